Source: an optimization exercise on an open RTL-to-GDS flow (aim: small area). Production flows keep margins and buffers that such runs may drop. Function was checked by simulation only, so behaviour that the tests miss may differ from the original. The runs stand in the order in which they began. Some may have run side by side, so a run need not build on the results above it, and the first need not be the original design. The series may have gaps, and a smaller design here may also do less where the tests do not look. No activity file was given, so power comes from the tool's default toggle rates.

==> flow/config.mk <==
export PLATFORM = sky130hd
export DESIGN_NAME = top_freq_test
export DESIGN_NICKNAME = top_freq_test
export VERILOG_FILES = /design/flow/design.v
export SDC_FILE = /design/flow/constraint.sdc
export NUM_CORES = 4
export LEC_CHECK = 0
export CAP_MARGIN = 40
export CORE_MARGIN = 2
export CORE_UTILIZATION = 35
export SLEW_MARGIN = 40
==> flow/constraint.sdc <==
create_clock -name core_clock -period 80.0 [get_ports {clk}]
set_input_delay 16.0000 -clock core_clock [delete_from_list [all_inputs] [get_ports {clk}]]
set_output_delay 16.0000 -clock core_clock [all_outputs]
set_load 0.01 [all_outputs]
==> flow/design.v <==
module freq_detector(
    input             clk               ,
    input             rst_n             ,
    input             pulse_in          ,  
    output reg [31:0] freq                 
);
localparam CLK_FREQ = 20000000;   
localparam CLK_300MHz = 300000; 
reg [31:0] freq_reg;  
reg  pulse_in_d1, pulse_in_d2;
wire rising_edge;
always @(posedge clk or negedge rst_n) begin
     if (!rst_n) begin
         pulse_in_d1 <= 1'b0;
         pulse_in_d2 <= 1'b0;
     end 
     else begin
         pulse_in_d1 <= pulse_in;
         pulse_in_d2 <= pulse_in_d1;
     end
 end
assign rising_edge = (pulse_in_d1 && !pulse_in_d2);  
reg [31:0]PULSE_ticks;      
always @(posedge clk or negedge rst_n) begin
    if (!rst_n) begin
        PULSE_ticks <= 0;
        freq_reg    <= 0;
    end
    else begin
    PULSE_ticks <= PULSE_ticks + 1;  
        if(rising_edge)begin   
            PULSE_ticks <= 1;  
            freq_reg <= CLK_FREQ / PULSE_ticks;  
        end
    end
end
always @(posedge clk or negedge rst_n) begin
    if(!rst_n)begin
        freq <= 0;
    end
    else if(freq_reg <= CLK_300MHz)begin
        freq <= freq_reg;
    end
end
endmodule
module top_freq_test (
    input wire         clk        ,  
    input wire         rst_n      ,  
    input wire         pulse_sig_1,  
    input wire         pulse_sig_2,  
    input wire         pulse_sig_3,  
    input wire         pulse_sig_4,  
    output wire [19:0] freq_out_1 ,  
    output wire [19:0] freq_out_2 ,  
    output wire [19:0] freq_out_3 ,  
    output wire [19:0] freq_out_4    
);
localparam CLK_FREQ = 20_000_000;   
wire rst;
assign rst = ~rst_n;
reg   [19:0] freq;
    freq_detector u_freq_detector_0(
        .clk      (clk          ),
        .rst_n    (rst_n        ),
        .pulse_in (pulse_sig_1  ),
        .freq     (freq_out_1   )
    );
    freq_detector u_freq_detector_1(
        .clk      (clk          ),
        .rst_n    (rst_n        ),
        .pulse_in (pulse_sig_2  ),
        .freq     (freq_out_2   )
    );
    freq_detector u_freq_detector_2(
        .clk      (clk          ),
        .rst_n    (rst_n        ),
        .pulse_in (pulse_sig_3 ),
        .freq     (freq_out_3   )
    );
    freq_detector u_freq_detector_3(
        .clk      (clk          ),
        .rst_n    (rst_n        ),
        .pulse_in (pulse_sig_4  ),
        .freq     (freq_out_4   )
    );
endmodule
==> flow/run.sh <==
#!/bin/bash
# synth_recipe.tcl (not shown) runs the flow's synth.tcl, then flattens the netlist and writes it again
# the make line also repeats each setting of config.mk as NAME=value (left out here)
make -C /OpenROAD-flow-scripts/flow DESIGN_CONFIG=/design/flow/config.mk WORK_HOME=/design/flow/orfs CLKGATE_MAP_FILE= SYNTH_SCRIPT=/design/flow/synth_recipe.tcl finish
==> results.toml, run 1 <==
[synthesis]
yosysSeqAreaShare_pct = 6.25
synth_top_area_share_pct = 18.2
yosys.area_share.adder_pct = 18.2
synth_cell_type_count = 104
synth_top_family_by_area = "compound AO/OA/AOI/OAI gates"
synth_compound_area_share_pct = 33.5
ys_ff_latch = 344
synth_largest_area_cell = "ha_1"
synth_xor_area_share_pct = 9.88
synth-simple-area-share_pct = 24.6
synth_mux_area_share_pct = 3.90
yosysWarnings = 5
syn_area_um2 = 138000
synth_cells = 19993
synth.avg_cell_area_um2 = 6.89
ys_top_cells_by_area = "ha_1 18%, xnor2_1 6.6%, dfrtp_1 6.3%"
ys_async_sr_fraction_pct = 100
synth_ff_type = "dfrtp_1"
synth-edff-count = 0

[setup_path]
worstReg2RegEnd = "u_freq_detector_3.freq_reg[0]$_DFFE_PN0P_"
crit_fanout = 23
startpoint = "u_freq_detector_3.PULSE_ticks[20]$_DFF_PN0_"
critical-path-max-stage-delay_ps = 740
rr_worst_depth = 312
crit_required_ps = 80690
reg2reg_from = "u_freq_detector_3.PULSE_ticks[20]$_DFF_PN0_"
cp-end-kind = "register"
slowest_stage = "or3_2"
cpMostUsedCell = "ha_1"
r2r_slack_ps = 4390
cp-start-kind = "register"
worstSetupPathType = "reg -> reg"
crit_arrival_ps = 76300
cp-endpoint = "u_freq_detector_3.freq_reg[0]$_DFFE_PN0P_"

[placement]
placed_area_um2 = 161000
port_buffers = 85
hpwl_um = 464000
globalplace.congestion = 1.02
placed_cells = 27028

[hold_path]
hp-class = "reg -> reg"

[global_routing]
grt_max_degree = 65
grt_pass1_wl_um = 893000
grt_usage_pct = 28.1
gr-total-overflow = 0
antenna_found_initial = 16
grt_pass1_vias = 151714

[layout]
drive_gt1_share_pct = 15.6
seqCellArea_um2 = 8620
nFillCells = 41031
design_area_um2 = 164000
num-nets-final = 23892
stdcell_count = 27158
area_delta_synth_final_pct = 19.1
multiInputGateArea_um2 = 125000

[routing]
dr.pass1.iters = 8
drt_iter0_drc = 14403
routed_wl_um = 588000
wl_per_cell_um = 21.6
vias = 161749
drc_errors = 0
drt-vias-per-instance = 5.96
ant_nets = 0

[floorplan]
ios = 86
fp.coreArea_um2 = 392000
die_h_um = 631
dieArea_um2 = 399000
start_util_pct = 35.1
rows = 230
die_w_um = 631

[flow_run]
drv_cap = 0

[clock_tree]
clk_latency_ps = 790
numCtsBuffers = 55
cts_buffer_depth = 3
clock-root-buffer = "clkbuf_16"
cts_tree = "yes"
clock_sinks = 344
clkTransAtPathRegs_ps = 70
htreeDepth = 2

[timing]
max_slew_margin_pct = 37.0
finalHoldViolations = 0
fmax_mhz = 13.2
post-route-period-util_pct = 94.5
hold_slack_ps = 418
setup_violations = 0
worst_pin_slew_ps = 937
maxSlewViolCount = 0
skew_ps = 52.1
fin_crit_ps = 75610

[outcome]
status = "no timing/DRC/antenna violations"
-- cell usage after synthesis (all sizes together) (212+ instances only) --
library cell / n
a21oi: 1705
o21ai: 1405
o211ai: 239
nor3: 555
nand2b: 315
a31oi: 345
dfrtp: 344
ha: 2000
nand3: 554
nor2b: 272
nand2: 2091
o31ai: 212
a21o: 732
mux2: 354
o21a: 535
xor2: 523
xnor2: 1030
inv: 741
nor2: 2234
a211oi: 234
clkbuf: 528
-- worst max-delay path: cells and delay by family (launching register included) --
kind,cells,cell delay [ps]
buffers and inverters,35,6410
flip-flops,1,470
multiplexers,8,2800
AND/OR/NAND/NOR,76,16860
AO/OA/AOI/OAI,160,38600
adder cells (fa/ha/maj),31,9740
XOR/XNOR,2,350
-- layout by cell type (no fill, tap or decap), types with 353 or more instances in the layout --
master	netlist	routed
a21o_1	732	726
a21oi_1	1705	1682
buf_4	0	2360
ha_1	2000	2000
inv_1	741	724
mux2_2	353	353
nand2_1	2090	2079
nand3_1	554	551
nor2_1	2234	2219
nor3_1	551	539
o21a_1	535	531
o21ai_0	1368	1346
xnor2_1	1030	1030
xor2_1	523	523
-- cells by family (layout without fill, tap and decap cells) --
logic type               Yosys count  count (layout)
AND/OR/NAND/NOR                 7273            7274
AO/OA/AOI/OAI                   6960            6960
adder cells (fa/ha/maj)         2000            2000
XOR/XNOR                        1553            1553
buffers and inverters           1372            3310
multiplexers                     491             491
flip-flops                       344             344
other                              0               6
-- routing by layer --
metal / share of wire, % / track usage (%) / routed length [µm]
met1: 44 / 37.4 / 261000
met2: 44 / 46.0 / 260000
met3: 6.3 / 2.62 / 37000
met4: 5.0 / 12.0 / 29400
met5: 0.011 / 0 / 66
-- area by class of cell --
cell class / instances / area share, %
Sequential cell: 344 / 5.25
Tap cell: 5220 / 3.98
Clock buffer: 66 / 0.890
Timing Repair Buffer: 2463 / 11.5
Multi-Input combinational cell: 18278 / 76.3
Clock inverter: 37 / 0.274
Inverter: 744 / 1.71
Antenna cell: 6 / 0.00915
-- how the worst min path moves through the flow --
stage                                            startpoint                                 endpoint  slack (ps)  cells past startpoint
floorplan           u_freq_detector_0.pulse_in_d1$_DFF_PN0_  u_freq_detector_0.pulse_in_d2$_DFF_PN0_         370                      0
global placement    u_freq_detector_2.pulse_in_d1$_DFF_PN0_  u_freq_detector_2.pulse_in_d2$_DFF_PN0_         400                      0
detailed placement  u_freq_detector_1.pulse_in_d1$_DFF_PN0_  u_freq_detector_1.pulse_in_d2$_DFF_PN0_         410                      0
CTS                 u_freq_detector_3.pulse_in_d1$_DFF_PN0_  u_freq_detector_3.pulse_in_d2$_DFF_PN0_         430                      0
global route        u_freq_detector_2.pulse_in_d1$_DFF_PN0_  u_freq_detector_2.pulse_in_d2$_DFF_PN0_         430                      0
finish              u_freq_detector_2.pulse_in_d1$_DFF_PN0_  u_freq_detector_2.pulse_in_d2$_DFF_PN0_         420                      0
-- per-stage QoR --
step           setup TNS (ps)  worst slack, ps  util [%]
2_1_floorplan               0             7520         -
3_3_place_gp                0             1660      41.0
3_5_place_dp                0             1220      41.1
4_1_cts                     0              875      41.6
5_1_grt                  -137            -94.5      41.8
6_report                    0             4390      41.8
-- timing repair --
| item | 4_1_cts | 5_1_grt |
|---|---|---|
| buffers inserted | 0 | 20 |
| gates resized for setup | 0 | 154 |
| setup endpoints to repair | 0 | 8 |
| hold buffers | 0 | 0 |
Power of run 1 is left out: the tool's default activity adds up to more than one toggle a clock period on the data nets, which glitch-free logic cannot reach.
==> run 2, diff against run 1 <==
==> flow/design.v (replaced) <==
module freq_detector(
    input             clk,
    input             rst_n,
    input             pulse_in,
    output reg [18:0] freq
);
reg d1, d2, d3;
always @(posedge clk or negedge rst_n) begin
    if (!rst_n) begin
        d1 <= 1'b0;
        d2 <= 1'b0;
        d3 <= 1'b0;
    end else begin
        d1 <= pulse_in;
        d2 <= d1;
        d3 <= d2;
    end
end
wire st1 = d1 & ~d2;    
wire st2 = d2 & ~d3;    
wire st0 = ~st1 & ~st2;
reg  [19:0] cnt;
wire        sat = &cnt[19:15];
wire [20:0] ic;                  
wire [19:0] cnt_inc;
assign ic[0] = st0 & ~sat;
genvar i;
generate
    for (i = 0; i < 20; i = i + 1) begin : g_inc
        assign cnt_inc[i] = cnt[i] ^ ic[i];
        assign ic[i+1]    = cnt[i] & ic[i];
    end
endgenerate
always @(posedge clk or negedge rst_n) begin
    if (!rst_n)
        cnt <= 20'd0;
    else if (st2)
        cnt <= 20'd2;
    else
        cnt <= cnt_inc;
end
wire lt67 = ~|cnt[19:7] & (~cnt[6] | (~|cnt[5:2] & ~(cnt[1] & cnt[0])));
reg  [6:0]  Q;
reg  [12:0] R;
wire [6:0]  Qg = st1 ? 7'd0 : Q;
wire [13:0] bw;                  
wire [12:0] rd;
assign bw[0] = 1'b0;
generate
    for (i = 0; i < 13; i = i + 1) begin : g_rd
        if (i < 7) begin : g_lo
            assign rd[i]   = R[i] ^ Qg[i] ^ bw[i];
            assign bw[i+1] = (~R[i] & Qg[i]) | (~R[i] & bw[i]) | (Qg[i] & bw[i]);
        end else begin : g_hi
            assign rd[i]   = R[i] ^ bw[i];
            assign bw[i+1] = ~R[i] & bw[i];
        end
    end
endgenerate
wire        neg = bw[13];
wire [13:0] ac;
wire [12:0] radj;
assign ac[0] = 1'b1;
generate
    for (i = 0; i < 13; i = i + 1) begin : g_ra
        assign radj[i] = rd[i] ^ cnt[i] ^ ac[i];
        assign ac[i+1] = (rd[i] & cnt[i]) | (rd[i] & ac[i]) | (cnt[i] & ac[i]);
    end
endgenerate
wire [7:0] qc;
wire [6:0] Qdec;
assign qc[0] = neg;
generate
    for (i = 0; i < 7; i = i + 1) begin : g_qd
        assign Qdec[i] = Q[i] ^ qc[i];
        assign qc[i+1] = ~Q[i] & qc[i];
    end
endgenerate
wire [6:0]  Qn = lt67 ? 7'd72  : Qdec;
wire [12:0] Rn = lt67 ? 13'd58 : (neg ? radj : rd);
always @(posedge clk) begin
    Q <= Qn;
    R <= Rn;
end
reg  [19:0] SR;       
reg  [7:0]  qs;       
wire [19:0] rin = st0 ? {7'd0, Rn} : SR;
wire        cin = ~st0;               
wire [3:0]  cb  = {st0, st0, 1'b0, st0};    
wire [19:0] ncnt = ~cnt;
wire [19:0] r0, r1, r2, r3;
wire [3:0]  qb;
div_row u_r0 (.p({rin, cb[3]}), .nd(ncnt), .cin(cin), .q(qb[3]), .r(r0));
div_row u_r1 (.p({r0,  cb[2]}), .nd(ncnt), .cin(cin), .q(qb[2]), .r(r1));
div_row u_r2 (.p({r1,  cb[1]}), .nd(ncnt), .cin(cin), .q(qb[1]), .r(r2));
div_row u_r3 (.p({r2,  cb[0]}), .nd(ncnt), .cin(cin), .q(qb[0]), .r(r3));
always @(posedge clk) begin
    SR <= r3;
    qs <= {qs[3:0], qb};
end
always @(posedge clk or negedge rst_n) begin
    if (!rst_n)
        freq <= 19'd0;
    else if (st2 & ~lt67)
        freq <= {Q, qs, qb};
end
endmodule
module div_row(
    input  [20:0] p,
    input  [19:0] nd,
    input         cin,
    output        q,
    output [19:0] r
);
wire [20:0] c;
wire [19:0] s;
assign c[0] = cin;
genvar i;
generate
    for (i = 0; i < 20; i = i + 1) begin : g_b
        assign s[i]   = p[i] ^ nd[i] ^ c[i];
        assign c[i+1] = (p[i] & nd[i]) | (p[i] & c[i]) | (nd[i] & c[i]);
    end
endgenerate
assign q = p[20] | c[20];
assign r = q ? s : p[19:0];
endmodule
module top_freq_test (
    input wire         clk        ,
    input wire         rst_n      ,
    input wire         pulse_sig_1,
    input wire         pulse_sig_2,
    input wire         pulse_sig_3,
    input wire         pulse_sig_4,
    output wire [19:0] freq_out_1 ,
    output wire [19:0] freq_out_2 ,
    output wire [19:0] freq_out_3 ,
    output wire [19:0] freq_out_4
);
assign freq_out_1[19] = 1'b0;
assign freq_out_2[19] = 1'b0;
assign freq_out_3[19] = 1'b0;
assign freq_out_4[19] = 1'b0;
freq_detector u_freq_detector_0 (.clk(clk), .rst_n(rst_n), .pulse_in(pulse_sig_1), .freq(freq_out_1[18:0]));
freq_detector u_freq_detector_1 (.clk(clk), .rst_n(rst_n), .pulse_in(pulse_sig_2), .freq(freq_out_2[18:0]));
freq_detector u_freq_detector_2 (.clk(clk), .rst_n(rst_n), .pulse_in(pulse_sig_3), .freq(freq_out_3[18:0]));
freq_detector u_freq_detector_3 (.clk(clk), .rst_n(rst_n), .pulse_in(pulse_sig_4), .freq(freq_out_4[18:0]));
endmodule
==> run 2 against run 1 <==
Against the previous run: still clean; setup slack better by 35000 ps; clock skew is 32 ps lower; synthesized cell count down 87%; sequential share of layout area increased by 20 points; area after synthesis fell by 80%; die area down 79%; non-clock buffer count fell by 2336; critical path depth shrank 193; via count is 88% lower; register-to-register slack better by 35000 ps; critical path type unchanged; critical endpoint is now u_freq_detector_0.SR[3]$_DFF_P_; highest routed layer is now met4.
==> results.toml, run 2 <==
[synthesis]
synth_common_cells = "360 x fa_1, 253 x inv_1, 199 x nand2_1, 192 x dfxtp_1, 187 x nor2_1"
synth_cells = 2698
yosysWarnings = 1
synth_most_common_cell = "fa_1"
synth-edff-count = 0
ys_ff_latch = 360
synth_ff_type = "dfxtp_1"
yosysSeqAreaShare_pct = 28.9
synth_largest_area_cell = "fa_1"
ys_top_cells_by_area = "fa_1 26%, dfrtp_1 15%, dfxtp_1 14%"
synth_cell_type_count = 85
ys_async_sr_fraction_pct = 46.7
syn_area_um2 = 27800
synth.avg_cell_area_um2 = 10.3
synth_top_area_share_pct = 25.9

[timing]
skew_ps = 19.9
fmax_mhz = 24.5
setup_violations = 0
maxSlewViolCount = 0
finalHoldViolations = 0
worst_pin_slew_ps = 836
max_slew_margin_pct = 43.9
rsz0062_at_grt = "false"
post-route-period-util_pct = 51.1
fin_crit_ps = 40870
setup_tns_ps = 0

[setup_path]
cp-end-kind = "register"
cpMostUsedCell = "fa_1"
cp-start-kind = "register"
slowest_stage = "nor4_2"
crit_fanout = 20
crit_required_ps = 80490
crit_arrival_ps = 41360
critical-path-max-stage-delay_ps = 790
worstSetupPathType = "reg -> reg"

[clock_tree]
post_cts_buffers = 0
numCtsBuffers = 45
htreeDepth = 2
clock-root-buffer = "clkbuf_16"
cts_tree = "yes"
cts_hold_buf = 0
cts_buffer_depth = 3
clk_latency_ps = 600
clkTransAtPathRegs_ps = 60
cts-resized-gates = 0
clock_sinks = 360

[pwr]
irDropWorstVdd_uv = 18.6
leakagePower_nw = 12.8
p_per_area_nw_per_um2 = 30.1

[layout]
num_antenna_cells = 0
final_cell_mix = "359 x fa_1, 253 x inv_1, 197 x nand2_1"
final_util_pct = 39.7
area_delta_synth_final_pct = 12.5
drive_gt1_share_pct = 8.85
num-nets-final = 3262
final_common_cell = "fa_1"

[routing]
drt_iter0_drc = 1114
drt-vias-per-instance = 5.18
dr.pass1.iters = 5
vias = 19846
wl_per_cell_um = 18.3
routed_wl_um = 70100
drc_errors = 0
ant_nets = 0

[global_routing]
grt_pass1_vias = 21197
grt_usage_pct = 17.7
antenna_found_initial = 0
gr-total-overflow = 0
grt_pass1_wl_um = 117000
grt_max_degree = 70

[hold_path]
hp-class = "reg -> reg"

[floorplan]
die_h_um = 286
die_w_um = 286
fp.coreArea_um2 = 78900
dieArea_um2 = 81800
start_util_pct = 35.3
ios = 86
rows = 103

[placement]
globalplace.congestion = 0.856
port_buffers = 81
hpwl_um = 51700

[flow_run]
drv_cap = 0

[outcome]
status = "no timing/DRC/antenna violations"
==> run 2: changes by cell type in the layout (fill, tap and decap cells not counted), moves of 521 or more <==
cell / delta
nand3_1: -521
nand2_1: -1882
ha_1: -1848
buf_4: -2316
o21ai_0: -1213
nor2_1: -2032
a21o_1: -716
a21oi_1: -1598
o21a_1: -525
xnor2_1: -1008
==> run 2: worst max-delay path, delay by kind of cell (launching register included) <==
family                     cells  cell delay, ps
AOI/OAI and AO/OA              9            1450
adders and majority gates     86           34000
DFF                            1             430
muxes                          2             500
and+or+nand+nor                8            2190
buffers and inverters         14            2100
==> run 2: area by class of cell <==
class / instances / area [µm²]
sequential: 360 / 8050
fill: 7764 / 47600
inverter: 263 / 987
tap: 1050 / 1310
clock buffer: 59 / 1260
multi-input combinational: 1947 / 18300
timing repair buffer: 127 / 1170
clock inverter: 25 / 288
==> run 2: metrics by stage <==
stage / hold WS, ps / instances / worst slack, ps / total power, mW / instance area (µm²)
global route: 354 / 3831 / 37150 / 1.03 / 31300
detailed placement: 335 / 3747 / 39050 / 0.727 / 29800
finish: 345 / 3831 / 39130 / 0.941 / 31300
CTS: 348 / 3831 / 38920 / 0.950 / 31300
floorplan: 327 / 2701 / 41250 / 0.616 / 27900
global placement: 334 / 3746 / 39110 / 0.722 / 29700
==> run 2: path summary, 6_finish.rpt <==
kind | from | endpoint | slack [ps] | cells past startpoint
hold reg to reg | u_freq_detector_3.qs[3]$_DFF_P_ | u_freq_detector_3.qs[7]$_DFF_P_ | 340 | 0
max in group asynchronous | rst_n | u_freq_detector_2.freq[8]$_DFFE_PN0P_ | 62940 | 3
min in group asynchronous | rst_n | u_freq_detector_1.d1$_DFF_PN0_ | 15420 | 1
hold / removal | u_freq_detector_3.qs[3]$_DFF_P_ | u_freq_detector_3.qs[7]$_DFF_P_ | 340 | 0
setup reg to reg | u_freq_detector_0.d2$_DFF_PN0_ | u_freq_detector_0.SR[3]$_DFF_P_ | 39130 | 119
setup / recovery | u_freq_detector_0.d2$_DFF_PN0_ | u_freq_detector_0.SR[3]$_DFF_P_ | 39130 | 119
==> run 2: cell families after synthesis <==
kind of cell	Yosys count	share of synthesized area [%]
muxes	167	6.26
adders and majority gates	512	32.7
AOI/OAI and AO/OA	508	12.8
xor gates and xnor gates	28	0.881
buffers and inverters	394	5.70
and+or+nand+nor	728	12.7
other	1	0.0135
DFF	360	28.9
==> run 2: per-layer routing <==
layer	up-vias	global-route usage, %	wire length [µm]
met5	-	0	0
met4	0	5.38	1790
li1	9299	-	-
met2	479	29.4	33400
met1	9953	24.1	31500
met3	115	2.34	3340
==> run 2: power by group <==
group          switching (mW)  internal (mW)
clock                  0.0885          0.125
combinational           0.271          0.233
sequential             0.0157          0.207
total                   0.376          0.566
==> run 3, diff against run 2 <==
==> flow/design.v (replaced) <==
module freq_detector(
    input             clk,
    input             rst_n,
    input             pulse_in,
    output reg [18:0] freq
);
reg d1, d2, d3;
always @(posedge clk or negedge rst_n) begin
    if (!rst_n) begin
        d1 <= 1'b0;
        d2 <= 1'b0;
        d3 <= 1'b0;
    end else begin
        d1 <= pulse_in;
        d2 <= d1;
        d3 <= d2;
    end
end
wire pre = pulse_in & ~d1;    
wire st1 = d1 & ~d2;          
wire st2 = d2 & ~d3;          
wire st0 = pre & ~st2;        
wire hold = pre | st1;
reg  [19:0] K;
wire        sat = &K[19:15];
wire [20:0] ic;
wire [19:0] K_inc;
assign ic[0] = ~hold & ~sat;
genvar i;
generate
    for (i = 0; i < 20; i = i + 1) begin : g_inc
        assign K_inc[i] = K[i] ^ ic[i];
        assign ic[i+1]  = K[i] & ic[i];
    end
endgenerate
always @(posedge clk or negedge rst_n) begin
    if (!rst_n)
        K <= 20'd1;
    else if (st2)
        K <= 20'd3;
    else
        K <= K_inc;
end
wire lt67 = ~|K[19:7] & (~K[6] | (~|K[5:2] & ~(K[1] & K[0])));
reg  [6:0]  Q;
reg  [19:0] X;
wire [13:0] bw;                  
wire [12:0] rd;
assign bw[0] = 1'b0;
generate
    for (i = 0; i < 13; i = i + 1) begin : g_rd
        if (i < 7) begin : g_lo
            assign rd[i]   = X[i] ^ Q[i] ^ bw[i];
            assign bw[i+1] = (~X[i] & Q[i]) | (~X[i] & bw[i]) | (Q[i] & bw[i]);
        end else begin : g_hi
            assign rd[i]   = X[i] ^ bw[i];
            assign bw[i+1] = ~X[i] & bw[i];
        end
    end
endgenerate
wire        neg = bw[13];
wire [13:0] ac;
wire [12:0] radj;
assign ac[0] = 1'b1;
generate
    for (i = 0; i < 13; i = i + 1) begin : g_ra
        assign radj[i] = rd[i] ^ K[i] ^ ac[i];
        assign ac[i+1] = (rd[i] & K[i]) | (rd[i] & ac[i]) | (K[i] & ac[i]);
    end
endgenerate
wire [7:0] qc;
wire [6:0] Qdec;
assign qc[0] = neg & ~hold;
generate
    for (i = 0; i < 7; i = i + 1) begin : g_qd
        assign Qdec[i] = Q[i] ^ qc[i];
        assign qc[i+1] = ~Q[i] & qc[i];
    end
endgenerate
wire [12:0] Rn = lt67 ? 13'd58 : (neg ? radj : rd);    
reg  [7:0]  qs;       
wire [3:0]  cb = {st0, st0, 1'b0, st0};    
wire [19:0] nK = ~K;
wire [19:0] r0, r1, r2, r3;
wire [3:0]  qb;
div_row u_r0 (.p({X,  cb[3]}), .nd(nK), .q(qb[3]), .r(r0));
div_row u_r1 (.p({r0, cb[2]}), .nd(nK), .q(qb[2]), .r(r1));
div_row u_r2 (.p({r1, cb[1]}), .nd(nK), .q(qb[1]), .r(r2));
div_row u_r3 (.p({r2, cb[0]}), .nd(nK), .q(qb[0]), .r(r3));
always @(posedge clk) begin
    Q  <= lt67 ? 7'd72 : Qdec;
    X  <= (st0 | st1) ? r3 : {7'd0, Rn};
    qs <= {qs[3:0], qb};
end
always @(posedge clk or negedge rst_n) begin
    if (!rst_n)
        freq <= 19'd0;
    else if (st2 & ~lt67)
        freq <= {Q, qs, qb};
end
endmodule
module div_row(
    input  [20:0] p,
    input  [19:0] nd,
    output        q,
    output [19:0] r
);
wire [20:0] c;
wire [19:0] s;
assign c[0] = 1'b1;
genvar i;
generate
    for (i = 0; i < 20; i = i + 1) begin : g_b
        assign s[i]   = p[i] ^ nd[i] ^ c[i];
        assign c[i+1] = (p[i] & nd[i]) | (p[i] & c[i]) | (nd[i] & c[i]);
    end
endgenerate
assign q = p[20] | c[20];
assign r = q ? s : p[19:0];
endmodule
module top_freq_test (
    input wire         clk        ,
    input wire         rst_n      ,
    input wire         pulse_sig_1,
    input wire         pulse_sig_2,
    input wire         pulse_sig_3,
    input wire         pulse_sig_4,
    output wire [19:0] freq_out_1 ,
    output wire [19:0] freq_out_2 ,
    output wire [19:0] freq_out_3 ,
    output wire [19:0] freq_out_4
);
assign freq_out_1[19] = 1'b0;
assign freq_out_2[19] = 1'b0;
assign freq_out_3[19] = 1'b0;
assign freq_out_4[19] = 1'b0;
freq_detector u_freq_detector_0 (.clk(clk), .rst_n(rst_n), .pulse_in(pulse_sig_1), .freq(freq_out_1[18:0]));
freq_detector u_freq_detector_1 (.clk(clk), .rst_n(rst_n), .pulse_in(pulse_sig_2), .freq(freq_out_2[18:0]));
freq_detector u_freq_detector_2 (.clk(clk), .rst_n(rst_n), .pulse_in(pulse_sig_3), .freq(freq_out_3[18:0]));
freq_detector u_freq_detector_3 (.clk(clk), .rst_n(rst_n), .pulse_in(pulse_sig_4), .freq(freq_out_4[18:0]));
endmodule
--- a/flow/config.mk
+++ b/flow/config.mk
@@ -5,7 +5,8 @@
 export SDC_FILE = /design/flow/constraint.sdc
 export NUM_CORES = 4
 export LEC_CHECK = 0
-export CAP_MARGIN = 40
+export CAP_MARGIN = 0
 export CORE_MARGIN = 2
-export CORE_UTILIZATION = 35
-export SLEW_MARGIN = 40
+export CORE_UTILIZATION = 50
+export GPL_TIMING_DRIVEN = 0
+export SLEW_MARGIN = 0
==> run 3 against run 2 <==
Against the previous run: still clean on timing, DRC and antenna; sequential power fell by 11%; via count is 16% lower; utilization increased by 17 points; wire length is 16% lower; flip-flop and latch count decreased by 52; critical path depth decreased by 11; area after synthesis shrank 12%; final cell count is 20% lower; clock power fell by 9%; worst hold slack better by 0.60 ps; global-route usage rose by 6.9 points; setup slack got worse by 14000 ps; critical path type is now in -> reg.
==> results.toml, run 3 <==
[outcome]
status = "no timing/DRC/antenna violations"

[pwr]
leakagePower_nw = 12.3
irDropWorstVdd_uv = 23.0
total_power_uw = 931
p_per_area_nw_per_um2 = 33.6

[hold_path]
hold_path_end = "u_freq_detector_2.qs[6]$_DFF_P_"
hp-class = "reg -> reg"
whs_path_depth = 0
min_from = "u_freq_detector_2.qs[2]$_DFF_P_"

[timing]
rsz0062_at_grt = "false"
setup_tns_ps = 0
skew_ps = 24.7
max_slew_margin_pct = 40.7
hold_slack_ps = 345
post-route-period-util_pct = 68.1
finalHoldViolations = 0
maxSlewViolCount = 0
worst_pin_slew_ps = 889
fin_crit_ps = 54480
fmax_mhz = 18.4
setup_violations = 0

[setup_path]
slowest_stage = "clkbuf_1"
crit_fanout = 10
cp-end-kind = "register"
reg2reg_from = "u_freq_detector_1.d2$_DFF_PN0_"
crit_arrival_ps = 54950
cpMostUsedCell = "fa_1"
cp-start-kind = "primary input"
rr_worst_depth = 109
worstReg2RegEnd = "u_freq_detector_1.X[11]$_DFF_P_"
critical-path-max-stage-delay_ps = 560
r2r_slack_ps = 40690
worstSetupPathType = "in -> reg"
crit_required_ps = 80460

[placement]
port_buffers = 81
placed_cells = 2997
hpwl_um = 45900
globalplace.congestion = 0.856

[floorplan]
ios = 86
die_w_um = 226
dieArea_um2 = 51000
start_util_pct = 50.4
die_h_um = 226
rows = 81
fp.coreArea_um2 = 48700

[routing]
ant_nets = 0
drt-vias-per-instance = 5.45
drt_iter0_drc = 970
wl_per_cell_um = 19.2
drc_errors = 0
routed_wl_um = 59000
dr.pass1.iters = 5
vias = 16713

[synthesis]
synth_xor_area_share_pct = 0.712
synth-simple-area-share_pct = 10.2
yosysSeqAreaShare_pct = 28.5
ys_async_sr_fraction_pct = 54.5
synth_cells = 2247
synth_compound_area_share_pct = 10.9
synth_largest_area_cell = "fa_1"
synth_most_common_cell = "fa_1"
yosysWarnings = 1
ys_ff_latch = 308
synth_top_family_by_area = "adder cells"
synth.avg_cell_area_um2 = 10.9
syn_area_um2 = 24600
synth-edff-count = 0
ys_top_cells_by_area = "fa_1 30%, dfrtp_1 17%, dfxtp_1 11%"
synth_mux_area_share_pct = 6.35
synth_ff_type = "dfrtp_1"
synth_top_area_share_pct = 30.0
synth_cell_type_count = 74
synth_common_cells = "368 x fa_1, 262 x inv_1, 190 x nand2_1, 164 x dfrtp_1, 144 x ha_1"
yosys.area_share.adder_pct = 37.3

[layout]
final_util_pct = 56.8
num-nets-final = 2891
area_delta_synth_final_pct = 12.6
final_common_cell = "fa_1"
seqCellArea_um2 = 7010
drive_gt1_share_pct = 10.5
stdcell_count = 3067
nFillCells = 4276
final_cell_mix = "368 x fa_1, 262 x inv_1, 190 x nand2_1"
multiInputGateArea_um2 = 16100
num_antenna_cells = 0

[clock_tree]
clock_sinks = 308
cts_tree = "yes"
clock-root-buffer = "clkbuf_16"
clk_latency_ps = 570
numCtsBuffers = 38
cts_hold_buf = 0
post_cts_buffers = 0
cts-resized-gates = 0
cts_buffer_depth = 3
htreeDepth = 2
clkTransAtPathRegs_ps = 60

[global_routing]
grt_pass1_wl_um = 98200
grt_max_degree = 112
antenna_found_initial = 0
grt_pass1_vias = 18206
grt_usage_pct = 24.6
gr-total-overflow = 0

[flow_run]
drv_cap = 0
## run 3: changes by cell type in the layout (fill, tap and decap cells not counted), moves of 30 or more
cell,previous run,this run
a21oi_1,84,40
and2_1,110,39
buf_4,44,12
clkbuf_1,7,66
dfxtp_1,192,140
mux2_2,56,86
mux2i_1,111,58
nor2_1,187,104
nor2b_1,9,50
## run 3: worst max path at each step
stage                           start  slack, ps                         endpoint
after floorplan           pulse_sig_2      28610   u_freq_detector_1.X[0]$_DFF_P_
after detailed placement  pulse_sig_2      24870  u_freq_detector_1.X[11]$_DFF_P_
after global placement    pulse_sig_2      25080  u_freq_detector_1.X[11]$_DFF_P_
final                     pulse_sig_2      25520  u_freq_detector_1.X[11]$_DFF_P_
after global routing      pulse_sig_2      23800   u_freq_detector_1.X[9]$_DFF_P_
after CTS                 pulse_sig_2      25310  u_freq_detector_1.X[11]$_DFF_P_
## run 3: per-stage QoR
step                setup WS [ps]  cell area, µm²
finish                      25520           27700
global route                23800           27700
CTS                         25310           27700
detailed placement          24870           26300
global placement            25080           26200
floorplan                   28610           24600
## run 3: power breakdown
part / leakage (nW) / internal, mW / switching, mW
Sequential: 3.36 / 0.175 / 0.0235
Clock: 0.693 / 0.124 / 0.0712
Combinational: 8.22 / 0.242 / 0.296
Total: 12.3 / 0.540 / 0.391
## run 3: cells by family after synthesis
family / Yosys count
fa+ha+maj: 512
buf+inv: 369
mux: 145
other cells: 1
compound gates: 373
flops: 308
xor+xnor: 20
simple gates: 519
## run 3: critical path, delay by kind of cell
| kind | cells | cell delay (ps) |
|---|---|---|
| fa+ha+maj | 76 | 32400 |
| compound gates | 9 | 1880 |
| simple gates | 7 | 1020 |
| buf+inv | 16 | 3660 |
## run 3: layout make-up
class,count,area share [%]
repair buffers,83,3.06
clock inverters,18,1.07
inverters,272,3.70
clock buffers,52,4.04
multi-input cells,1573,58.1
well taps,664,3.00
flip-flops and latches,308,25.3
plain buffers,97,1.68
## run 3: routing by layer
layer / routed length (µm) / share of wire [%] / GRT usage (%)
met3: 2320 / 3.9 / 2.86
met2: 29100 / 49 / 41.4
met4: 1220 / 2.1 / 6.86
met1: 26300 / 45 / 33.7
met5: 0 / 0 / 0
==> run 4, diff against run 3 <==
--- a/flow/config.mk
+++ b/flow/config.mk
@@ -8,5 +8,8 @@
 export CAP_MARGIN = 0
 export CORE_MARGIN = 2
 export CORE_UTILIZATION = 50
+export CTS_BUF_LIST = sky130_fd_sc_hd__clkbuf_8
+export CTS_CLUSTER_DIAMETER = 60
+export CTS_CLUSTER_SIZE = 16
 export GPL_TIMING_DRIVEN = 0
 export SLEW_MARGIN = 0
==> run 4 against run 3 <==
Against the previous run: setup slack improved by 76 ps; count of clock-buffer cells in the layout down 13; non-clock buffer count unchanged; synthesized cell count is the same; wire length shrank 0.48%; clock power down 33%; critical path type unchanged; final cell count about the same; clock skew grew 6.3 ps; maximum frequency up 0.14%; highest routed layer unchanged; global-route usage decreased by 0.076 points; still clean on timing, DRC and antenna; via count is 0.10% lower; largest cell class unchanged.
==> results.toml, run 4 <==
[layout]
final_common_cell = "fa_1"
drive_gt1_share_pct = 10.7
area_delta_synth_final_pct = 10.4
design_area_um2 = 27100
num-nets-final = 2891
nFillCells = 4363
final_cell_mix = "368 x fa_1, 263 x inv_1, 190 x nand2_1"

[synthesis]
synth_ff_type = "dfrtp_1"
synth_cell_type_count = 74
synth_top_area_share_pct = 30.0
ys_async_sr_fraction_pct = 54.5
synth-edff-count = 0
synth_cells = 2247
yosysSeqAreaShare_pct = 28.5
syn_area_um2 = 24600
yosysWarnings = 1
ys_top_cells_by_area = "fa_1 30%, dfrtp_1 17%, dfxtp_1 11%"
ys_ff_latch = 308
synth_most_common_cell = "fa_1"
synth.avg_cell_area_um2 = 10.9
synth_largest_area_cell = "fa_1"
synth_common_cells = "368 x fa_1, 262 x inv_1, 190 x nand2_1, 164 x dfrtp_1, 144 x ha_1"

[hold_path]
hp-class = "reg -> reg"
min_from = "u_freq_detector_2.qs[1]$_DFF_P_"

[placement]
dp_worst_setup_slack_ps = 24870
globalplace.congestion = 0.856
port_buffers = 81
hpwl_um = 45900
placed_area_um2 = 26300

[timing]
setup_violations = 0
fmax_mhz = 18.4
worst_pin_slew_ps = 887
setup_tns_ps = 0
fin_crit_ps = 54410
skew_ps = 31.1
max_slew_margin_pct = 40.9
setup_slack_ps = 25590
rsz0062_at_grt = "false"
post-route-period-util_pct = 68.0
maxSlewViolCount = 0
finalHoldViolations = 0

[global_routing]
gr-total-overflow = 0
grt_usage_pct = 24.5
antenna_found_initial = 0
grt_pass1_vias = 18240
grt_pass1_wl_um = 98200
grt_max_degree = 112

[pwr]
total_power_uw = 865
internal-power_uw = 471
p_sw_share_pct = 45.5
irDropWorstVdd_uv = 21.5
p_per_area_nw_per_um2 = 31.9
pwr-share-clk_pct = 15.1
pwr-share-seq_pct = 22.9
comb_power_share_pct = 62.0
p_switching_uw = 394
leakagePower_nw = 12.0

[clock_tree]
clkTransAtPathRegs_ps = 100
numCtsBuffers = 38
post_cts_buffers = 0
cts_tree = "yes"
htreeDepth = 2
cts-resized-gates = 0
cts_buffer_depth = 3
clk_latency_ps = 640
clock-root-buffer = "clkbuf_8"
clock_sinks = 308
cts_hold_buf = 0

[routing]
ant_nets = 0
drt_iter0_drc = 959
drt-vias-per-instance = 5.44
routed_wl_um = 58700
drc_errors = 0
vias = 16696
dr.pass1.iters = 5
wl_per_cell_um = 19.1

[floorplan]
dieArea_um2 = 51000
die_w_um = 226
rows = 81
ios = 86
fp.coreArea_um2 = 48700
die_h_um = 226
start_util_pct = 50.4

[setup_path]
slowest_stage = "clkbuf_1"
worstSetupPathType = "in -> reg"
startpoint = "pulse_sig_2"
cp-end-kind = "register"
crit_required_ps = 80510
crit_family = "adder cells"
crit_fanout = 10
reg2reg_from = "u_freq_detector_1.d2$_DFF_PN0_"
crit_arrival_ps = 54920
cp-start-kind = "primary input"
cpMostUsedCell = "fa_1"
worst-path-buf-inv = 16
critical-path-max-stage-delay_ps = 560

[flow_run]
drv_cap = 0

[outcome]
status = "no timing/DRC/antenna violations"
-- run 4: changes by cell type in the layout (fill, tap and decap cells not counted) --
cell	before	now
clkinv_8	0	5
clkbuf_1	66	60
inv_8	0	8
clkbuf_16	41	0
clkinv_2	8	2
inv_6	0	6
bufinv_16	8	1
diode_2	0	1
clkbuf_8	5	39
clkinv_4	0	2
inv_1	262	263
clkinvlp_4	2	6
-- run 4: logic make-up after synthesis --
logic type | synth area share (%)
AOI/OAI and AO/OA | 10.9
buffers and inverters | 6.06
xor gates and xnor gates | 0.712
muxes | 6.35
other | 0.0153
DFF | 28.5
and+or+nand+nor | 10.2
adders and majority gates | 37.3
-- run 4: worst paths after layout --
path | cells after the start | endpoint | slack [ps]
max in group asynchronous | 2 | u_freq_detector_0.K[0]$_DFF_PN1_ | 63670
hold reg to reg | 0 | u_freq_detector_2.qs[5]$_DFF_P_ | 350
hold / removal | 0 | u_freq_detector_2.qs[5]$_DFF_P_ | 350
setup / recovery | 108 | u_freq_detector_1.X[11]$_DFF_P_ | 25590
min in group asynchronous | 1 | u_freq_detector_1.freq[18]$_DFFE_PN0P_ | 15430
setup reg to reg | 109 | u_freq_detector_1.X[11]$_DFF_P_ | 40690
-- run 4: cell type report --
cell class                 instances  area [µm²]  share of cell area [%]
multi-input combinational       1573       16100                    59.3
tap                              664         831                    3.06
timing repair buffer              83         848                    3.13
inverter                         272        1020                    3.77
clock inverter                    31         330                    1.22
buffer                            97         465                    1.71
sequential                       308        7010                    25.8
clock buffer                      39         537                    1.98
antenna                            1        2.50                 0.00922
-- run 4: per-stage QoR --
| stage | cells | util (%) | hold slack [ps] |
|---|---|---|---|
| after floorplan | 2250 | - | 327 |
| after global placement | 2995 | 53.8 | 330 |
| after detailed placement | 2997 | 53.9 | 335 |
| after CTS | 3067 | 55.7 | 352 |
| after global routing | 3067 | 55.7 | 357 |
| final | 3068 | 55.7 | 350 |
-- run 4: power groups by stage --
| stage | Sequential (mW) | Clock, mW | Combinational (mW) |
|---|---|---|---|
| finish | 0.198 | 0.130 | 0.536 |
| global route | 0.202 | 0.141 | 0.628 |
| CTS | 0.199 | 0.136 | 0.542 |
| detailed placement | 0.202 | 0 | 0.541 |
| global placement | 0.201 | 0 | 0.510 |
| floorplan | 0.195 | 0 | 0.420 |
-- run 4: worst reg2reg max path: cells and delay by family (launching register included) --
kind | cells | cell delay [ps]
and+or+nand+nor | 8 | 1280
buffers and inverters | 16 | 3240
DFF | 1 | 410
adders and majority gates | 76 | 32440
AOI/OAI and AO/OA | 9 | 1870
-- run 4: routing by layer --
| metal | share of wire, % | up-vias | routed length, µm | global-route usage [%] |
|---|---|---|---|---|
| li1 | - | 7744 | - | - |
| met1 | 45 | 8587 | 26600 | 33.6 |
| met2 | 49 | 286 | 28800 | 41.4 |
| met3 | 3.5 | 79 | 2040 | 2.63 |
| met4 | 2.2 | 0 | 1270 | 6.81 |
| met5 | 0 | - | 0 | 0 |
==> run 5, diff against run 4 <==
--- a/flow/config.mk
+++ b/flow/config.mk
@@ -5,6 +5,7 @@
 export SDC_FILE = /design/flow/constraint.sdc
 export NUM_CORES = 4
 export LEC_CHECK = 0
+export ABC_AREA = 1
 export CAP_MARGIN = 0
 export CORE_MARGIN = 2
 export CORE_UTILIZATION = 50
==> run 5 against run 4 <==
Against the previous run: worst hold slack improved by 5.8 ps; synthesized cell count rose by 36%; first-iteration DRC count grew 12%; count of clock-buffer cells in the layout down 2; area after synthesis is 4.4% higher; total power grew 12%; wire length is 7.3% higher; setup slack gained 2400 ps; clock power is 6% lower; maximum frequency increased by 4.6%; via count increased by 17%; critical endpoint is now u_freq_detector_0.X[5]$_DFF_P_.
==> results.toml, run 5 <==
[synthesis]
ys_ff_latch = 308
yosysWarnings = 1
synth-simple-area-share_pct = 21.3
synth_top_area_share_pct = 28.7
synth_largest_area_cell = "fa_1"
synth_common_cells = "861 x nand2_1, 568 x inv_1, 368 x fa_1, 194 x nor2_1, 190 x o21ai_0"
yosys.area_share.adder_pct = 35.7
yosysSeqAreaShare_pct = 27.3
synth_cell_type_count = 37
synth_top_family_by_area = "adder cells"
synth_xor_area_share_pct = 0.341
ys_top_cells_by_area = "fa_1 29%, dfrtp_1 16%, nand2_1 13%"
synth_cells = 3067
synth_most_common_cell = "nand2_1"
synth.avg_cell_area_um2 = 8.37
synth_mux_area_share_pct = 0.117
syn_area_um2 = 25700
synth_ff_type = "dfrtp_1"
ys_async_sr_fraction_pct = 54.5
synth_compound_area_share_pct = 4.72
synth-edff-count = 0

[global_routing]
antenna_found_initial = 0
grt_pass1_wl_um = 106000
grt_pass1_vias = 20384
gr-total-overflow = 0
grt_max_degree = 108
grt_usage_pct = 25.0

[clock_tree]
clock_sinks = 308
clock-root-buffer = "clkbuf_8"
cts_tree = "yes"
post_cts_buffers = 0
cts_hold_buf = 0
numCtsBuffers = 35
htreeDepth = 2
cts-resized-gates = 0
clkTransAtPathRegs_ps = 90
clk_latency_ps = 640
cts_buffer_depth = 3

[pwr]
p_per_area_nw_per_um2 = 34.3
leakagePower_nw = 14.3
irDropWorstVdd_uv = 19.8

[routing]
ant_nets = 0
drt-vias-per-instance = 5.02
dr.pass1.iters = 6
vias = 19541
drt_iter0_drc = 1075
routed_wl_um = 62900
wl_per_cell_um = 16.2
drc_errors = 0

[layout]
num-nets-final = 3707
drive_gt1_share_pct = 5.85
num_antenna_cells = 0
final_common_cell = "nand2_1"
final_util_pct = 55.2
area_delta_synth_final_pct = 9.62
final_cell_mix = "861 x nand2_1, 574 x inv_1, 368 x fa_1"

[flow_run]
drv_cap = 0

[setup_path]
cpMostUsedCell = "fa_1"
cp-start-kind = "primary input"
critical-path-max-stage-delay_ps = 500
reg2reg_from = "u_freq_detector_0.d3$_DFF_PN0_"
worstSetupPathType = "in -> reg"
rr_worst_depth = 106
crit_arrival_ps = 52560
slowest_stage = "fa_1"
crit_required_ps = 80520
crit_fanout = 10
cp-end-kind = "register"
startpoint = "pulse_sig_1"
worstReg2RegEnd = "u_freq_detector_0.X[5]$_DFF_P_"
r2r_slack_ps = 43320

[placement]
port_buffers = 81
dp_worst_setup_slack_ps = 27270
globalplace.congestion = 0.909
hpwl_um = 49700

[floorplan]
dieArea_um2 = 53200
rows = 83
fp.coreArea_um2 = 51000
die_h_um = 231
ios = 86
die_w_um = 231
start_util_pct = 50.4

[timing]
setup_violations = 0
finalHoldViolations = 0
skew_ps = 32.7
setup_tns_ps = 0
max_slew_margin_pct = 53.6
worst_pin_slew_ps = 696
maxSlewViolCount = 0
fmax_mhz = 19.2
post-route-period-util_pct = 65.0
fin_crit_ps = 52040
setup_slack_ps = 27960
rsz0062_at_grt = "false"

[outcome]
status = "no timing/DRC/antenna violations"

[hold_path]
hold_path_end = "u_freq_detector_2.qs[6]$_DFF_P_"
hp-class = "reg -> reg"
whs_path_depth = 0
min_from = "u_freq_detector_2.qs[2]$_DFF_P_"
[run 5: layout make-up]
| cell class | instances | area [µm²] |
|---|---|---|
| fill | 4803 | 22800 |
| multi-input combinational | 2080 | 16000 |
| sequential | 308 | 7010 |
| inverter | 579 | 2170 |
| tap | 680 | 851 |
| timing repair buffer | 82 | 843 |
| buffer | 103 | 510 |
| clock buffer | 37 | 509 |
| clock inverter | 26 | 256 |
[run 5: critical path, delay by kind of cell]
kind / cells / cell delay [ps]
AND/OR/NAND/NOR: 14 / 1660
AO/OA/AOI/OAI: 2 / 500
adder cells (fa/ha/maj): 76 / 32560
buffers and inverters: 13 / 1790
[run 5: routing by layer]
metal / up-vias / GRT usage [%] / share of wire (%)
met5: - / 0 / 0
met4: 0 / 8.02 / 3.1
met3: 127 / 4.14 / 5.2
met2: 450 / 41.6 / 47
met1: 9491 / 33.5 / 44
li1: 9473 / - / -
[run 5: how the worst max path moves through the flow]
stage | endpoint | slack, ps | depth (start not counted)
final | u_freq_detector_0.X[5]$_DFF_P_ | 27960 | 105
after global routing | u_freq_detector_0.X[4]$_DFF_P_ | 26640 | 105
after CTS | u_freq_detector_0.X[12]$_DFF_P_ | 27870 | 105
after detailed placement | u_freq_detector_0.X[12]$_DFF_P_ | 27270 | 105
after global placement | u_freq_detector_0.X[5]$_DFF_P_ | 27510 | 105
after floorplan | u_freq_detector_1.X[10]$_DFF_P_ | 30330 | 106
[run 5: kinds of logic (layout without fill, tap and decap cells)]
logic type               count (synthesis)  count (layout)
multiplexers                             3               3
AND/OR/NAND/NOR                       1318            1318
XOR/XNOR                                10              10
AO/OA/AOI/OAI                          233             233
flip-flops                             308             308
other                                    1               4
buffers and inverters                  682             827
adder cells (fa/ha/maj)                512             512
[run 5: stage by stage]
step	area, µm²	hold WS (ps)	power (mW)	cells
6_report	28100	356	0.966	3895
5_1_grt	28100	364	1.10	3895
4_1_cts	28100	354	0.977	3895
3_5_place_dp	27400	339	0.849	3832
3_3_place_gp	27400	334	0.814	3831
2_1_floorplan	25700	331	0.706	3070
[run 5: report_power, final]
group	switching (mW)	internal (mW)
Combinational	0.392	0.256
Clock	0.0692	0.0531
Sequential	0.0222	0.174
Total	0.483	0.483
==> run 6, diff against run 5 <==
==> flow/flow/run.sh (new file) <==
#!/bin/bash
# Standard ORFS layout (standard.sh), with two changes:
#  * port buffers use sky130_fd_sc_hd__buf_1 (every port still gets a buffer)
#  * clock tree synthesis does not insert dummy loads
# The whole make output goes to flow.log in this folder.
set -euo pipefail
export BUFFER_PORTS_ARGS="-buffer_cell sky130_fd_sc_hd__buf_1"
export CTS_ARGS="-sink_clustering_enable -repair_clock_nets -dont_use_dummy_load -buf_list sky130_fd_sc_hd__clkbuf_8 -sink_clustering_size 16 -sink_clustering_max_diameter 60"
bash standard.sh finish > flow.log 2>&1
==> flow/standard.sh (new file) <==
#!/bin/bash
# synth_recipe.tcl (not shown) runs the flow's synth.tcl, then flattens the netlist and writes it again
# the make line also repeats each setting of config.mk as NAME=value (left out here)
make -C /OpenROAD-flow-scripts/flow DESIGN_CONFIG=/design/flow/config.mk WORK_HOME=/design/flow/orfs CLKGATE_MAP_FILE= SYNTH_SCRIPT=/design/flow/synth_recipe.tcl "${@:-finish}"
--- a/flow/config.mk
+++ b/flow/config.mk
@@ -5,7 +5,6 @@
 export SDC_FILE = /design/flow/constraint.sdc
 export NUM_CORES = 4
 export LEC_CHECK = 0
-export ABC_AREA = 1
 export CAP_MARGIN = 0
 export CORE_MARGIN = 2
 export CORE_UTILIZATION = 50
removed: flow/run.sh
==> run 6 against run 5 <==
Against the previous run: via count decreased by 15%; die area down 4.2%; final area down 6.5%; combinational power decreased by 17%; global-route usage fell by 0.89 points; clock power fell by 21%; clock skew rose by 26 ps; sequential power is essentially flat; register-to-register slack got worse by 2700 ps; worst hold slack got worse by 36 ps; utilization decreased by 1.2 points; critical path depth increased by 3; largest cell class unchanged; largest power group unchanged.
==> results.toml, run 6 <==
[synthesis]
yosysSeqAreaShare_pct = 28.5
synth_cells = 2247
syn_area_um2 = 24600
yosysWarnings = 1
synth_top_area_share_pct = 30.0
ys_top_cells_by_area = "fa_1 30%, dfrtp_1 17%, dfxtp_1 11%"
synth.avg_cell_area_um2 = 10.9
synth_ff_type = "dfrtp_1"
synth_cell_type_count = 74
ys_ff_latch = 308
synth_common_cells = "368 x fa_1, 262 x inv_1, 190 x nand2_1, 164 x dfrtp_1, 144 x ha_1"
ys_async_sr_fraction_pct = 54.5
synth_most_common_cell = "fa_1"
synth-edff-count = 0
synth_largest_area_cell = "fa_1"

[global_routing]
gr-total-overflow = 0
grt_max_degree = 39
grt_pass1_wl_um = 96900
grt_usage_pct = 24.1
grt_pass1_vias = 18208
antenna_found_initial = 0

[timing]
max_slew_margin_pct = 37.3
setup_violations = 0
post-route-period-util_pct = 67.6
hold_slack_ps = 320
finalHoldViolations = 0
worst_pin_slew_ps = 935
setup_tns_ps = 0
fin_crit_ps = 54080
fmax_mhz = 18.5
maxSlewViolCount = 0
rsz0062_at_grt = "false"
skew_ps = 58.4

[placement]
globalplace.congestion = 0.883
port_buffers = 81
hpwl_um = 45900

[routing]
wl_met3_um = 2430
met1_length_um = 25900
drc_errors = 0
highest_layer = "met4"
wl_met2_um = 27900
ant_nets = 0
vias = 16636
wl_per_cell_um = 19.0
drt-vias-per-instance = 5.48
dr.pass1.iters = 5
drt_iter0_drc = 828
routed_wl_um = 57600

[clock_tree]
clk_latency_ps = 630
clkTransAtPathRegs_ps = 80
clock_sinks = 308
cts_tree = "yes"
post_cts_buffers = 0
cts_hold_buf = 0
cts_buffer_depth = 3
numCtsBuffers = 36
cts-resized-gates = 0
clock-root-buffer = "clkbuf_8"
htreeDepth = 2

[setup_path]
slowest_stage = "clkbuf_1"
crit_fanout = 10
crit_arrival_ps = 54570
cp-start-kind = "primary input"
crit_required_ps = 80500
cpMostUsedCell = "fa_1"
worst-path-buf-inv = 16
worstSetupPathType = "in -> reg"
critical-path-max-stage-delay_ps = 580
crit_family = "adder cells"
cp-end-kind = "register"

[layout]
final_common_cell = "fa_1"
nFillCells = 4345
drive_gt1_share_pct = 9.57
num_antenna_cells = 0
num-nets-final = 2891
area_delta_synth_final_pct = 7.01
final_cell_mix = "368 x fa_1, 262 x inv_1, 190 x nand2_1"

[floorplan]
fp.coreArea_um2 = 48700
die_h_um = 226
rows = 81
die_w_um = 226
start_util_pct = 50.4
ios = 86
dieArea_um2 = 51000

[pwr]
irDropWorstVdd_uv = 18.7
leakagePower_nw = 11.7
total_power_uw = 833
p_per_area_nw_per_um2 = 31.7

[hold_path]
hp-class = "reg -> reg"

[outcome]
status = "no timing/DRC/antenna violations"

[flow_run]
drv_cap = 0
## run 6: final timing paths
check	start	end	slack, ps	cells past startpoint
setup / recovery	pulse_sig_2	u_freq_detector_1.X[10]$_DFF_P_	25920	108
min in group asynchronous	rst_n	u_freq_detector_1.freq[18]$_DFFE_PN0P_	15490	1
max in group asynchronous	rst_n	u_freq_detector_0.K[19]$_DFF_PN0_	63440	3
hold reg to reg	u_freq_detector_2.qs[2]$_DFF_P_	u_freq_detector_2.qs[6]$_DFF_P_	320	0
hold / removal	u_freq_detector_2.qs[2]$_DFF_P_	u_freq_detector_2.qs[6]$_DFF_P_	320	0
setup reg to reg	u_freq_detector_1.d2$_DFF_PN0_	u_freq_detector_1.X[10]$_DFF_P_	40620	109
## run 6: area by class of cell
class | count | area [µm²] | share of cell area [%]
clock buffer | 36 | 495 | 1.88
timing repair buffer | 85 | 385 | 1.46
multi-input combinational | 1573 | 16100 | 61.2
buffer | 97 | 465 | 1.77
inverter | 272 | 1020 | 3.89
sequential | 308 | 7010 | 26.7
tap | 664 | 831 | 3.16
## run 6: cell families (layout without fill, tap and decap cells)
logic type	count (synthesis)	after routing	synth area share, %
flops	308	308	28.5
buf+inv	369	490	6.06
compound gates	373	373	10.9
xor+xnor	20	20	0.712
fa+ha+maj	512	512	37.3
other cells	1	4	0.0153
simple gates	519	519	10.2
mux	145	145	6.35
## run 6: worst reg2reg max path, delay by kind of cell (launching register included)
kind | cells | cell delay, ps
fa+ha+maj | 76 | 32370
buf+inv | 16 | 3310
compound gates | 9 | 1890
simple gates | 8 | 1260
flops | 1 | 420
## run 6: metrics by stage
step	cells	instance area, µm²	setup slack (ps)	util [%]
6_report	3035	26300	25920	54.0
5_1_grt	3035	26300	24250	54.0
4_1_cts	3035	26300	25830	54.0
3_5_place_dp	2999	25800	25320	53.0
3_3_place_gp	2995	25700	25490	52.8
2_1_floorplan	2250	24600	28610	-
## run 6: where the power goes
part | switching (mW) | internal, mW | leakage (nW) | total [mW]
sequential | 0.0231 | 0.175 | 3.36 | 0.198
clock | 0.0563 | 0.0401 | 0.259 | 0.0963
combinational | 0.297 | 0.241 | 8.05 | 0.539
## run 6: per-layer routing
metal | track usage, % | vias up
met2 | 40.1 | 312
met5 | 0 | -
li1 | - | 7707
met1 | 33.3 | 8532
met3 | 3.37 | 85
met4 | 6.45 | 0
==> run 7, diff against run 6 <==
--- a/flow/design.v
+++ b/flow/design.v
@@ -43,29 +43,29 @@
 end
 wire lt67 = ~|K[19:7] & (~K[6] | (~|K[5:2] & ~(K[1] & K[0])));
 reg  [6:0]  Q;
-reg  [19:0] X;
-wire [13:0] bw;                  
-wire [12:0] rd;
-assign bw[0] = 1'b0;
+reg  [19:0] nX;
+wire [13:0] sc;
+wire [12:0] s;
+assign sc[0] = 1'b0;
 generate
-    for (i = 0; i < 13; i = i + 1) begin : g_rd
+    for (i = 0; i < 13; i = i + 1) begin : g_s
         if (i < 7) begin : g_lo
-            assign rd[i]   = X[i] ^ Q[i] ^ bw[i];
-            assign bw[i+1] = (~X[i] & Q[i]) | (~X[i] & bw[i]) | (Q[i] & bw[i]);
+            assign s[i]    = nX[i] ^ Q[i] ^ sc[i];
+            assign sc[i+1] = (nX[i] & Q[i]) | (nX[i] & sc[i]) | (Q[i] & sc[i]);
         end else begin : g_hi
-            assign rd[i]   = X[i] ^ bw[i];
-            assign bw[i+1] = ~X[i] & bw[i];
+            assign s[i]    = nX[i] ^ sc[i];
+            assign sc[i+1] = nX[i] & sc[i];
         end
     end
 endgenerate
-wire        neg = bw[13];
+wire        neg = sc[13];
 wire [13:0] ac;
-wire [12:0] radj;
-assign ac[0] = 1'b1;
+wire [12:0] sadj;
+assign ac[0] = 1'b0;
 generate
     for (i = 0; i < 13; i = i + 1) begin : g_ra
-        assign radj[i] = rd[i] ^ K[i] ^ ac[i];
-        assign ac[i+1] = (rd[i] & K[i]) | (rd[i] & ac[i]) | (K[i] & ac[i]);
+        assign sadj[i] = s[i] ^ ~K[i] ^ ac[i];
+        assign ac[i+1] = (s[i] & ~K[i]) | (s[i] & ac[i]) | (~K[i] & ac[i]);
     end
 endgenerate
 wire [7:0] qc;
@@ -77,19 +77,18 @@
         assign qc[i+1] = ~Q[i] & qc[i];
     end
 endgenerate
-wire [12:0] Rn = lt67 ? 13'd58 : (neg ? radj : rd);    
+wire [12:0] nRn = lt67 ? ~13'd58 : (neg ? sadj : s);
 reg  [7:0]  qs;       
-wire [3:0]  cb = {st0, st0, 1'b0, st0};    
-wire [19:0] nK = ~K;
+wire [3:0]  ncb = ~{st0, st0, 1'b0, st0};    
 wire [19:0] r0, r1, r2, r3;
 wire [3:0]  qb;
-div_row u_r0 (.p({X,  cb[3]}), .nd(nK), .q(qb[3]), .r(r0));
-div_row u_r1 (.p({r0, cb[2]}), .nd(nK), .q(qb[2]), .r(r1));
-div_row u_r2 (.p({r1, cb[1]}), .nd(nK), .q(qb[1]), .r(r2));
-div_row u_r3 (.p({r2, cb[0]}), .nd(nK), .q(qb[0]), .r(r3));
+div_row u_r0 (.np({nX, ncb[3]}), .d(K), .q(qb[3]), .nr(r0));
+div_row u_r1 (.np({r0, ncb[2]}), .d(K), .q(qb[2]), .nr(r1));
+div_row u_r2 (.np({r1, ncb[1]}), .d(K), .q(qb[1]), .nr(r2));
+div_row u_r3 (.np({r2, ncb[0]}), .d(K), .q(qb[0]), .nr(r3));
 always @(posedge clk) begin
     Q  <= lt67 ? 7'd72 : Qdec;
-    X  <= (st0 | st1) ? r3 : {7'd0, Rn};
+    nX <= (st0 | st1) ? r3 : {7'h7f, nRn};
     qs <= {qs[3:0], qb};
 end
 always @(posedge clk or negedge rst_n) begin
@@ -100,23 +99,23 @@
 end
 endmodule
 module div_row(
-    input  [20:0] p,
-    input  [19:0] nd,
+    input  [20:0] np,
+    input  [19:0] d,
     output        q,
-    output [19:0] r
+    output [19:0] nr
 );
-wire [20:0] c;
-wire [19:0] s;
-assign c[0] = 1'b1;
+wire [20:0] b;        
+wire [19:0] ns;       
+assign b[0] = 1'b0;
 genvar i;
 generate
     for (i = 0; i < 20; i = i + 1) begin : g_b
-        assign s[i]   = p[i] ^ nd[i] ^ c[i];
-        assign c[i+1] = (p[i] & nd[i]) | (p[i] & c[i]) | (nd[i] & c[i]);
+        assign ns[i]  = np[i] ^ d[i] ^ b[i];
+        assign b[i+1] = (np[i] & d[i]) | (np[i] & b[i]) | (d[i] & b[i]);
     end
 endgenerate
-assign q = p[20] | c[20];
-assign r = q ? s : p[19:0];
+assign q  = ~(np[20] & b[20]);
+assign nr = q ? ns : np[19:0];
 endmodule
 module top_freq_test (
     input wire         clk        ,
==> flow/flow/run.sh (replaced) <==
#!/bin/bash
# The standard layout (standard.sh), with these changes:
#  * synthesis: the ABC mapping script is flow/abc_area_map.script (area
#    mapping without ABC's buffering/upsizing for delay), and Yosys's generic
#    'abc -fast' pass inside 'synth -run fine:' is skipped (-noabc); the
#    rest of ORFS's synthesis (flop mapping, flattening, names) is unchanged.
#  * port buffers are sky130_fd_sc_hd__buf_1 (every port still gets one).
#  * clock tree synthesis uses clkbuf_8 and inserts no dummy loads.
# make's whole output goes to flow.log here; ORFS's per-step logs are under orfs/logs.
set -euo pipefail
here=$(pwd)
rm -rf "$here/scripts"
cp -r "$FLOW_HOME/scripts" "$here/scripts"
cp "$here/flow/abc_area_map.script" "$here/scripts/abc_speed.script"
sed -i 's/synth -top $::env(DESIGN_NAME) -run fine: {\*}$synth_full_args/synth -top $::env(DESIGN_NAME) -run fine: -noabc {*}$synth_full_args/' "$here/scripts/synth.tcl"
grep -q -- '-run fine: -noabc' "$here/scripts/synth.tcl"
export SCRIPTS_DIR="$here/scripts"
export BUFFER_PORTS_ARGS="-buffer_cell sky130_fd_sc_hd__buf_1"
export CTS_ARGS="-sink_clustering_enable -repair_clock_nets -dont_use_dummy_load -buf_list sky130_fd_sc_hd__clkbuf_8 -sink_clustering_size 16 -sink_clustering_max_diameter 60"
bash standard.sh finish > flow.log 2>&1
==> flow/flow/abc_area_map.script (new file) <==
strash
dch
map -a
topo
&get -n
&st
&dch
&nf -R 1000 -p
&put
--- a/flow/config.mk
+++ b/flow/config.mk
@@ -8,8 +8,5 @@
 export CAP_MARGIN = 0
 export CORE_MARGIN = 2
 export CORE_UTILIZATION = 50
-export CTS_BUF_LIST = sky130_fd_sc_hd__clkbuf_8
-export CTS_CLUSTER_DIAMETER = 60
-export CTS_CLUSTER_SIZE = 16
 export GPL_TIMING_DRIVEN = 0
 export SLEW_MARGIN = 0
==> run 7 against run 6 <==
Against the previous run: sequential power hardly changed; utilization grew 1.0 points; maximum frequency down 3.8%; combinational power is 15% lower; non-clock buffer count decreased by 69; count of clock-buffer cells in the layout up 4; clock power is 6% higher.
==> results.toml, run 7 <==
[outcome]
status = "no timing/DRC/antenna violations"

[pwr]
p_switching_uw = 330
total_power_uw = 754
irDropWorstVdd_uv = 17.0
pwr-share-clk_pct = 13.5
p_sw_share_pct = 43.8
p_per_area_nw_per_um2 = 30.3
comb_power_share_pct = 60.7
leakagePower_nw = 10.9
internal-power_uw = 424
pwr-share-seq_pct = 25.8

[synthesis]
synth_cells = 1839
synth_common_cells = "372 x fa_1, 260 x mux2_1, 196 x nand2_1, 164 x dfrtp_1, 140 x dfxtp_1"
ys_async_sr_fraction_pct = 54.5
synth-edff-count = 0
ys_ff_latch = 308
yosysWarnings = 1
synth_most_common_cell = "fa_1"
yosysSeqAreaShare_pct = 30.6
ys_top_cells_by_area = "fa_1 32%, dfrtp_1 18%, mux2_1 13%"
synth_cell_type_count = 30
synth_top_area_share_pct = 32.5
synth.avg_cell_area_um2 = 12.5
synth_ff_type = "dfrtp_1"
synth_largest_area_cell = "fa_1"
syn_area_um2 = 22900

[clock_tree]
clkTransAtPathRegs_ps = 90
clock-root-buffer = "clkbuf_8"
clock_sinks = 308
htreeDepth = 2
cts_buffer_depth = 3
cts_tree = "yes"
cts-resized-gates = 0
clk_latency_ps = 630
cts_hold_buf = 0
post_cts_buffers = 0
numCtsBuffers = 40

[global_routing]
grt_usage_pct = 21.4
grt_max_degree = 37
grt_pass1_wl_um = 81500
gr-total-overflow = 0
antenna_found_initial = 0
grt_pass1_vias = 15798

[timing]
hold_slack_ps = 326
skew_ps = 55.0
setup_tns_ps = 0
max_slew_margin_pct = 19.0
worst_pin_slew_ps = 1210
fmax_mhz = 17.8
setup_violations = 0
rsz0062_at_grt = "false"
setup_slack_ps = 23800
finalHoldViolations = 0
fin_crit_ps = 56200
post-route-period-util_pct = 70.3
maxSlewViolCount = 0

[setup_path]
cp-end-kind = "register"
cpMostUsedCell = "fa_1"
crit_family = "adder cells"
worst-path-buf-inv = 7
critical-path-max-stage-delay_ps = 840
cp-start-kind = "primary input"
crit_fanout = 24
crit_arrival_ps = 56660
worstSetupPathType = "in -> reg"
slowest_stage = "nand2_1"
crit_required_ps = 80460

[placement]
placed_cells = 2551
globalplace.congestion = 0.801
placed_area_um2 = 24400
port_buffers = 81
dp_worst_setup_slack_ps = 22830
hpwl_um = 36000

[floorplan]
dieArea_um2 = 47600
rows = 78
ios = 86
fp.coreArea_um2 = 45300
die_h_um = 218
die_w_um = 218
start_util_pct = 50.6

[layout]
final_common_cell = "fa_1"
multiInputGateArea_um2 = 15500
seqCellArea_um2 = 7010
final_cell_mix = "372 x fa_1, 260 x mux2_1, 196 x nand2_1"
design_area_um2 = 24900
nFillCells = 3937
area_delta_synth_final_pct = 8.63
num-nets-final = 2507
num_antenna_cells = 0
stdcell_count = 2591
final_util_pct = 55.0
drive_gt1_share_pct = 4.07

[routing]
wl_per_cell_um = 17.8
drc_errors = 0
drt_iter0_drc = 522
vias = 13898
dr.pass1.iters = 5
drt-vias-per-instance = 5.36
ant_nets = 0
routed_wl_um = 46200

[flow_run]
drv_cap = 0

[hold_path]
hp-class = "reg -> reg"
## run 7: changes by cell type in the layout (fill, tap and decap cells not counted), moves of 22 or more
cell,before,now
inv_1,262,0
mux2_1,1,260
clkinv_1,0,96
mux2_2,86,0
and2_0,0,72
clkbuf_1,60,0
nor2_1,104,48
mux2i_1,58,12
nor2b_1,50,4
o221ai_1,40,0
and2_1,39,0
o21ai_0,141,108
nand3_1,32,3
o22a_1,22,0
## run 7: path summary, 6_finish.rpt
| kind | startpoint | to | slack, ps | cells past startpoint |
|---|---|---|---|---|
| setup / recovery | pulse_sig_2 | u_freq_detector_1.nX[0]$_DFF_P_ | 23800 | 97 |
| hold / removal | u_freq_detector_2.qs[2]$_DFF_P_ | u_freq_detector_2.qs[6]$_DFF_P_ | 330 | 0 |
| setup reg to reg | u_freq_detector_1.d2$_DFF_PN0_ | u_freq_detector_1.nX[0]$_DFF_P_ | 38360 | 96 |
| hold reg to reg | u_freq_detector_2.qs[2]$_DFF_P_ | u_freq_detector_2.qs[6]$_DFF_P_ | 330 | 0 |
| max in group asynchronous | rst_n | u_freq_detector_0.K[0]$_DFF_PN1_ | 63630 | 4 |
| min in group asynchronous | rst_n | u_freq_detector_2.K[4]$_DFF_PN0_ | 15300 | 1 |
## run 7: area by class of cell
cell class,count,area share (%)
clock buffer,40,2.21
tap,600,3.01
buffer,4,0.121
multi-input combinational,1434,62.4
timing repair buffer,109,2.63
sequential,308,28.1
inverter,96,1.45
## run 7: kinds of logic after synthesis
group           synth area share (%)
compound gates                  6.07
xor+xnor                       0.306
fa+ha+maj                       39.9
buf+inv                         1.70
flops                           30.6
mux                             13.3
other cells                   0.0164
simple gates                    8.14
## run 7: power by group through the flow
stage               Combinational, mW  Clock [mW]  Sequential, mW
floorplan                       0.374           0           0.192
CTS                             0.467       0.107           0.195
global placement                0.441           0           0.198
detailed placement              0.464           0           0.198
global route                    0.553       0.113           0.198
finish                          0.458       0.102           0.195
## run 7: metal layers
layer	wire, µm	up-vias	share of wire [%]	global-route usage (%)
met1	21100	7079	46	29.1
met4	1080	0	2.3	6.24
li1	-	6551	-	-
met5	0	-	0	0
met2	22500	195	49	35.9
met3	1490	73	3.2	2.81
## run 7: worst register-to-register path, delay by kind of cell (launching register included)
kind / cells / cell delay, ps
DFF: 1 / 400
adders and majority gates: 77 / 35710
buffers and inverters: 6 / 1600
and+or+nand+nor: 5 / 2040
AOI/OAI and AO/OA: 8 / 1780
==> run 8, diff against run 7 <==
--- a/flow/flow/run.sh
+++ b/flow/flow/run.sh
@@ -5,7 +5,7 @@
 #    'abc -fast' pass inside 'synth -run fine:' is skipped (-noabc); the
 #    rest of ORFS's synthesis (flop mapping, flattening, names) is unchanged.
 #  * port buffers are sky130_fd_sc_hd__buf_1 (every port still gets one).
-#  * clock tree synthesis uses clkbuf_8 and inserts no dummy loads.
+#  * clock tree synthesis uses clkbuf_4 and inserts no dummy loads.
 # make's whole output goes to flow.log here; ORFS's per-step logs are under orfs/logs.
 set -euo pipefail
 here=$(pwd)
@@ -16,5 +16,5 @@
 grep -q -- '-run fine: -noabc' "$here/scripts/synth.tcl"
 export SCRIPTS_DIR="$here/scripts"
 export BUFFER_PORTS_ARGS="-buffer_cell sky130_fd_sc_hd__buf_1"
-export CTS_ARGS="-sink_clustering_enable -repair_clock_nets -dont_use_dummy_load -buf_list sky130_fd_sc_hd__clkbuf_8 -sink_clustering_size 16 -sink_clustering_max_diameter 60"
+export CTS_ARGS="-sink_clustering_enable -repair_clock_nets -dont_use_dummy_load -buf_list sky130_fd_sc_hd__clkbuf_4 -sink_clustering_size 10 -sink_clustering_max_diameter 40"
 bash standard.sh finish > flow.log 2>&1
==> run 8 against run 7 <==
Against the previous run: utilization down 0.099 points; sequential share of layout area up 0.051 points; largest cell class unchanged; final cell count is 1.1% higher; first-iteration DRC count fell by 8.4%; register-to-register slack better by 30 ps; area after synthesis is the same; total power decreased by 0.68%; maximum frequency increased by 0.18%; clock power decreased by 6%; flip-flop and latch count did not move; still clean; synthesized cell count stayed put; die area unchanged.
==> results.toml, run 8 <==
[routing]
vias = 14066
ant_nets = 0
drt-vias-per-instance = 5.37
dr.pass1.iters = 5
routed_wl_um = 46300
drc_errors = 0
wl_per_cell_um = 17.7
drt_iter0_drc = 478

[clock_tree]
cts_hold_buf = 0
cts_tree = "yes"
post_cts_buffers = 0
clkTransAtPathRegs_ps = 90
numCtsBuffers = 67
htreeDepth = 3
clk_latency_ps = 750
clock-root-buffer = "clkbuf_4"
cts_buffer_depth = 3
clock_sinks = 308
cts-resized-gates = 0

[synthesis]
yosysWarnings = 1
synth.avg_cell_area_um2 = 12.5
synth_ff_type = "dfrtp_1"
synth-edff-count = 0
synth_largest_area_cell = "fa_1"
ys_async_sr_fraction_pct = 54.5
ys_ff_latch = 308
yosysSeqAreaShare_pct = 30.6
synth_common_cells = "372 x fa_1, 260 x mux2_1, 196 x nand2_1, 164 x dfrtp_1, 140 x dfxtp_1"
synth_cells = 1839
synth_top_area_share_pct = 32.5
synth_most_common_cell = "fa_1"
ys_top_cells_by_area = "fa_1 32%, dfrtp_1 18%, mux2_1 13%"
synth_cell_type_count = 30
syn_area_um2 = 22900

[setup_path]
critical-path-max-stage-delay_ps = 840
cp-start-kind = "primary input"
cpMostUsedCell = "fa_1"
crit_required_ps = 80560
crit_arrival_ps = 56660
worstSetupPathType = "in -> reg"
r2r_slack_ps = 38390
crit_fanout = 24
slowest_stage = "nand2_1"
cp-end-kind = "register"

[global_routing]
antenna_found_initial = 1
grt_usage_pct = 21.5
met2_usage_pct = 35.9
gr-total-overflow = 0
globalRoute.busiestLayer = "met2"
grt_max_degree = 37
grt_use_met3_pct = 3.66
grt_pass1_wl_um = 81900
grt_pass1_vias = 16045
met1_usage_pct = 28.9

[timing]
post-route-period-util_pct = 70.1
skew_ps = 85.5
fmax_mhz = 17.8
setup_violations = 0
hold_slack_ps = 318
worst_pin_slew_ps = 1220
fin_crit_ps = 56100
finalHoldViolations = 0
max_slew_margin_pct = 18.5
maxSlewViolCount = 0
rsz0062_at_grt = "false"
setup_tns_ps = 0

[floorplan]
rows = 78
die_w_um = 218
start_util_pct = 50.6
dieArea_um2 = 47600
ios = 86
fp.coreArea_um2 = 45300
die_h_um = 218

[layout]
stdcell_count = 2619
area_delta_synth_final_pct = 8.43
final_common_cell = "fa_1"
nFillCells = 3959
num-nets-final = 2534
final_cell_mix = "372 x fa_1, 260 x mux2_1, 196 x nand2_1"
drive_gt1_share_pct = 5.35
final_util_pct = 54.9

[placement]
placed_cells = 2551
port_buffers = 81
hpwl_um = 36000
globalplace.congestion = 0.801

[flow_run]
drv_cap = 0

[pwr]
p_per_area_nw_per_um2 = 30.1
total_power_uw = 749
leakagePower_nw = 11.0
irDropWorstVdd_uv = 16.5

[hold_path]
hp-class = "reg -> reg"

[outcome]
status = "no timing/DRC/antenna violations"
## run 8: cell counts after synthesis
Identical to the previous run, type by type.
## run 8: final timing paths
path	from	cells past startpoint	end
max in group asynchronous	rst_n	4	u_freq_detector_0.K[0]$_DFF_PN1_
min	u_freq_detector_2.qs[1]$_DFF_P_	0	u_freq_detector_2.qs[5]$_DFF_P_
max	pulse_sig_2	97	u_freq_detector_1.nX[0]$_DFF_P_
min reg2reg	u_freq_detector_2.qs[1]$_DFF_P_	0	u_freq_detector_2.qs[5]$_DFF_P_
min in group asynchronous	rst_n	1	u_freq_detector_2.K[5]$_DFF_PN0_
max reg2reg	u_freq_detector_1.d2$_DFF_PN0_	96	u_freq_detector_1.nX[0]$_DFF_P_
## run 8: logic make-up (layout without fill, tap and decap cells)
group | count (synthesis) | in the layout | synth area share, %
buffers and inverters | 100 | 276 | 1.70
AOI/OAI and AO/OA | 243 | 243 | 6.07
and+or+nand+nor | 399 | 399 | 8.14
other | 1 | 5 | 0.0164
muxes | 272 | 272 | 13.3
DFF | 308 | 308 | 30.6
xor gates and xnor gates | 8 | 8 | 0.306
adders and majority gates | 508 | 508 | 39.9
## run 8: layout make-up
class	count	area, µm²	share of cell area [%]
Multi-Input combinational cell	1434	15500	62.5
Sequential cell	308	7010	28.2
Tap cell	600	751	3.02
Timing Repair Buffer	109	656	2.64
Clock buffer	67	503	2.02
Inverter	96	360	1.45
Buffer	4	30.0	0.121
Antenna cell	1	2.50	0.0101
## run 8: where the power goes
| part | internal (mW) | switching, mW |
|---|---|---|
| Sequential | 0.172 | 0.0226 |
| Combinational | 0.208 | 0.251 |
| Clock | 0.0381 | 0.0574 |
| Total | 0.418 | 0.331 |
## run 8: metrics by stage
stage / setup slack [ps] / area [µm²]
floorplan: 25200 / 22900
global placement: 21420 / 24000
detailed placement: 22830 / 24400
CTS: 23620 / 24900
global route: 22180 / 24900
finish: 23900 / 24900
## run 8: per-layer routing
| metal | share of wire [%] | routed length (µm) | vias up |
|---|---|---|---|
| met1 | 45 | 21000 | 7168 |
| met4 | 1.9 | 883 | 0 |
| met5 | 0 | 0 | - |
| met2 | 49 | 22800 | 202 |
| li1 | - | - | 6622 |
| met3 | 3.7 | 1690 | 74 |
## run 8: critical path: cells and delay by family
family / cells / cell delay, ps
AOI/OAI and AO/OA: 8 / 1760
and+or+nand+nor: 5 / 1540
buffers and inverters: 7 / 1680
adders and majority gates: 77 / 35670
==> run 9, diff against run 8 <==
--- a/flow/design.v
+++ b/flow/design.v
@@ -43,79 +43,72 @@
 end
 wire lt67 = ~|K[19:7] & (~K[6] | (~|K[5:2] & ~(K[1] & K[0])));
 reg  [6:0]  Q;
-reg  [19:0] nX;
-wire [13:0] sc;
-wire [12:0] s;
-assign sc[0] = 1'b0;
+reg  [19:0] X;
+reg  [7:0]  qs;       
+wire        idle = ~(pre | st1 | st2);
+wire [20:0] vc;
+wire [19:0] v;
+assign vc[0] = ic[0];
 generate
-    for (i = 0; i < 13; i = i + 1) begin : g_s
+    for (i = 0; i < 20; i = i + 1) begin : g_v
         if (i < 7) begin : g_lo
-            assign s[i]    = nX[i] ^ Q[i] ^ sc[i];
-            assign sc[i+1] = (nX[i] & Q[i]) | (nX[i] & sc[i]) | (Q[i] & sc[i]);
+            assign v[i]    = X[i] ^ Q[i] ^ vc[i];
+            assign vc[i+1] = (X[i] & Q[i]) | (X[i] & vc[i]) | (Q[i] & vc[i]);
         end else begin : g_hi
-            assign s[i]    = nX[i] ^ sc[i];
-            assign sc[i+1] = nX[i] & sc[i];
+            assign v[i]    = X[i] ^ vc[i];
+            assign vc[i+1] = X[i] & vc[i];
         end
     end
 endgenerate
-wire        neg = sc[13];
-wire [13:0] ac;
-wire [12:0] sadj;
-assign ac[0] = 1'b0;
-generate
-    for (i = 0; i < 13; i = i + 1) begin : g_ra
-        assign sadj[i] = s[i] ^ ~K[i] ^ ac[i];
-        assign ac[i+1] = (s[i] & ~K[i]) | (s[i] & ac[i]) | (~K[i] & ac[i]);
-    end
-endgenerate
+wire [3:0]  ncb = st0 ? 4'b0010 : 4'b1111;
+wire [19:0] nK  = ~K;
+wire [19:0] r0, r1, r2, r3;
+wire [3:0]  nq;       
+wire [20:0] p3 = idle ? {1'b0, v} : {r2, ncb[0]};
+div_row u_r0 (.p({X,  ncb[3]}), .nd(nK), .cin(1'b1),  .q(nq[3]), .r(r0));
+div_row u_r1 (.p({r0, ncb[2]}), .nd(nK), .cin(1'b1),  .q(nq[2]), .r(r1));
+div_row u_r2 (.p({r1, ncb[1]}), .nd(nK), .cin(1'b1),  .q(nq[1]), .r(r2));
+div_row u_r3 (.p(p3),           .nd(nK), .cin(~idle), .q(nq[0]), .r(r3));
 wire [7:0] qc;
 wire [6:0] Qdec;
-assign qc[0] = neg & ~hold;
+assign qc[0] = nq[0] & idle;
 generate
     for (i = 0; i < 7; i = i + 1) begin : g_qd
         assign Qdec[i] = Q[i] ^ qc[i];
         assign qc[i+1] = ~Q[i] & qc[i];
     end
 endgenerate
-wire [12:0] nRn = lt67 ? ~13'd58 : (neg ? sadj : s);
-reg  [7:0]  qs;       
-wire [3:0]  ncb = ~{st0, st0, 1'b0, st0};    
-wire [19:0] r0, r1, r2, r3;
-wire [3:0]  qb;
-div_row u_r0 (.np({nX, ncb[3]}), .d(K), .q(qb[3]), .nr(r0));
-div_row u_r1 (.np({r0, ncb[2]}), .d(K), .q(qb[2]), .nr(r1));
-div_row u_r2 (.np({r1, ncb[1]}), .d(K), .q(qb[1]), .nr(r2));
-div_row u_r3 (.np({r2, ncb[0]}), .d(K), .q(qb[0]), .nr(r3));
 always @(posedge clk) begin
     Q  <= lt67 ? 7'd72 : Qdec;
-    nX <= (st0 | st1) ? r3 : {7'h7f, nRn};
-    qs <= {qs[3:0], qb};
+    X  <= lt67 ? 20'd8 : r3;
+    qs <= {qs[3:0], nq};
 end
 always @(posedge clk or negedge rst_n) begin
     if (!rst_n)
         freq <= 19'd0;
     else if (st2 & ~lt67)
-        freq <= {Q, qs, qb};
+        freq <= {Q, ~qs, ~nq};
 end
 endmodule
 module div_row(
-    input  [20:0] np,
-    input  [19:0] d,
+    input  [20:0] p,
+    input  [19:0] nd,
+    input         cin,
     output        q,
-    output [19:0] nr
+    output [19:0] r
 );
-wire [20:0] b;        
-wire [19:0] ns;       
-assign b[0] = 1'b0;
+wire [20:0] c;
+wire [19:0] s;
+assign c[0] = cin;
 genvar i;
 generate
     for (i = 0; i < 20; i = i + 1) begin : g_b
-        assign ns[i]  = np[i] ^ d[i] ^ b[i];
-        assign b[i+1] = (np[i] & d[i]) | (np[i] & b[i]) | (d[i] & b[i]);
+        assign s[i]   = p[i] ^ nd[i] ^ c[i];
+        assign c[i+1] = (p[i] & nd[i]) | (p[i] & c[i]) | (nd[i] & c[i]);
     end
 endgenerate
-assign q  = ~(np[20] & b[20]);
-assign nr = q ? ns : np[19:0];
+assign q = p[20] | c[20];
+assign r = q ? s : p[19:0];
 endmodule
 module top_freq_test (
     input wire         clk        ,
==> run 9 against run 8 <==
Against the previous run: still clean; die area is 4.3% lower; sequential power decreased by 11%; sequential share of layout area rose by 1.2 points; count of clock-buffer cells in the layout fell by 11; final area decreased by 4.1%; wire length is 3.6% lower; flip-flop and latch count unchanged; synthesized cell count increased by 5.9%; clock skew is 22 ps lower; non-clock buffer count shrank 13; critical path type unchanged; critical endpoint is now u_freq_detector_2.Q[6]$_SDFF_PP1_.
==> results.toml, run 9 <==
[outcome]
status = "no timing/DRC/antenna violations"

[synthesis]
synth_top_area_share_pct = 30.3
ys_ff_latch = 308
synth-edff-count = 0
syn_area_um2 = 21900
synth_cell_type_count = 31
synth_mux_area_share_pct = 3.49
synth-simple-area-share_pct = 11.4
synth.avg_cell_area_um2 = 11.3
synth_top_family_by_area = "adder cells"
yosys.area_share.adder_pct = 39.2
ys_top_cells_by_area = "fa_1 30%, dfrtp_1 19%, dfxtp_1 13%"
synth_largest_area_cell = "fa_1"
synth_common_cells = "332 x fa_1, 249 x nor2_1, 164 x dfrtp_1, 156 x ha_1, 155 x a21oi_1"
yosysSeqAreaShare_pct = 32.0
yosysWarnings = 1
synth_cells = 1948
ys_async_sr_fraction_pct = 54.5
synth_ff_type = "dfrtp_1"
synth_most_common_cell = "fa_1"
synth_xor_area_share_pct = 0.480
synth_compound_area_share_pct = 11.1

[routing]
wl_per_cell_um = 16.6
ant_nets = 0
drc_errors = 0
routed_wl_um = 44600
drt-vias-per-instance = 5.39
dr.pass1.iters = 4
vias = 14492
drt_iter0_drc = 675

[timing]
finalHoldViolations = 0
skew_ps = 63.9
setup_violations = 0
rsz0062_at_grt = "false"
setup_tns_ps = 0
worst_pin_slew_ps = 1220
maxSlewViolCount = 0
fin_crit_ps = 54660
max_slew_margin_pct = 18.7
fmax_mhz = 18.3
post-route-period-util_pct = 68.3

[placement]
placed_cells = 2632
placed_area_um2 = 23400
globalplace.congestion = 0.828
port_buffers = 81
hpwl_um = 33500

[floorplan]
die_w_um = 213
start_util_pct = 50.8
die_h_um = 213
ios = 86
dieArea_um2 = 45500
fp.coreArea_um2 = 43200
rows = 76

[layout]
multiInputGateArea_um2 = 14500
stdcell_count = 2691
seqCellArea_um2 = 7010
design_area_um2 = 23900
num-nets-final = 2599
final_cell_mix = "332 x fa_1, 245 x nor2_1, 164 x dfrtp_1"
nFillCells = 3862
final_common_cell = "fa_1"
drive_gt1_share_pct = 4.71
area_delta_synth_final_pct = 8.84

[clock_tree]
numCtsBuffers = 56
cts_buffer_depth = 3
cts_tree = "yes"
cts_hold_buf = 0
post_cts_buffers = 0
clk_latency_ps = 830
clock_sinks = 308
clock-root-buffer = "clkbuf_4"
htreeDepth = 2
cts-resized-gates = 0
clkTransAtPathRegs_ps = 100

[pwr]
leakagePower_nw = 10.1
total_power_uw = 599
irDropWorstVdd_uv = 15.0
p_per_area_nw_per_um2 = 25.1

[setup_path]
slowest_stage = "fa_1"
crit_required_ps = 80700
cp-start-kind = "primary input"
cp-end-kind = "register"
crit_fanout = 24
cpMostUsedCell = "fa_1"
worstSetupPathType = "in -> reg"
crit_arrival_ps = 55350
critical-path-max-stage-delay_ps = 500

[global_routing]
grt_max_degree = 43
gr-total-overflow = 0
grt_usage_pct = 21.4
grt_pass1_wl_um = 78200
antenna_found_initial = 2
grt_pass1_vias = 15455

[flow_run]
drv_cap = 0

[hold_path]
hp-class = "reg -> reg"
-- run 9: cell count changes after synthesis, sizes merged, moves of 34 or more --
cell,before,now
a211oi,0,76
a21oi,56,155
clkinv,96,130
fa,372,332
mux2,260,68
nand2,196,52
nor2,52,249
nor2b,4,90
o22ai,16,68
-- run 9: routing by layer --
metal / track usage [%] / share of wire (%) / wire length [µm] / up-vias
met4: 5.32 / 1.8 / 816 / 0
li1: - / - / - / 6958
met5: 0 / 0 / 0 / -
met3: 3.91 / 3.6 / 1620 / 62
met1: 29.4 / 46 / 20600 / 7288
met2: 35.4 / 48 / 21500 / 184
-- run 9: where the power goes --
part / switching [mW] / total, mW / internal (mW) / leakage, nW
logic: 0.192 / 0.339 / 0.147 / 6.50
clock network: 0.0561 / 0.0877 / 0.0316 / 0.258
registers: 0.00976 / 0.173 / 0.163 / 3.33
-- run 9: area by class of cell --
class,count,area share (%)
Clock buffer,56,1.76
Inverter,130,2.05
Antenna cell,3,0.0315
Sequential cell,308,29.4
Buffer,4,0.126
Multi-Input combinational cell,1509,60.9
Timing Repair Buffer,96,2.64
Tap cell,585,3.07
-- run 9: stage by stage --
stage | util, % | hold WS [ps] | worst slack, ps
finish | 55.3 | 332 | 25340
detailed placement | 54.2 | 338 | 24290
floorplan | - | 331 | 26340
global route | 55.3 | 327 | 23820
global placement | 53.2 | 334 | 23230
CTS | 55.2 | 332 | 25080
-- run 9: path summary, 6_finish.rpt --
path,cells after the start,slack [ps],startpoint,to
max,99,25340,pulse_sig_3,u_freq_detector_2.Q[6]$_SDFF_PP1_
min,0,330,u_freq_detector_0.qs[2]$_DFF_P_,u_freq_detector_0.qs[6]$_DFF_P_
max reg2reg,98,39570,u_freq_detector_2.d3$_DFF_PN0_,u_freq_detector_2.Q[6]$_SDFF_PP1_
min reg2reg,0,330,u_freq_detector_0.qs[2]$_DFF_P_,u_freq_detector_0.qs[6]$_DFF_P_
max in group asynchronous,4,63870,rst_n,u_freq_detector_3.K[7]$_DFF_PN0_
min in group asynchronous,1,15100,rst_n,u_freq_detector_2.freq[18]$_DFFE_PN0P_
-- run 9: critical path: cells and delay by family --
| kind | cells | cell delay, ps |
|---|---|---|
| AO/OA/AOI/OAI | 6 | 1320 |
| adder cells (fa/ha/maj) | 82 | 36180 |
| buffers and inverters | 4 | 860 |
| AND/OR/NAND/NOR | 6 | 870 |
| XOR/XNOR | 1 | 110 |
-- run 9: kinds of logic after synthesis --
family                   count (synthesis)
AO/OA/AOI/OAI                          416
XOR/XNOR                                12
adder cells (fa/ha/maj)                488
buffers and inverters                  134
flip-flops                             308
multiplexers                            68
other                                    1
AND/OR/NAND/NOR                        521
==> run 10, diff against run 9 <==
--- a/flow/config.mk
+++ b/flow/config.mk
@@ -7,6 +7,6 @@
 export LEC_CHECK = 0
 export CAP_MARGIN = 0
 export CORE_MARGIN = 2
-export CORE_UTILIZATION = 50
+export CORE_UTILIZATION = 70
 export GPL_TIMING_DRIVEN = 0
 export SLEW_MARGIN = 0
==> run 10 against run 9 <==
Against the previous run: still clean; global-route usage rose by 7.7 points; total power shrank 0.49%; wire length is 2.5% lower; clock skew is 46 ps higher; combinational power barely moved; via count is 2.5% higher; worst hold slack worse by 5.5 ps; die area shrank 28%; final cell count shrank 7.3%; sequential power hardly changed; critical path type unchanged.
==> results.toml, run 10 <==
[setup_path]
cp-end-kind = "register"
crit_family = "adder cells"
cp-start-kind = "primary input"
cpMostUsedCell = "fa_1"
critical-path-max-stage-delay_ps = 520
worstSetupPathType = "in -> reg"
crit_required_ps = 80630
rr_worst_depth = 98
worstReg2RegEnd = "u_freq_detector_2.Q[6]$_SDFF_PP1_"
r2r_slack_ps = 39690
slowest_stage = "fa_1"
crit_fanout = 26
reg2reg_from = "u_freq_detector_2.d3$_DFF_PN0_"
worst-path-buf-inv = 4
crit_arrival_ps = 55260

[clock_tree]
clock-root-buffer = "clkbuf_4"
cts_tree = "yes"
clk_latency_ps = 770
numCtsBuffers = 51
cts_buffer_depth = 3
cts-resized-gates = 0
htreeDepth = 2
clock_sinks = 308
cts_hold_buf = 0
post_cts_buffers = 0
clkTransAtPathRegs_ps = 110

[synthesis]
synth_cells = 1948
ys_top_cells_by_area = "fa_1 30%, dfrtp_1 19%, dfxtp_1 13%"
ys_async_sr_fraction_pct = 54.5
synth_most_common_cell = "fa_1"
synth_largest_area_cell = "fa_1"
synth_top_area_share_pct = 30.3
synth-edff-count = 0
yosysWarnings = 1
syn_area_um2 = 21900
synth_cell_type_count = 31
synth_ff_type = "dfrtp_1"
synth.avg_cell_area_um2 = 11.3
yosysSeqAreaShare_pct = 32.0
synth_common_cells = "332 x fa_1, 249 x nor2_1, 164 x dfrtp_1, 156 x ha_1, 155 x a21oi_1"
ys_ff_latch = 308

[floorplan]
rows = 64
die_w_um = 181
die_h_um = 181
ios = 86
start_util_pct = 71.3
fp.coreArea_um2 = 30700
dieArea_um2 = 32700

[timing]
maxSlewViolCount = 0
max_slew_margin_pct = 17.7
setup_violations = 0
worst_pin_slew_ps = 1230
skew_ps = 110
rsz0062_at_grt = "false"
post-route-period-util_pct = 68.3
fmax_mhz = 18.3
finalHoldViolations = 0
setup_tns_ps = 0
fin_crit_ps = 54620

[pwr]
p_per_area_nw_per_um2 = 25.3
leakagePower_nw = 10.0
irDropWorstVdd_uv = 21.1

[routing]
drc_errors = 0
ant_nets = 0
drt-vias-per-instance = 5.95
vias = 14848
dr.pass1.iters = 4
routed_wl_um = 43500
wl_per_cell_um = 17.4
drt_iter0_drc = 623

[placement]
globalplace.congestion = 0.845
hpwl_um = 32900
placed_cells = 2441
placed_area_um2 = 23100
port_buffers = 81

[layout]
design_area_um2 = 23500
area_delta_synth_final_pct = 7.42
stdcell_count = 2494
num-nets-final = 2592
final_cell_mix = "332 x fa_1, 245 x nor2_1, 164 x dfrtp_1"
final_common_cell = "fa_1"
drive_gt1_share_pct = 4.39

[global_routing]
grt_pass1_vias = 16025
grt_max_degree = 43
gr-total-overflow = 0
antenna_found_initial = 2
grt_pass1_wl_um = 78200
grt_usage_pct = 29.1

[outcome]
status = "no timing/DRC/antenna violations"

[hold_path]
min_from = "u_freq_detector_1.qs[2]$_DFF_P_"
whs_path_depth = 0
hold_path_end = "u_freq_detector_1.qs[6]$_DFF_P_"
hp-class = "reg -> reg"

[flow_run]
drv_cap = 0
## run 10: cell counts after synthesis
Identical to the previous run, type by type.
## run 10: power breakdown
| group | leakage (nW) | switching, mW | internal (mW) |
|---|---|---|---|
| Clock | 0.235 | 0.0535 | 0.0289 |
| Sequential | 3.33 | 0.00991 | 0.163 |
| Combinational | 6.48 | 0.193 | 0.148 |
| Total | 10.0 | 0.256 | 0.340 |
## run 10: worst max-delay path by stage
stage / start / to / slack [ps] / cells past startpoint
2_1_floorplan: pulse_sig_2 / u_freq_detector_1.X[3]$_SDFF_PP1_ / 26340 / 90
4_1_cts: pulse_sig_3 / u_freq_detector_2.Q[6]$_SDFF_PP1_ / 25170 / 99
3_5_place_dp: pulse_sig_3 / u_freq_detector_2.Q[6]$_SDFF_PP1_ / 24450 / 99
5_1_grt: pulse_sig_3 / u_freq_detector_2.Q[6]$_SDFF_PP1_ / 23940 / 99
3_3_place_gp: pulse_sig_1 / u_freq_detector_0.X[3]$_SDFF_PP1_ / 23540 / 90
6_report: pulse_sig_3 / u_freq_detector_2.Q[6]$_SDFF_PP1_ / 25380 / 99
## run 10: metal layers
metal / track usage (%) / wire length [µm]
met3: 4.13 / 1740
met4: 7.19 / 923
met1: 39.8 / 19200
met5: 0 / 0
met2: 49.8 / 21600
## run 10: final cells by class
cell class / count / area, µm²
flip-flops and latches: 308 / 7010
plain buffers: 4 / 30.0
inverters: 130 / 488
clock buffers: 51 / 383
well taps: 396 / 495
multi-input cells: 1509 / 14500
fillers: 2176 / 7210
diodes: 2 / 5.00
repair buffers: 94 / 596
## run 10: logic make-up after synthesis
kind of cell    synth area share (%)
compound gates                  11.1
xor+xnor                       0.480
fa+ha+maj                       39.2
buf+inv                         2.36
flops                           32.0
mux                             3.49
other cells                   0.0171
simple gates                    11.4
## run 10: per-stage QoR
| step | utilization, % | worst slack, ps | total power [mW] | hold WS (ps) |
|---|---|---|---|---|
| CTS | 76.5 | 25170 | 0.606 | 336 |
| finish | 76.6 | 25380 | 0.596 | 327 |
| global placement | 73.9 | 23540 | 0.496 | 332 |
| detailed placement | 75.3 | 24450 | 0.522 | 336 |
| floorplan | - | 26340 | 0.442 | 331 |
| global route | 76.6 | 23940 | 0.670 | 348 |
==> run 11, diff against run 10 <==
--- a/flow/design.v
+++ b/flow/design.v
@@ -42,16 +42,16 @@
         K <= K_inc;
 end
 wire lt67 = ~|K[19:7] & (~K[6] | (~|K[5:2] & ~(K[1] & K[0])));
-reg  [6:0]  Q;
+reg  [8:0]  Q;
 reg  [19:0] X;
-reg  [7:0]  qs;       
+reg  [5:0]  qs;       
 wire        idle = ~(pre | st1 | st2);
 wire [20:0] vc;
 wire [19:0] v;
 assign vc[0] = ic[0];
 generate
     for (i = 0; i < 20; i = i + 1) begin : g_v
-        if (i < 7) begin : g_lo
+        if (i < 9) begin : g_lo
             assign v[i]    = X[i] ^ Q[i] ^ vc[i];
             assign vc[i+1] = (X[i] & Q[i]) | (X[i] & vc[i]) | (Q[i] & vc[i]);
         end else begin : g_hi
@@ -60,34 +60,53 @@
         end
     end
 endgenerate
-wire [3:0]  ncb = st0 ? 4'b0010 : 4'b1111;
+wire [2:0]  ncb = st0 ? 3'b101 : 3'b111;
 wire [19:0] nK  = ~K;
-wire [19:0] r0, r1, r2, r3;
-wire [3:0]  nq;       
-wire [20:0] p3 = idle ? {1'b0, v} : {r2, ncb[0]};
-div_row u_r0 (.p({X,  ncb[3]}), .nd(nK), .cin(1'b1),  .q(nq[3]), .r(r0));
-div_row u_r1 (.p({r0, ncb[2]}), .nd(nK), .cin(1'b1),  .q(nq[2]), .r(r1));
-div_row u_r2 (.p({r1, ncb[1]}), .nd(nK), .cin(1'b1),  .q(nq[1]), .r(r2));
-div_row u_r3 (.p(p3),           .nd(nK), .cin(~idle), .q(nq[0]), .r(r3));
-wire [7:0] qc;
-wire [6:0] Qdec;
-assign qc[0] = nq[0] & idle;
+wire [20:0] p0  = idle ? {3'd0, v[19:2]} : {X, ncb[2]};
+wire        c1  = idle ? v[1] : ncb[1];
+wire        c0  = idle ? v[0] : ncb[0];
+wire [19:0] r0, r1, r2;
+wire [2:0]  nq;       
+div_row u_r0 (.p(p0),       .nd(nK), .cin(~idle), .q(nq[2]), .r(r0));
+div_row u_r1 (.p({r0, c1}), .nd(nK), .cin(~idle), .q(nq[1]), .r(r1));
+div_row u_r2 (.p({r1, c0}), .nd(nK), .cin(~idle), .q(nq[0]), .r(r2));
+wire [20:0] fc;
+assign fc[0] = 1'b1;
 generate
-    for (i = 0; i < 7; i = i + 1) begin : g_qd
-        assign Qdec[i] = Q[i] ^ qc[i];
-        assign qc[i+1] = ~Q[i] & qc[i];
+    for (i = 0; i < 20; i = i + 1) begin : g_f
+        if (i == 0) begin : g_0
+            assign fc[1] = 1'b1 | nK[0];    
+        end else begin : g_n
+            assign fc[i+1] = (r2[i-1] & nK[i]) | (r2[i-1] & fc[i]) | (nK[i] & fc[i]);
+        end
+    end
+endgenerate
+wire        nq0 = r2[19] | fc[20];
+wire [2:0]  dq = idle ? nq : 3'd0;
+wire [9:0]  qb_;
+wire [8:0]  Qn;
+assign qb_[0] = 1'b0;
+generate
+    for (i = 0; i < 9; i = i + 1) begin : g_qd
+        if (i < 3) begin : g_lo
+            assign Qn[i]    = Q[i] ^ dq[i] ^ qb_[i];
+            assign qb_[i+1] = (~Q[i] & dq[i]) | (~Q[i] & qb_[i]) | (dq[i] & qb_[i]);
+        end else begin : g_hi
+            assign Qn[i]    = Q[i] ^ qb_[i];
+            assign qb_[i+1] = ~Q[i] & qb_[i];
+        end
     end
 endgenerate
 always @(posedge clk) begin
-    Q  <= lt67 ? 7'd72 : Qdec;
-    X  <= lt67 ? 20'd8 : r3;
-    qs <= {qs[3:0], nq};
+    Q  <= lt67 ? 9'd291 : Qn;
+    X  <= lt67 ? 20'd32 : r2;
+    qs <= {qs[2:0], nq};
 end
 always @(posedge clk or negedge rst_n) begin
     if (!rst_n)
         freq <= 19'd0;
     else if (st2 & ~lt67)
-        freq <= {Q, ~qs, ~nq};
+        freq <= {Q, ~qs, ~nq, ~nq0};
 end
 endmodule
 module div_row(
--- a/flow/config.mk
+++ b/flow/config.mk
@@ -7,6 +7,6 @@
 export LEC_CHECK = 0
 export CAP_MARGIN = 0
 export CORE_MARGIN = 2
-export CORE_UTILIZATION = 70
+export CORE_UTILIZATION = 50
 export GPL_TIMING_DRIVEN = 0
 export SLEW_MARGIN = 0
==> run 11 against run 10 <==
Against the previous run: utilization down 21 points; global-route usage decreased by 7.4 points; via count shrank 0.42%; synthesized cell count grew 4.9%.
==> results.toml, run 11 <==
[synthesis]
synth_largest_area_cell = "fa_1"
synth_cells = 2043
synth_common_cells = "321 x nor2_1, 287 x nand2_1, 284 x fa_1, 164 x dfrtp_1"
syn_area_um2 = 21500
synth_top_area_share_pct = 26.5
ys_ff_latch = 308
synth-edff-count = 0
ys_top_cells_by_area = "fa_1 26%, dfrtp_1 19%, dfxtp_1 13%"
yosysSeqAreaShare_pct = 32.6
ys_async_sr_fraction_pct = 54.5
synth_most_common_cell = "nor2_1"
yosysWarnings = 1
synth_ff_type = "dfrtp_1"
synth_cell_type_count = 46
synth.avg_cell_area_um2 = 10.5

[layout]
final_common_cell = "nor2_1"
num-nets-final = 2636
area_delta_synth_final_pct = 8.64
nFillCells = 3716
seqCellArea_um2 = 7010
final_cell_mix = "317 x nor2_1, 287 x nand2_1, 284 x fa_1"
multiInputGateArea_um2 = 14100
drive_gt1_share_pct = 4.63

[clock_tree]
htreeDepth = 2
cts_tree = "yes"
clk_latency_ps = 850
clock-root-buffer = "clkbuf_4"
numCtsBuffers = 58
clkTransAtPathRegs_ps = 90
cts_buffer_depth = 3
post_cts_buffers = 0
cts-resized-gates = 0
clock_sinks = 308
cts_hold_buf = 0

[floorplan]
die_h_um = 211
dieArea_um2 = 44600
die_w_um = 211
start_util_pct = 51.0
fp.coreArea_um2 = 42100
ios = 86
rows = 75

[timing]
setup_tns_ps = 0
finalHoldViolations = 0
max_slew_margin_pct = 31.0
worst_pin_slew_ps = 1030
hold_slack_ps = 350
post-route-period-util_pct = 61.8
maxSlewViolCount = 0
skew_ps = 103
rsz0062_at_grt = "false"
setup_violations = 0
fin_crit_ps = 49460
fmax_mhz = 20.2

[setup_path]
reg2reg_from = "u_freq_detector_3.K[19]$_DFF_PN0_"
crit_fanout = 26
cp-end-kind = "register"
crit_required_ps = 80660
worstSetupPathType = "in -> reg"
critical-path-max-stage-delay_ps = 820
crit_arrival_ps = 50120
cp-start-kind = "primary input"
crit_family = "adder cells"
startpoint = "pulse_sig_4"
slowest_stage = "nand2_1"
cpMostUsedCell = "fa_1"
worst-path-buf-inv = 5

[routing]
drc_errors = 0
vias = 14786
drt-vias-per-instance = 5.39
ant_nets = 0
wl_per_cell_um = 16.4
drt_iter0_drc = 611
routed_wl_um = 45000
dr.pass1.iters = 6

[pwr]
internal-power_uw = 295
pwr-share-clk_pct = 17.8
comb_power_share_pct = 48.4
leakagePower_nw = 10.5
p_sw_share_pct = 40.8
pwr-share-seq_pct = 33.8
irDropWorstVdd_uv = 15.7
p_switching_uw = 203
p_per_area_nw_per_um2 = 21.4

[global_routing]
grt_usage_pct = 21.6
grt_pass1_vias = 15721
grt_pass1_wl_um = 78400
grt_max_degree = 38
antenna_found_initial = 2
gr-total-overflow = 0

[flow_run]
drv_cap = 0

[placement]
port_buffers = 81
hpwl_um = 34400
globalplace.congestion = 0.819

[outcome]
status = "no timing/DRC/antenna violations"

[hold_path]
hp-class = "reg -> reg"
min_from = "u_freq_detector_1.qs[2]$_DFF_P_"
==> run 11: power by group through the flow <==
stage | logic (mW) | registers, mW | clock network, mW
2_1_floorplan | 0.195 | 0.169 | 0
3_3_place_gp | 0.234 | 0.172 | 0
3_5_place_dp | 0.244 | 0.172 | 0
4_1_cts | 0.246 | 0.169 | 0.0941
5_1_grt | 0.288 | 0.170 | 0.0992
6_report | 0.241 | 0.169 | 0.0886
==> run 11: final timing paths <==
kind,endpoint,slack (ps),depth (start not counted)
worst max-delay path,u_freq_detector_3.freq[0]$_DFFE_PN0P_,30540,88
worst min-delay path,u_freq_detector_1.qs[5]$_DFF_P_,350,0
worst max register to register,u_freq_detector_3.freq[0]$_DFFE_PN0P_,45300,86
min in group asynchronous,u_freq_detector_0.freq[9]$_DFFE_PN0P_,15110,1
worst min register to register,u_freq_detector_1.qs[5]$_DFF_P_,350,0
max in group asynchronous,u_freq_detector_3.K[0]$_DFF_PN1_,63780,4
==> run 11: layout make-up <==
type / instances / area share [%]
Antenna cell: 2 / 0.0214
Buffer: 4 / 0.129
Clock buffer: 58 / 1.87
Inverter: 108 / 1.74
Multi-Input combinational cell: 1626 / 60.6
Sequential cell: 308 / 30.0
Tap cell: 539 / 2.89
Timing Repair Buffer: 100 / 2.72
==> run 11: metal layers <==
| metal | track usage (%) | routed length [µm] | vias up |
|---|---|---|---|
| met5 | 0 | 0 | - |
| met4 | 7.19 | 1130 | 0 |
| met3 | 3.36 | 1940 | 88 |
| met2 | 35.3 | 20900 | 252 |
| met1 | 29.7 | 21000 | 7267 |
| li1 | - | - | 7179 |
==> run 11: per-stage QoR <==
| step | total power, mW | setup WS (ps) | cell area, µm² | cells | utilization, % |
|---|---|---|---|---|---|
| floorplan | 0.365 | 32510 | 21500 | 2046 | - |
| global placement | 0.406 | 29280 | 22500 | 2666 | 53.3 |
| detailed placement | 0.416 | 29610 | 22900 | 2685 | 54.3 |
| CTS | 0.508 | 30390 | 23300 | 2743 | 55.4 |
| global route | 0.557 | 28870 | 23300 | 2745 | 55.4 |
| finish | 0.498 | 30540 | 23300 | 2745 | 55.4 |
==> run 11: logic make-up (layout without fill, tap and decap cells) <==
group | Yosys count | after routing | synth area share (%)
other | 1 | 6 | 0.0175
buffers and inverters | 112 | 270 | 2.03
adder cells (fa/ha/maj) | 424 | 424 | 34.6
AND/OR/NAND/NOR | 782 | 782 | 15.6
AO/OA/AOI/OAI | 268 | 268 | 7.81
XOR/XNOR | 8 | 8 | 0.326
multiplexers | 140 | 140 | 6.95
flip-flops | 308 | 308 | 32.6
==> run 12, diff against run 11 <==
--- a/flow/config.mk
+++ b/flow/config.mk
@@ -7,6 +7,6 @@
 export LEC_CHECK = 0
 export CAP_MARGIN = 0
 export CORE_MARGIN = 2
-export CORE_UTILIZATION = 50
+export CORE_UTILIZATION = 70
 export GPL_TIMING_DRIVEN = 0
 export SLEW_MARGIN = 0
==> run 12 against run 11 <==
Against the previous run: combinational power about the same; register-to-register slack better by 110 ps; critical endpoint unchanged; largest cell class unchanged; setup slack better by 110 ps; total power down 1.3%; global-route usage up 7.9 points; critical path type unchanged; clock power down 11%; die area down 28%; still clean; critical path depth unchanged; synthesized cell count unchanged; highest routed layer unchanged; largest power group unchanged.
==> results.toml, run 12 <==
[outcome]
status = "no timing/DRC/antenna violations"

[layout]
area_delta_synth_final_pct = 7.23
drive_gt1_share_pct = 4.15
final_cell_mix = "316 x nor2_1, 287 x nand2_1, 284 x fa_1"
num-nets-final = 2623
nFillCells = 2194
final_common_cell = "nor2_1"

[timing]
fin_crit_ps = 49350
setup_tns_ps = 0
maxSlewViolCount = 0
setup_violations = 0
fmax_mhz = 20.3
finalHoldViolations = 0
rsz0062_at_grt = "false"
worst_pin_slew_ps = 1040
skew_ps = 73.5
post-route-period-util_pct = 61.7
max_slew_margin_pct = 30.9

[synthesis]
synth_top_area_share_pct = 26.5
ys_top_cells_by_area = "fa_1 26%, dfrtp_1 19%, dfxtp_1 13%"
yosysWarnings = 1
synth_cells = 2043
synth_common_cells = "321 x nor2_1, 287 x nand2_1, 284 x fa_1, 164 x dfrtp_1"
synth.avg_cell_area_um2 = 10.5
synth_largest_area_cell = "fa_1"
synth_most_common_cell = "nor2_1"
synth-edff-count = 0
synth_cell_type_count = 46
ys_async_sr_fraction_pct = 54.5
ys_ff_latch = 308
yosysSeqAreaShare_pct = 32.6
synth_ff_type = "dfrtp_1"
syn_area_um2 = 21500

[floorplan]
ios = 86
rows = 64
dieArea_um2 = 32100
die_w_um = 179
start_util_pct = 70.6
fp.coreArea_um2 = 30400
die_h_um = 179

[hold_path]
whs_path_depth = 0
hold_path_end = "u_freq_detector_1.qs[5]$_DFF_P_"
hp-class = "reg -> reg"
min_from = "u_freq_detector_1.qs[2]$_DFF_P_"

[pwr]
irDropWorstVdd_uv = 15.8
p_per_area_nw_per_um2 = 21.3
leakagePower_nw = 10.4
total_power_uw = 492

[clock_tree]
cts_buffer_depth = 3
htreeDepth = 2
clock_sinks = 308
clk_latency_ps = 730
post_cts_buffers = 0
clkTransAtPathRegs_ps = 100
cts_tree = "yes"
cts_hold_buf = 0
numCtsBuffers = 47
cts-resized-gates = 0
clock-root-buffer = "clkbuf_4"

[setup_path]
rr_worst_depth = 86
r2r_slack_ps = 45410
cp-end-kind = "register"
reg2reg_from = "u_freq_detector_3.K[19]$_DFF_PN0_"
critical-path-max-stage-delay_ps = 790
worstSetupPathType = "in -> reg"
crit_arrival_ps = 49950
crit_required_ps = 80600
worstReg2RegEnd = "u_freq_detector_3.freq[0]$_DFFE_PN0P_"
cpMostUsedCell = "fa_1"
slowest_stage = "nand2_1"
crit_fanout = 26
cp-start-kind = "primary input"

[global_routing]
grt_max_degree = 40
grt_pass1_wl_um = 75900
grt_pass1_vias = 15781
gr-total-overflow = 0
antenna_found_initial = 1
grt_usage_pct = 29.6

[routing]
wl_per_cell_um = 17.0
wl_met3_um = 2170
routed_wl_um = 43900
highest_layer = "met4"
wl_met2_um = 22300
vias = 14978
dr.pass1.iters = 5
met1_length_um = 18700
ant_nets = 0
drt-vias-per-instance = 5.79
drc_errors = 0
drt_iter0_drc = 825

[placement]
globalplace.congestion = 0.838
port_buffers = 81
hpwl_um = 33600

[flow_run]
drv_cap = 0
## run 12: worst max-delay path: cells and delay by family
| kind | cells | cell delay [ps] |
|---|---|---|
| AO/OA/AOI/OAI | 16 | 2600 |
| buffers and inverters | 5 | 1300 |
| AND/OR/NAND/NOR | 7 | 1760 |
| adder cells (fa/ha/maj) | 60 | 28260 |
## run 12: per-layer routing
layer,up-vias,track usage [%]
li1,7138,-
met2,353,51.2
met5,-,0
met1,7421,39.8
met4,0,7.09
met3,66,4.20
## run 12: cell type report
type	instances	area, µm²	share of cell area (%)
diodes	2	5.00	0.0217
well taps	396	495	2.15
inverters	108	405	1.76
plain buffers	4	30.0	0.130
flip-flops and latches	308	7010	30.4
multi-input cells	1626	14100	61.3
clock buffers	47	353	1.53
repair buffers	98	603	2.62
## run 12: logic make-up (layout without fill, tap and decap cells)
logic type / count (synthesis) / count (layout) / share of synthesized area [%]
compound gates: 268 / 268 / 7.81
fa+ha+maj: 424 / 424 / 34.6
flops: 308 / 308 / 32.6
mux: 140 / 140 / 6.95
simple gates: 782 / 782 / 15.6
xor+xnor: 8 / 8 / 0.326
buf+inv: 112 / 257 / 2.03
other cells: 1 / 6 / 0.0175
## run 12: worst max-delay path by stage
stage / end / start / cells after the start
2_1_floorplan: u_freq_detector_3.freq[0]$_DFFE_PN0P_ / pulse_sig_4 / 87
3_3_place_gp: u_freq_detector_3.freq[0]$_DFFE_PN0P_ / pulse_sig_4 / 88
3_5_place_dp: u_freq_detector_3.freq[0]$_DFFE_PN0P_ / pulse_sig_4 / 88
4_1_cts: u_freq_detector_3.freq[0]$_DFFE_PN0P_ / pulse_sig_4 / 88
5_1_grt: u_freq_detector_3.freq[0]$_DFFE_PN0P_ / pulse_sig_4 / 89
6_report: u_freq_detector_3.freq[0]$_DFFE_PN0P_ / pulse_sig_4 / 88
## run 12: power breakdown
part | leakage (nW) | switching, mW | internal [mW]
combinational | 6.86 | 0.141 | 0.103
clock | 0.216 | 0.0520 | 0.0268
sequential | 3.33 | 0.00907 | 0.160
total | 10.4 | 0.202 | 0.290
## run 12: through the flow
stage                     util [%]  instances  worst slack, ps  instance area [µm²]  hold WS (ps)
after floorplan                  -       2046            32510                21500           331
after global placement        73.3       2523            29670                22300           334
after detailed placement      74.4       2540            29570                22700           338
after CTS                     75.6       2587            30290                23000           342
after global routing          75.7       2589            29150                23000           352
final                         75.7       2589            30650                23000           344
==> run 13, diff against run 12 <==
--- a/flow/flow/run.sh
+++ b/flow/flow/run.sh
@@ -5,7 +5,7 @@
 #    'abc -fast' pass inside 'synth -run fine:' is skipped (-noabc); the
 #    rest of ORFS's synthesis (flop mapping, flattening, names) is unchanged.
 #  * port buffers are sky130_fd_sc_hd__buf_1 (every port still gets one).
-#  * clock tree synthesis uses clkbuf_4 and inserts no dummy loads.
+#  * clock tree synthesis uses clkbuf_8 and inserts no dummy loads.
 # make's whole output goes to flow.log here; ORFS's per-step logs are under orfs/logs.
 set -euo pipefail
 here=$(pwd)
@@ -16,5 +16,5 @@
 grep -q -- '-run fine: -noabc' "$here/scripts/synth.tcl"
 export SCRIPTS_DIR="$here/scripts"
 export BUFFER_PORTS_ARGS="-buffer_cell sky130_fd_sc_hd__buf_1"
-export CTS_ARGS="-sink_clustering_enable -repair_clock_nets -dont_use_dummy_load -buf_list sky130_fd_sc_hd__clkbuf_4 -sink_clustering_size 10 -sink_clustering_max_diameter 40"
+export CTS_ARGS="-sink_clustering_enable -repair_clock_nets -dont_use_dummy_load -buf_list sky130_fd_sc_hd__clkbuf_8 -sink_clustering_size 16 -sink_clustering_max_diameter 60"
 bash standard.sh finish > flow.log 2>&1
==> run 13 against run 12 <==
Against the previous run: worst hold slack gained 12 ps; area after synthesis is the same; utilization grew 0.18 points; clock power grew 6.6%; critical path depth is the same; flip-flop and latch count is the same; total power grew 1.1%; count of clock-buffer cells in the layout shrank 17; synthesized cell count is the same; combinational power is essentially flat; clock skew shrank 21 ps; critical path type unchanged.
==> results.toml, run 13 <==
[routing]
drt_iter0_drc = 805
vias = 14896
drt-vias-per-instance = 5.80
routed_wl_um = 43900
drc_errors = 0
dr.pass1.iters = 7
wl_per_cell_um = 17.1
ant_nets = 0

[clock_tree]
clkTransAtPathRegs_ps = 100
cts_buffer_depth = 3
htreeDepth = 1
clock-root-buffer = "clkbuf_8"
cts_hold_buf = 0
post_cts_buffers = 0
cts-resized-gates = 0
clock_sinks = 308
cts_tree = "yes"
numCtsBuffers = 30
clk_latency_ps = 610

[pwr]
p_per_area_nw_per_um2 = 21.5
irDropWorstVdd_uv = 15.5
leakagePower_nw = 10.4

[global_routing]
gr-total-overflow = 0
grt_pass1_vias = 15748
grt_pass1_wl_um = 76200
grt_max_degree = 40
grt_usage_pct = 29.5
antenna_found_initial = 0

[layout]
final_common_cell = "nor2_1"
area_delta_synth_final_pct = 7.48
final_cell_mix = "316 x nor2_1, 287 x nand2_1, 284 x fa_1"
num-nets-final = 2606
nFillCells = 2177
num_antenna_cells = 0
drive_gt1_share_pct = 3.40
final_util_pct = 75.9

[timing]
finalHoldViolations = 0
worst_pin_slew_ps = 1020
setup_violations = 0
setup_tns_ps = 0
skew_ps = 52.9
maxSlewViolCount = 0
fmax_mhz = 20.2
fin_crit_ps = 49540
rsz0062_at_grt = "false"
post-route-period-util_pct = 61.9
max_slew_margin_pct = 31.8

[setup_path]
crit_arrival_ps = 50000
crit_fanout = 26
cpMostUsedCell = "fa_1"
cp-start-kind = "primary input"
cp-end-kind = "register"
critical-path-max-stage-delay_ps = 790
worstSetupPathType = "in -> reg"
crit_required_ps = 80460
slowest_stage = "nand2_1"

[synthesis]
synth_top_area_share_pct = 26.5
yosysWarnings = 1
synth-edff-count = 0
synth_common_cells = "321 x nor2_1, 287 x nand2_1, 284 x fa_1, 164 x dfrtp_1"
ys_ff_latch = 308
synth_cells = 2043
synth_most_common_cell = "nor2_1"
synth_ff_type = "dfrtp_1"
yosysSeqAreaShare_pct = 32.6
ys_async_sr_fraction_pct = 54.5
synth_largest_area_cell = "fa_1"
ys_top_cells_by_area = "fa_1 26%, dfrtp_1 19%, dfxtp_1 13%"
synth_cell_type_count = 46
syn_area_um2 = 21500
synth.avg_cell_area_um2 = 10.5

[placement]
port_buffers = 81
globalplace.congestion = 0.838
hpwl_um = 33600

[floorplan]
ios = 86
start_util_pct = 70.6
die_w_um = 179
rows = 64
fp.coreArea_um2 = 30400
dieArea_um2 = 32100
die_h_um = 179

[outcome]
status = "no timing/DRC/antenna violations"

[hold_path]
hp-class = "reg -> reg"

[flow_run]
drv_cap = 0
[run 13: cell counts after synthesis]
No cell type changed its count.
[run 13: worst max-delay path, delay by kind of cell]
family                   cells  cell delay [ps]
adder cells (fa/ha/maj)     60            28270
AND/OR/NAND/NOR              7             1790
AO/OA/AOI/OAI               16             2600
buffers and inverters        5             1290
[run 13: path summary, 6_finish.rpt]
kind	start	slack, ps	cells past startpoint	to
worst min-delay path	u_freq_detector_3.qs[1]$_DFF_P_	360	0	u_freq_detector_3.qs[4]$_DFF_P_
worst max-delay path	pulse_sig_4	30460	88	u_freq_detector_3.freq[0]$_DFFE_PN0P_
worst min register to register	u_freq_detector_3.qs[1]$_DFF_P_	360	0	u_freq_detector_3.qs[4]$_DFF_P_
max in group asynchronous	rst_n	63650	3	u_freq_detector_1.K[0]$_DFF_PN1_
min in group asynchronous	rst_n	15370	1	u_freq_detector_2.freq[0]$_DFFE_PN0P_
worst max register to register	u_freq_detector_3.K[19]$_DFF_PN0_	45320	86	u_freq_detector_3.freq[0]$_DFFE_PN0P_
[run 13: kinds of logic after synthesis]
logic type               after synthesis  share of synthesized area, %
AND/OR/NAND/NOR                      782                          15.6
adder cells (fa/ha/maj)              424                          34.6
flip-flops                           308                          32.6
AO/OA/AOI/OAI                        268                          7.81
multiplexers                         140                          6.95
buffers and inverters                112                          2.03
XOR/XNOR                               8                         0.326
other                                  1                        0.0175
[run 13: through the flow]
stage / worst slack, ps / hold slack, ps / power (mW) / std cells / area, µm²
3_3_place_gp: 29670 / 334 / 0.401 / 2523 / 22300
2_1_floorplan: 32510 / 331 / 0.365 / 2046 / 21500
4_1_cts: 30150 / 357 / 0.502 / 2570 / 23100
5_1_grt: 28960 / 363 / 0.550 / 2570 / 23100
6_report: 30460 / 356 / 0.497 / 2570 / 23100
3_5_place_dp: 29570 / 338 / 0.417 / 2540 / 22700
[run 13: per-layer routing]
layer	track usage, %	share of wire [%]	vias to the layer above
met4	5.91	1.7	0
met5	0	0	-
met2	51.9	51	348
met3	3.07	4.3	55
met1	40.3	43	7411
li1	-	-	7082
[run 13: power breakdown]
part | switching [mW] | internal (mW) | leakage (nW)
Sequential | 0.00904 | 0.160 | 3.33
Combinational | 0.141 | 0.103 | 6.86
Clock | 0.0509 | 0.0331 | 0.216
Total | 0.201 | 0.296 | 10.4
[run 13: area by class of cell]
class | count | area (µm²) | area share, %
buffer | 4 | 30.0 | 0.130
clock buffer | 30 | 413 | 1.79
inverter | 108 | 405 | 1.76
multi-input combinational | 1626 | 14100 | 61.2
sequential | 308 | 7010 | 30.4
tap | 396 | 495 | 2.15
timing repair buffer | 98 | 603 | 2.61
==> run 14, diff against run 13 <==
--- a/flow/flow/run.sh
+++ b/flow/flow/run.sh
@@ -5,7 +5,7 @@
 #    'abc -fast' pass inside 'synth -run fine:' is skipped (-noabc); the
 #    rest of ORFS's synthesis (flop mapping, flattening, names) is unchanged.
 #  * port buffers are sky130_fd_sc_hd__buf_1 (every port still gets one).
-#  * clock tree synthesis uses clkbuf_8 and inserts no dummy loads.
+#  * clock tree synthesis uses clkbuf_4 and inserts no dummy loads.
 # make's whole output goes to flow.log here; ORFS's per-step logs are under orfs/logs.
 set -euo pipefail
 here=$(pwd)
@@ -16,5 +16,5 @@
 grep -q -- '-run fine: -noabc' "$here/scripts/synth.tcl"
 export SCRIPTS_DIR="$here/scripts"
 export BUFFER_PORTS_ARGS="-buffer_cell sky130_fd_sc_hd__buf_1"
-export CTS_ARGS="-sink_clustering_enable -repair_clock_nets -dont_use_dummy_load -buf_list sky130_fd_sc_hd__clkbuf_8 -sink_clustering_size 16 -sink_clustering_max_diameter 60"
+export CTS_ARGS="-sink_clustering_enable -repair_clock_nets -dont_use_dummy_load -buf_list sky130_fd_sc_hd__clkbuf_4 -sink_clustering_size 10 -sink_clustering_max_diameter 40"
 bash standard.sh finish > flow.log 2>&1
==> flow/flow/abc_area_map.script (replaced) <==
&get -n
&st
&dch
&nf -R 1000 -p -F 8 -A 8 -C 32
&put
==> run 14 against run 13 <==
Against the previous run: still clean on timing, DRC and antenna; flip-flop and latch count did not move; maximum frequency down 8.4%; wire length down 10%; worst hold slack got worse by 33 ps; clock skew up 32 ps; synthesized cell count fell by 17%; utilization increased by 0.84 points; non-clock buffer count increased by 4; critical path depth increased by 8; sequential share of layout area rose by 0.47 points; critical path type unchanged; critical endpoint is now u_freq_detector_0.freq[0]$_DFFE_PN0P_.
==> results.toml, run 14 <==
[placement]
placed_area_um2 = 22400
hpwl_um = 31200
port_buffers = 81
globalplace.congestion = 0.805

[synthesis]
yosysSeqAreaShare_pct = 33.3
synth_cell_type_count = 32
ys_ff_latch = 308
ys_top_cells_by_area = "fa_1 27%, dfrtp_1 19%, dfxtp_1 13%"
syn_area_um2 = 21100
synth-edff-count = 0
synth_top_area_share_pct = 27.0
synth_ff_type = "dfrtp_1"
synth_largest_area_cell = "fa_1"
synth_most_common_cell = "fa_1"
synth.avg_cell_area_um2 = 12.5
yosysWarnings = 1
ys_async_sr_fraction_pct = 54.5
synth_common_cells = "284 x fa_1, 224 x mux2_1, 164 x dfrtp_1, 161 x nor2_1"
synth_cells = 1688

[pwr]
p_per_area_nw_per_um2 = 19.9
leakagePower_nw = 9.66
total_power_uw = 452
irDropWorstVdd_uv = 14.5

[setup_path]
cp-end-kind = "register"
crit_arrival_ps = 54690
crit_fanout = 23
worst-path-buf-inv = 4
crit_required_ps = 80610
crit_family = "adder cells"
worstSetupPathType = "in -> reg"
critical-path-max-stage-delay_ps = 570
cp-start-kind = "primary input"
cpMostUsedCell = "fa_1"
slowest_stage = "fa_1"

[timing]
fmax_mhz = 18.5
worst_pin_slew_ps = 1000
setup_violations = 0
rsz0062_at_grt = "false"
post-route-period-util_pct = 67.6
max_slew_margin_pct = 33.2
skew_ps = 84.6
finalHoldViolations = 0
maxSlewViolCount = 0
setup_tns_ps = 0
fin_crit_ps = 54080

[routing]
drt_iter0_drc = 480
drt-vias-per-instance = 5.82
ant_nets = 0
vias = 12987
routed_wl_um = 39400
drc_errors = 0
wl_per_cell_um = 17.7
dr.pass1.iters = 5

[floorplan]
start_util_pct = 71.1
dieArea_um2 = 31500
die_h_um = 178
die_w_um = 178
ios = 86
fp.coreArea_um2 = 29600
rows = 63

[global_routing]
grt_pass1_wl_um = 69400
grt_pass1_vias = 14165
grt_max_degree = 40
gr-total-overflow = 0
antenna_found_initial = 1
grt_usage_pct = 27.4

[hold_path]
hp-class = "reg -> reg"

[outcome]
status = "no timing/DRC/antenna violations"

[flow_run]
drv_cap = 0

[layout]
drive_gt1_share_pct = 5.38
area_delta_synth_final_pct = 7.83
final_cell_mix = "284 x fa_1, 224 x mux2_1, 164 x dfrtp_1"
num-nets-final = 2273
final_common_cell = "fa_1"
seqCellArea_um2 = 7010
design_area_um2 = 22700
nFillCells = 1981
multiInputGateArea_um2 = 14000

[clock_tree]
cts-resized-gates = 0
cts_hold_buf = 0
cts_buffer_depth = 3
numCtsBuffers = 48
clock-root-buffer = "clkbuf_4"
clk_latency_ps = 730
clkTransAtPathRegs_ps = 110
htreeDepth = 2
clock_sinks = 308
cts_tree = "yes"
post_cts_buffers = 0
-- run 14: cell types whose count changed in the layout (fill, tap and decap cells not counted), sizes merged, moves of 45 or more --
| cell | delta |
|---|---|
| clkinv | -55 |
| mux2 | +151 |
| a21oi | -66 |
| nand2 | -198 |
| o21ai | +45 |
| nor2 | -160 |
-- run 14: cells by family (layout without fill, tap and decap cells) --
| kind of cell | count (synthesis) | after routing | synth area share [%] |
|---|---|---|---|
| AOI/OAI and AO/OA | 166 | 166 | 4.37 |
| muxes | 288 | 288 | 15.0 |
| buffers and inverters | 57 | 207 | 1.09 |
| other | 1 | 5 | 0.0178 |
| and+or+nand+nor | 394 | 394 | 8.68 |
| adders and majority gates | 466 | 466 | 37.3 |
| DFF | 308 | 308 | 33.3 |
| xor gates and xnor gates | 8 | 8 | 0.332 |
-- run 14: report_power, final --
| part | internal (mW) | total (mW) | switching, mW |
|---|---|---|---|
| Combinational | 0.0942 | 0.205 | 0.111 |
| Sequential | 0.160 | 0.168 | 0.00876 |
| Clock | 0.0274 | 0.0791 | 0.0517 |
| Total | 0.281 | 0.452 | 0.171 |
-- run 14: layout make-up --
class | instances | area share [%]
Antenna cell | 1 | 0.0110
Buffer | 4 | 0.132
Clock buffer | 48 | 1.58
Inverter | 53 | 0.875
Multi-Input combinational cell | 1326 | 61.4
Sequential cell | 308 | 30.8
Tap cell | 390 | 2.15
Timing Repair Buffer | 102 | 3.00
-- run 14: worst paths after layout --
path | start | to | slack, ps | depth (start not counted)
min | u_freq_detector_3.qs[2]$_DFF_P_ | u_freq_detector_3.qs[5]$_DFF_P_ | 320 | 0
max | pulse_sig_1 | u_freq_detector_0.freq[0]$_DFFE_PN0P_ | 25920 | 96
max reg2reg | u_freq_detector_0.K[15]$_DFF_PN0_ | u_freq_detector_0.freq[0]$_DFFE_PN0P_ | 40790 | 94
min reg2reg | u_freq_detector_3.qs[2]$_DFF_P_ | u_freq_detector_3.qs[5]$_DFF_P_ | 320 | 0
max in group asynchronous | rst_n | u_freq_detector_3.K[10]$_DFF_PN0_ | 63540 | 3
min in group asynchronous | rst_n | u_freq_detector_2.freq[2]$_DFFE_PN0P_ | 15400 | 1
-- run 14: metrics by stage --
stage	hold slack, ps	setup slack [ps]	cells	util, %
after global routing	333	24640	2232	76.7
after global placement	328	22900	2162	73.9
after CTS	322	25760	2231	76.7
after detailed placement	332	25030	2183	75.5
final	323	25920	2232	76.7
after floorplan	326	26030	1691	-
-- run 14: worst reg2reg max path: cells and delay by family (launching register included) --
family | cells | cell delay [ps]
buffers and inverters | 2 | 400
AND/OR/NAND/NOR | 2 | 290
multiplexers | 3 | 960
AO/OA/AOI/OAI | 8 | 1700
adder cells (fa/ha/maj) | 79 | 35210
flip-flops | 1 | 540
-- run 14: routing by layer --
metal / wire, µm / up-vias / global-route usage [%]
met5: 0 / - / 0
met4: 716 / 0 / 6.56
met3: 1400 / 53 / 4.09
met2: 20100 / 190 / 47.2
met1: 17200 / 6619 / 36.8
li1: - / 6125 / -

## port drivers added, routing unchanged
Ports are ideal in the flow. The routed layouts listed here were re-timed in OpenROAD.
Step 1 sets driving cells, clkbuf_16 on the clock port and buf_2 on the other inputs (assumed; they add their load-dependent delay and slew).
Step 2 also shifts input and output timing later by t, the mid clock arrival at the registers, as if the neighbouring blocks saw the same clock.
Slacks: no drivers / after step 1 / after step 2; pairs: no drivers / after step 1.
run	t (ns)	setup slack, ns	clock arrival spread, ns	worst slew at a driven data input, ns
run 1	0.871	4.389 / 4.389 / 4.389	0.064 / 0.064	0.07
run 2	0.652	39.131 / 39.131 / 39.131	0.024 / 0.024	0.07
run 3	0.619	25.517 / 25.553 / 24.933	0.025 / 0.025	0.05
run 4	0.681	25.593 / 25.623 / 24.941	0.037 / 0.037	0.05
run 5	0.677	27.965 / 27.988 / 27.311	0.033 / 0.033	0.05
run 6	0.653	25.925 / 25.947 / 25.294	0.066 / 0.065	0.05
run 7	0.649	23.800 / 23.788 / 23.139	0.063 / 0.063	0.07
run 8	0.767	23.902 / 23.888 / 23.121	0.103 / 0.103	0.07
run 9	0.844	25.342 / 25.355 / 24.511	0.080 / 0.080	0.04
run 10	0.768	25.376 / 25.384 / 24.616	0.114 / 0.114	0.05
run 11	0.848	30.540 / 30.563 / 29.716	0.106 / 0.107	0.04
run 12	0.740	30.653 / 30.666 / 29.926	0.075 / 0.075	0.04
run 13	0.636	30.459 / 30.473 / 29.837	0.056 / 0.056	0.04
run 14	0.739	25.923 / 25.929 / 25.190	0.102 / 0.102	0.04
After both steps every run listed still meets setup and hold. The setup slack of run 9, which loses most, moves by +0.013 ns with the drivers and by -0.831 ns with both steps.
